This design comes from an exercise in tuning for small area on the open sky130 flow, not from production work. RTL that was checked went through simulation tests only; none was proved equivalent to the original. Runs are listed by start time; runs that overlapped did not see each other's results, and the first one shown may already differ from the original design. Not every run is shown, and edits may drop behaviour that the tests do not exercise. For runs 6 to 9, only the layout was checked, not whether the RTL still works. The clock cells of runs 8 to 14 come from the design's own scripts or RTL, not from TritonCTS. The flow treats the clock pin as an ideal source. Dropping or thinning the clock tree relies on that and would not hold on a real chip. No activity file was given, so power comes from the tool's default toggle rates.

==> flow/design.v <==
`timescale 1ns / 1ps
module divisor_reloj(
    input clk,
    input rst,                  
    output tick_slow,           
    output tick_anim1,          
    output reg clk_anim2,       
    output reg clk_anim3        
);
    reg [14:0] contador;
    reg clk_slow, clk_anim1;
    always @(posedge clk) begin
        if (rst) begin
            contador  <= 0;
            clk_slow  <= 0;
            clk_anim1 <= 0;
            clk_anim2 <= 0;
            clk_anim3 <= 0;
        end else begin
            contador  <= contador + 1;
            clk_slow  <= contador[1];
            clk_anim1 <= contador[13];
            clk_anim2 <= contador[11];
            clk_anim3 <= contador[12];
        end
    end
    assign tick_slow  = ~clk_slow  & contador[1];
    assign tick_anim1 = ~clk_anim1 & contador[13];
endmodule
`timescale 1ns / 1ps
module multiplexor_nombre(
    input clk,
    input rst,
    input tick,
    input enable,
    output reg [6:0] segmentos,
    output reg [7:0] anodos
);
    reg [2:0] indice;
    wire [6:0] letras [0:4];
    assign letras[0] = 7'b0100001;  
    assign letras[1] = 7'b0001000;  
    assign letras[2] = 7'b1100011;  
    assign letras[3] = 7'b1111011;  
    assign letras[4] = 7'b0100001;  
    always @(posedge clk) begin
        if (rst) begin
            indice <= 0;
            anodos <= 8'b11111111;
            segmentos <= 7'b1111111;
        end else if (tick) begin
            if (enable) begin
                case (indice)
                    0: begin anodos <= 8'b10111111; segmentos <= letras[0]; end
                    1: begin anodos <= 8'b11011111; segmentos <= letras[1]; end
                    2: begin anodos <= 8'b11101111; segmentos <= letras[2]; end
                    3: begin anodos <= 8'b11110111; segmentos <= letras[3]; end
                    4: begin anodos <= 8'b11111011; segmentos <= letras[4]; end
                    default: begin anodos <= 8'b11111111; segmentos <= 7'b1111111; end
                endcase
                indice <= (indice == 4) ? 0 : indice + 1;
            end else begin
                anodos <= 8'b11111111;       
                segmentos <= 7'b1111111;     
            end
        end
    end
endmodule
`timescale 1ns / 1ps
module animacion1(
    input clk,
    input rst,
    input tick,              
    input enable,            
    output reg [6:0] segmentos,
    output reg [7:0] anodos
);
    wire [6:0] letras [0:4];
    assign letras[0] = 7'b0100001;  
    assign letras[1] = 7'b0001000;  
    assign letras[2] = 7'b1100011;  
    assign letras[3] = 7'b1111011;  
    assign letras[4] = 7'b0100001;  
    reg [2:0] display;           
    reg [2:0] letras_mostradas;  
    always @(posedge clk) begin
        if (rst) begin
            display <= 0;
            letras_mostradas <= 0;
            anodos <= 8'b11111111;
            segmentos <= 7'b1111111;
        end else if (tick) begin
            if (enable) begin
                case (display)
                    0: begin anodos <= 8'b10111111; segmentos <= (letras_mostradas > 0) ? letras[0] : 7'b1111111; end
                    1: begin anodos <= 8'b11011111; segmentos <= (letras_mostradas > 1) ? letras[1] : 7'b1111111; end
                    2: begin anodos <= 8'b11101111; segmentos <= (letras_mostradas > 2) ? letras[2] : 7'b1111111; end
                    3: begin anodos <= 8'b11110111; segmentos <= (letras_mostradas > 3) ? letras[3] : 7'b1111111; end
                    4: begin anodos <= 8'b11111011; segmentos <= (letras_mostradas > 4) ? letras[4] : 7'b1111111; end
                    default: begin anodos <= 8'b11111111; segmentos <= 7'b1111111; end
                endcase
                display <= (display == 4) ? 0 : display + 1;
                if (display == 4 && letras_mostradas < 5)
                    letras_mostradas <= letras_mostradas + 1;
            end else begin
                segmentos <= 7'b1111111;
                anodos <= 8'b11111111;
                letras_mostradas <= 0;
                display <= 0;
            end
        end
    end
endmodule
`timescale 1ns / 1ps
module animacion2(
    input clk,
    input rst,
    input tick_slow,         
    input clk_anim,          
    input enable,
    output reg [6:0] segmentos,
    output reg [7:0] anodos
);
    wire [6:0] letras_rom [0:11];
    assign letras_rom[0]  = 7'b1111111;  
    assign letras_rom[1]  = 7'b1111111;  
    assign letras_rom[2]  = 7'b1111111;  
    assign letras_rom[3]  = 7'b0100001;  
    assign letras_rom[4]  = 7'b0001000;  
    assign letras_rom[5]  = 7'b1100011;  
    assign letras_rom[6]  = 7'b1111011;  
    assign letras_rom[7]  = 7'b0100001;  
    assign letras_rom[8]  = 7'b1111111;  
    assign letras_rom[9]  = 7'b1111111;  
    assign letras_rom[10] = 7'b1111111;  
    assign letras_rom[11] = 7'b1111111;  
    reg [3:0] offset;       
    reg dir;                
    reg [2:0] display;
    reg [6:0] buffer [0:7];  
    reg prev_clk_anim;
    integer i;
    always @(posedge clk) begin
        if (rst) begin
            offset <= 0;
            dir <= 0;
            prev_clk_anim <= 0;
            for (i = 0; i < 8; i = i + 1)
                buffer[i] <= 7'b1111111;
        end else if (tick_slow) begin
            prev_clk_anim <= clk_anim;
            if (enable && prev_clk_anim == 0 && clk_anim == 1) begin
                if (dir == 0) begin  
                    if (offset == 4) begin
                        dir <= 1;
                        offset <= offset - 1;
                    end else begin
                        offset <= offset + 1;
                    end
                end else begin  
                    if (offset == 0) begin
                        dir <= 0;
                        offset <= offset + 1;
                    end else begin
                        offset <= offset - 1;
                    end
                end
            end
            buffer[0] <= letras_rom[offset];
            buffer[1] <= letras_rom[offset + 1];
            buffer[2] <= letras_rom[offset + 2];
            buffer[3] <= letras_rom[offset + 3];
            buffer[4] <= letras_rom[offset + 4];
            buffer[5] <= letras_rom[offset + 5];
            buffer[6] <= letras_rom[offset + 6];
            buffer[7] <= letras_rom[offset + 7];
        end
    end
    always @(posedge clk) begin
        if (rst) begin
            display <= 0;
            anodos <= 8'b11111111;
            segmentos <= 7'b1111111;
        end else if (tick_slow) begin
            if (enable) begin
                case (display)
                    0: begin anodos <= 8'b01111111; segmentos <= buffer[0]; end
                    1: begin anodos <= 8'b10111111; segmentos <= buffer[1]; end
                    2: begin anodos <= 8'b11011111; segmentos <= buffer[2]; end
                    3: begin anodos <= 8'b11101111; segmentos <= buffer[3]; end
                    4: begin anodos <= 8'b11110111; segmentos <= buffer[4]; end
                    5: begin anodos <= 8'b11111011; segmentos <= buffer[5]; end
                    6: begin anodos <= 8'b11111101; segmentos <= buffer[6]; end
                    7: begin anodos <= 8'b11111110; segmentos <= buffer[7]; end
                    default: begin anodos <= 8'b11111111; segmentos <= 7'b1111111; end
                endcase
                display <= (display == 7) ? 0 : display + 1;
            end else begin
                anodos <= 8'b11111111;
                segmentos <= 7'b1111111;
                display <= 0;
            end
        end
    end
endmodule
`timescale 1ns / 1ps
module animacion3(
    input clk,
    input rst,
    input tick_slow,         
    input clk_anim,          
    input enable,
    output reg [6:0] segmentos,
    output reg [7:0] anodos
);
    wire [6:0] letras_rom [0:12];
    assign letras_rom[0]  = 7'b0100001;  
    assign letras_rom[1]  = 7'b0001000;  
    assign letras_rom[2]  = 7'b1100011;  
    assign letras_rom[3]  = 7'b1111011;  
    assign letras_rom[4]  = 7'b0100001;  
    assign letras_rom[5]  = 7'b1111111;  
    assign letras_rom[6]  = 7'b1111111;  
    assign letras_rom[7]  = 7'b1111111;  
    assign letras_rom[8]  = 7'b1111111;  
    assign letras_rom[9]  = 7'b1111111;  
    assign letras_rom[10] = 7'b1111111;  
    assign letras_rom[11] = 7'b1111111;  
    assign letras_rom[12] = 7'b1111111;  
    reg [3:0] offset;       
    reg [2:0] display;      
    reg [6:0] buffer [0:7];  
    reg prev_clk_anim;
    integer i;
    always @(posedge clk) begin
        if (rst) begin
            offset <= 0;
            prev_clk_anim <= 0;
            for (i = 0; i < 8; i = i + 1)
                buffer[i] <= 7'b1111111;
        end else if (tick_slow) begin
            prev_clk_anim <= clk_anim;
            if (enable && prev_clk_anim == 0 && clk_anim == 1) begin
                offset <= (offset == 12) ? 0 : offset + 1;  
            end
            buffer[0] <= letras_rom[(offset) % 13];
            buffer[1] <= letras_rom[(offset + 1) % 13];
            buffer[2] <= letras_rom[(offset + 2) % 13];
            buffer[3] <= letras_rom[(offset + 3) % 13];
            buffer[4] <= letras_rom[(offset + 4) % 13];
            buffer[5] <= letras_rom[(offset + 5) % 13];
            buffer[6] <= letras_rom[(offset + 6) % 13];
            buffer[7] <= letras_rom[(offset + 7) % 13];
        end
    end
    always @(posedge clk) begin
        if (rst) begin
            display <= 0;
            anodos <= 8'b11111111;
            segmentos <= 7'b1111111;
        end else if (tick_slow) begin
            if (enable) begin
                case (display)
                    0: begin anodos <= 8'b01111111; segmentos <= buffer[0]; end
                    1: begin anodos <= 8'b10111111; segmentos <= buffer[1]; end
                    2: begin anodos <= 8'b11011111; segmentos <= buffer[2]; end
                    3: begin anodos <= 8'b11101111; segmentos <= buffer[3]; end
                    4: begin anodos <= 8'b11110111; segmentos <= buffer[4]; end
                    5: begin anodos <= 8'b11111011; segmentos <= buffer[5]; end
                    6: begin anodos <= 8'b11111101; segmentos <= buffer[6]; end
                    7: begin anodos <= 8'b11111110; segmentos <= buffer[7]; end
                    default: begin anodos <= 8'b11111111; segmentos <= 7'b1111111; end
                endcase
                display <= (display == 7) ? 0 : display + 1;
            end else begin
                anodos <= 8'b11111111;
                segmentos <= 7'b1111111;
                display <= 0;
            end
        end
    end
endmodule
`timescale 1ns / 1ps
module error_display(
    input clk,
    input rst,
    input tick,
    input enable,
    output reg [6:0] segmentos,
    output reg [7:0] anodos
);
    reg [2:0] indice;   
    wire [6:0] letras_err [0:4];
    assign letras_err[0] = 7'b0000110;  
    assign letras_err[1] = 7'b0101111;  
    assign letras_err[2] = 7'b0101111;  
    assign letras_err[3] = 7'b1000000;  
    assign letras_err[4] = 7'b0101111;  
    always @(posedge clk) begin
        if (rst) begin
            indice <= 0;
            anodos <= 8'b11111111;
            segmentos <= 7'b1111111;
        end else if (tick) begin
            if (enable) begin
                case (indice)
                    0: begin anodos <= 8'b01111111; segmentos <= letras_err[0]; end  
                    1: begin anodos <= 8'b10111111; segmentos <= letras_err[1]; end  
                    2: begin anodos <= 8'b11011111; segmentos <= letras_err[2]; end  
                    3: begin anodos <= 8'b11101111; segmentos <= letras_err[3]; end  
                    4: begin anodos <= 8'b11110111; segmentos <= letras_err[4]; end  
                    default: begin anodos <= 8'b11111111; segmentos <= 7'b1111111; end
                endcase
                indice <= (indice == 4) ? 0 : indice + 1;
            end else begin
                anodos <= 8'b11111111;
                segmentos <= 7'b1111111;
                indice <= 0;
            end
        end
    end
endmodule
`timescale 1ns / 1ps
module main(
    input clk,
    input rst,        
    input [9:0] sw,   
    output reg [6:0] segmentos,
    output reg [7:0] anodos
);
    wire tick_slow, tick_anim1, clk_anim2, clk_anim3;
    wire [6:0] segmentos_a1, segmentos_a2, segmentos_a3, segmentos_mux, segmentos_err;
    wire [7:0] anodos_a1, anodos_a2, anodos_a3, anodos_mux, anodos_err;
    wire error_condition = (sw[7] + sw[8] + sw[9]) > 1;
    divisor_reloj div(
        .clk(clk),
        .rst(rst),
        .tick_slow(tick_slow),
        .tick_anim1(tick_anim1),
        .clk_anim2(clk_anim2),
        .clk_anim3(clk_anim3)
    );
    multiplexor_nombre mux(
        .clk(clk),
        .rst(rst),
        .tick(tick_slow),
        .enable(sw[0] & ~error_condition & ~(sw[7] | sw[8] | sw[9])),
        .segmentos(segmentos_mux),
        .anodos(anodos_mux)
    );
    animacion1 a1 (
        .clk(clk),
        .rst(rst),
        .tick(tick_anim1),
        .enable(sw[7] & sw[0] & ~error_condition),
        .segmentos(segmentos_a1),
        .anodos(anodos_a1)
    );
    animacion2 a2 (
        .clk(clk),
        .rst(rst),
        .tick_slow(tick_slow),
        .clk_anim(clk_anim2),
        .enable(sw[8] & sw[0] & ~error_condition),
        .segmentos(segmentos_a2),
        .anodos(anodos_a2)
    );
    animacion3 a3 (
        .clk(clk),
        .rst(rst),
        .tick_slow(tick_slow),
        .clk_anim(clk_anim3),
        .enable(sw[9] & sw[0] & ~error_condition),
        .segmentos(segmentos_a3),
        .anodos(anodos_a3)
    );
    error_display err (
        .clk(clk),
        .rst(rst),
        .tick(tick_slow),
        .enable(error_condition & sw[0]),
        .segmentos(segmentos_err),
        .anodos(anodos_err)
    );
    always @(*) begin
        if (~sw[0]) begin   
            segmentos = 7'b1111111;
            anodos = 8'b11111111;
        end else if (error_condition) begin   
            segmentos = segmentos_err;
            anodos = anodos_err;
        end else if (sw[9]) begin   
            segmentos = segmentos_a3;
            anodos = anodos_a3;
        end else if (sw[8]) begin
            segmentos = segmentos_a2;
            anodos = anodos_a2;
        end else if (sw[7]) begin
            segmentos = segmentos_a1;
            anodos = anodos_a1;
        end else begin
            segmentos = segmentos_mux;
            anodos = anodos_mux;
        end
    end
endmodule
==> flow/run.sh <==
#!/bin/bash
# synth_recipe.tcl (not shown) runs the flow's synth.tcl, then flattens the netlist and writes it again
# the make line also repeats each setting of config.mk as NAME=value (left out here)
make -C /OpenROAD-flow-scripts/flow DESIGN_CONFIG=/design/flow/config.mk WORK_HOME=/design/flow/orfs CLKGATE_MAP_FILE= SYNTH_SCRIPT=/design/flow/synth_recipe.tcl finish
==> flow/config.mk <==
export PLATFORM = sky130hd
export DESIGN_NAME = main
export DESIGN_NICKNAME = main
export VERILOG_FILES = /design/flow/design.v
export SDC_FILE = /design/flow/constraint.sdc
export NUM_CORES = 4
export LEC_CHECK = 0
export CAP_MARGIN = 20
export CORE_MARGIN = 2
export CORE_UTILIZATION = 40
export SLEW_MARGIN = 20
==> flow/constraint.sdc <==
create_clock -name core_clock -period 10.0 [get_ports {clk}]
set_input_delay 2.0000 -clock core_clock [delete_from_list [all_inputs] [get_ports {clk}]]
set_output_delay 2.0000 -clock core_clock [all_outputs]
set_load 0.01 [all_outputs]
==> impl_metrics.json, run 1 <==
{
  "setup_viol": 0,
  "hpwl_mm": 21.6,
  "async_flop_share_pct": 0,
  "place_inst": 1851,
  "wl_met3_mm": 1.18,
  "clockBufferDepth": 2,
  "ys_ff_latch": 182,
  "cts-root-buf": "clkbuf_16",
  "cts_buffers": 17,
  "finalCriticalPeriod_ns": 7.27,
  "viasPerCell": 5.80,
  "die_area_um2": 31400,
  "power.leakage_nw": 4.89,
  "place_congestion": 0.852,
  "wl_met1_mm": 15.4,
  "hold_ws_ns": 0.445,
  "placed_cell_area_um2": 12400,
  "num_rows": 63,
  "antenna_left": 0,
  "wl_mm": 31.2,
  "final_max_slew_viol_count": 0,
  "die_h_um": 177,
  "synthToLayoutAreaGrowth_pct": 7.97,
  "cp.required_ns": 8.00,
  "finalClockSkew_ns": 0.0143,
  "finalSetupTns_ns": 0,
  "wl_met2_mm": 14.1,
  "htree_levels": 4,
  "dr.pass1.iters": 8,
  "synth_warnings": 9,
  "holdBufCountCts": 0,
  "ios": 27,
  "post-place-ws_ns": 2.74,
  "p_per_area_nw_per_um2": 125,
  "stdcell_count": 1883,
  "finalCritPeriodShare_pct": 72.7,
  "grt_pass1_vias": 9976,
  "drc_errors": 0,
  "grt_usage_pct": 20.1,
  "initial_core_util_pct": 40.6,
  "worst_slew_pin_slew_ns": 1.04,
  "status": "timing/DRC/antenna clean",
  "syn_avg_cell_area_um2": 7.82,
  "hold_path.class": "reg -> reg",
  "wl_per_cell_um": 16.6,
  "crit_path_start_kind": "input pin",
  "dieWidth_um": 177,
  "cp_max_fo": 32,
  "max-vdd-ir-drop_mv": 0.0958,
  "synthCells": 1533,
  "hold_viol_final": 0,
  "setup_ws_ns": 2.73,
  "drv_cap": 0,
  "num_vias": 10900,
  "rsz0062_at_grt": "false",
  "seq_area_frac_synth_pct": 30.4,
  "design.core.area_um2": 29600,
  "drt_iter0_drc": 1005,
  "syn_nets": 1634,
  "synth.distinct_cells": 93,
  "final_area_um2": 13000,
  "path_clk_slew_ns": 0.07,
  "grt_max_degree": 83,
  "clock.fmax_mhz": 138,
  "port_buffers": 20,
  "grt_pass1_wl_mm": 51.6,
  "top_layer": "met4",
  "post_cts_buffers": 0,
  "critPathKind": "in -> out",
  "cts.sinks": 182,
  "num-fill-cells": 2962,
  "antenna_found_initial": 0,
  "diodes": 0,
  "synth_edf_count": 0,
  "syn_area_um2": 12000,
  "cts_tree": "done",
  "post_cts_resized": 0,
  "fin_nets": 1581,
  "drive_above_1_share_pct": 6.70,
  "critPathCaptureType": "primary output",
  "slew_headroom_pct": 30.3,
  "clock_latency_ns": 0.44,
  "synth_ff_type": "dfxtp_1",
  "arrival_ns": 5.27,
  "overflow": 0
}
## worst max-delay path, cell delays in order
cell,delay (ns)
clkdlybuf4s50_1,1.16
ha_1,0.40
a21oi_1,0.47
and2_1,0.49
o21ai_0,0.22
clkdlybuf4s50_1,0.52
## final timing paths
path | start | end | slack [ns] | cells after the start
max | sw[9] | anodos[1] | 2.73 | 6
min | a3.buffer[0][1] | a3.buffer[0][1] | 0.45 | 2
max reg2reg | a3.offset[1] | a3.buffer[3][3] | 4.50 | 16
min reg2reg | a3.buffer[0][1] | a3.buffer[0][1] | 0.45 | 2
## kinds of logic after synthesis
logic type | synth area share [%]
and+or+nand+nor | 21.1
AOI/OAI and AO/OA | 26.7
DFF | 30.4
buffers and inverters | 5.40
adders and majority gates | 9.37
xor gates and xnor gates | 4.37
muxes | 2.75
## power by group
part           internal (mW)  total [mW]  switching, mW
registers              0.762       0.787         0.0248
clock network          0.335       0.674          0.339
logic                 0.0566       0.158          0.101
total                   1.15        1.62          0.465
## state kept, by name, indices dropped and copies added (netlist names), 4 cells and up
| signal | count |
|---|---|
| err.segmentos | 4 |
| mux.anodos | 5 |
| err.anodos | 5 |
| a2.buffer | 40 |
| a3.anodos | 8 |
| a2.anodos | 8 |
| a2.offset | 4 |
| a3.offset | 4 |
| a1.anodos | 5 |
| a1.segmentos | 5 |
| a2.segmentos | 5 |
| div.contador | 14 |
| a3.segmentos | 5 |
| a3.buffer | 40 |
| mux.segmentos | 5 |
## area by class of cell
type                       instances  area, um^2  area share [%]
clock buffer                      17         425            3.28
clock inverter                    15         164            1.27
inverter                          60         225            1.74
multi-input combinational       1187        7720            59.6
sequential                       182        3640            28.1
tap                              390         488            3.77
timing repair buffer              32         285            2.20
## cell usage in the layout (no fill, tap or decap), types with 9 or more instances in the layout
cell and count:
nand2_1 193, dfxtp_1 181, nor2_1 149, a21oi_1 110
ha_1 89, o21ai_0 88, inv_1 54, nand3_1 51
nor3_1 40, xnor2_1 34, o211ai_1 34, mux2i_1 24
nor2b_1 20, clkdlybuf4s50_1 19, o22ai_1 18, a222oi_1 17
clkbuf_16 17, a211oi_1 15, a31oi_1 15, o221ai_1 15
a211o_1 13, nand2b_1 12, a21o_1 12, buf_4 12
xor2_1 11, or3_1 10, o31ai_1 10, o32ai_1 10
and2_1 9, o2111ai_1 9
## synthesized netlist by cell type (all sizes together) (15+ instances only)
cell type	count	area share [%]
a211oi	18	1.3
a21oi	113	4.8
a222oi	17	1.4
a31oi	15	0.78
buf	37	1.4
clkbuf	67	2.1
dfxtp	182	30
ha	89	9.3
inv	59	1.8
mux2i	24	2.0
nand2	194	6.1
nand3	51	2.1
nor2	149	4.7
nor2b	21	1.1
nor3	43	2.0
o211ai	34	2.1
o21ai	95	4.0
o221ai	15	1.1
o22ai	18	0.94
xnor2	40	3.3
## stage by stage
stage / total power [mW] / utilization [%]
after CTS: 1.63 / 43.8
after floorplan: 0.912 / -
after global placement: 0.959 / 41.8
final: 1.62 / 43.8
after global routing: 1.69 / 43.8
after detailed placement: 0.961 / 41.8
## layer usage
layer | vias up | track usage (%)
met5 | - | 0
met4 | 0 | 6.34
met3 | 46 | 2.41
met2 | 256 | 32.1
met1 | 5161 | 28.2
li1 | 5456 | -
==> run 2: changes to the inputs <==
==> flow/design.v (replaced) <==
`timescale 1ns / 1ps
module main(
    input clk,
    input rst,        
    input [9:0] sw,   
    output reg [6:0] segmentos,
    output reg [7:0] anodos
);
    reg [13:0] c;
    always @(posedge clk) c <= rst ? 14'd0 : c + 14'd1;
    wire ts  = (c[1:0] == 2'b10);           
    wire ta1 = (c == 14'h2000);             
    wire cap = (c[10:0] == 11'h002);        
    wire app = (c[10:0] == 11'h00A);        
    wire err   = (sw[7] & sw[8]) | (sw[7] & sw[9]) | (sw[8] & sw[9]);
    wire m_err = sw[0] & err;
    wire m_a3  = sw[0] & ~err & sw[9];
    wire m_a2  = sw[0] & ~err & sw[8];
    wire m_a1  = sw[0] & ~err & sw[7];
    wire m_nom = sw[0] & ~(sw[7] | sw[8] | sw[9]);
    localparam [2:0] G_NONE = 3'd0, G_ERR = 3'd1, G_A2 = 3'd2, G_A3 = 3'd3, G_NOM = 3'd4;
    reg [2:0] g;       
    reg [2:0] k;       
    reg [2:0] n;       
    always @(posedge clk) begin
        if (rst) begin
            g <= G_NONE;
            n <= 3'd0;
        end else if (ts) begin
            if (m_err) begin
                k <= (g == G_ERR) ? ((k == 3'd4) ? 3'd0 : k + 3'd1) : 3'd0;
                g <= G_ERR;
            end else if (m_a2) begin
                k <= (g == G_A2) ? k + 3'd1 : 3'd0;
                g <= G_A2;
            end else if (m_a3) begin
                k <= (g == G_A3) ? k + 3'd1 : 3'd0;
                g <= G_A3;
            end else if (m_nom) begin
                k <= n + 3'd1;
                n <= (n == 3'd4) ? 3'd0 : n + 3'd1;
                g <= G_NOM;
            end else begin
                g <= G_NONE;
            end
        end
    end
    reg fresh;
    always @(posedge clk) fresh <= rst | (fresh & ~(c[2] & c[1]));
    reg       f;       
    reg [2:0] p;       
    reg [3:0] q;       
    always @(posedge clk) begin
        if (cap) f <= c[11] ? m_a2 : (c[12] & m_a3);
        if (rst) begin
            p <= 3'd0;
            q <= 4'd0;
        end else if (app & f) begin
            if (c[11]) p <= p + 3'd1;
            else       q <= (q == 4'd12) ? 4'd0 : q + 4'd1;
        end
    end
    reg [2:0] d;       
    reg [2:0] l;       
    always @(posedge clk) begin
        if (rst) begin
            d <= 3'd0;
            l <= 3'd0;
        end else if (ta1) begin
            if (m_a1) begin
                d <= (d == 3'd4) ? 3'd0 : d + 3'd1;
                if (d == 3'd4 && l != 3'd6) l <= l + 3'd1;
            end else begin
                d <= 3'd0;
                l <= 3'd0;
            end
        end
    end
    function [6:0] david(input [2:0] i);
        case (i)
            3'd0: david = 7'b0100001;  
            3'd1: david = 7'b0001000;  
            3'd2: david = 7'b1100011;  
            3'd3: david = 7'b1111011;  
            3'd4: david = 7'b0100001;  
            default: david = 7'b1111111;
        endcase
    endfunction
    function [6:0] error_l(input [2:0] i);
        case (i)
            3'd0: error_l = 7'b0000110;  
            3'd3: error_l = 7'b1000000;  
            default: error_l = 7'b0101111;  
        endcase
    endfunction
    wire [2:0] o2 = p[2] ? 3'd0 - p : p;            
    wire [3:0] s2 = {1'b0, o2} + {1'b0, k} - 4'd3;   
    wire [4:0] s3r = {1'b0, q} + {2'b0, k};
    wire [3:0] s3 = (s3r >= 5'd13) ? s3r - 5'd13 : s3r[3:0];
    wire [2:0] p1 = (d == 3'd0) ? 3'd5 : d;
    wire show1 = (d == 3'd0) ? (l == 3'd6) : (l >= d);
    always @(*) begin
        segmentos = 7'b1111111;
        anodos = 8'b11111111;
        if (m_a1) begin
            if (d != 3'd0 || l != 3'd0) begin
                anodos = ~(8'h80 >> p1);
                segmentos = show1 ? david(p1 - 3'd1) : 7'b1111111;
            end
        end else if ((m_err & g == G_ERR) | (m_a2 & g == G_A2) |
                     (m_a3 & g == G_A3) | (m_nom & g == G_NOM)) begin
            anodos = ~(8'h80 >> k);
            case (g)
                G_ERR: segmentos = error_l(k);
                G_NOM: segmentos = david(k - 3'd1);
                G_A2:  segmentos = (s2 < 4'd5) ? david(s2[2:0]) : 7'b1111111;
                default: segmentos = (!fresh && s3 < 4'd5) ? david(s3[2:0]) : 7'b1111111;
            endcase
        end
    end
endmodule
==> impl_metrics.json, run 2 <==
{
  "worstHoldEndpoint": "c[0]",
  "diodes": 0,
  "ys_ff_latch": 38,
  "largest_reg_flops": 14,
  "yosysMostFrequentCell": "nor2_1",
  "synthToLayoutAreaGrowth_pct": 11.0,
  "wl_per_cell_um": 13.7,
  "synthTopCellsByCount": "nor2_1 (43), ha_1 (38), dfxtp_1 (34)",
  "finalCriticalPeriod_ns": 6.72,
  "overflow": 0,
  "hpwl_mm": 5.36,
  "synthCells": 400,
  "num_rows": 32,
  "arrival_ns": 4.72,
  "grt.busiest_layer": "met2",
  "clock_latency_ns": 0.29,
  "place_inst": 507,
  "holdPathStages": 1,
  "initial_core_util_pct": 41.3,
  "synth.distinct_cells": 62,
  "r2r_end": "l[2]",
  "cp.required_ns": 8.00,
  "die_area_um2": 8720,
  "ios": 27,
  "synth_warnings": 1,
  "clock.fmax_mhz": 149,
  "yosys-top-cells-area": "dfxtp_1 (21%), ha_1 (15%), nor2_1 (5.1%)",
  "cts_tree": "done",
  "antenna_left": 0,
  "finalClockSkew_ns": 0.00926,
  "seq_area_frac_synth_pct": 25.1,
  "synth_edf_count": 4,
  "post_cts_resized": 0,
  "die_h_um": 93.4,
  "synth_top_area_share_pct": 21.3,
  "slew_headroom_pct": 41.1,
  "rsz0062_at_grt": "false",
  "async_flop_share_pct": 0,
  "p_switching_mw": 0.0723,
  "grt_usage_pct": 16.3,
  "setup_viol": 0,
  "cts_buffers": 5,
  "fin_nets": 464,
  "syn_avg_cell_area_um2": 7.99,
  "place_congestion": 0.880,
  "reg.largest.list": "c (14), q (4)",
  "num_vias": 2853,
  "r2r_slack_ns": 7.83,
  "worst_slew_pin_slew_ns": 0.876,
  "regMostFlops": "c",
  "max-vdd-ir-drop_mv": 0.0737,
  "post_cts_buffers": 0,
  "drt_iter0_drc": 111,
  "p_per_area_nw_per_um2": 82.7,
  "min_from": "c[0]",
  "viasPerCell": 5.54,
  "synth_ff_type": "dfxtp_1",
  "syn_nets": 452,
  "holdBufCountCts": 0,
  "design.core.area_um2": 7730,
  "crit_path_start_kind": "input pin",
  "grt_pass1_wl_mm": 11.7,
  "intPower_mw": 0.221,
  "dr.pass1.iters": 4,
  "grt_pass1_vias": 2516,
  "use_met2_pct": 26.6,
  "status": "timing/DRC/antenna clean",
  "cts-root-buf": "clkbuf_8",
  "rr_worst_depth": 6,
  "final_max_slew_viol_count": 0,
  "drive_above_1_share_pct": 3.87,
  "syn_area_um2": 3190,
  "p_sw_share_pct": 24.6,
  "cts.sinks": 38,
  "drc_errors": 0,
  "critPathCaptureType": "primary output",
  "critPathKind": "in -> out",
  "htree_levels": 2,
  "antenna_found_initial": 0,
  "grt_max_degree": 36,
  "layout_commonest_cell": "nor2_1",
  "r2r_start": "c[7]",
  "hold_path.class": "reg -> reg",
  "dieWidth_um": 93.4,
  "post-synth-top-area-cell": "dfxtp_1",
  "cp_max_fo": 11,
  "finalCritPeriodShare_pct": 67.2,
  "power.share.clock_pct": 37.6,
  "grtUsageMet3_pct": 2.42,
  "port_buffers": 20,
  "stdcell_count": 515,
  "wl_mm": 7.06,
  "comb_power_share_pct": 8.5,
  "path_clk_slew_ns": 0.08,
  "clockBufferDepth": 2,
  "drv_cap": 0,
  "p_seq_share_pct": 53.9,
  "power.leakage_nw": 1.35,
  "final_cell_mix": "nor2_1 (43), ha_1 (38), dfxtp_1 (34)",
  "hold_viol_final": 0,
  "fin_util_pct": 45.9,
  "finalSetupTns_ns": 0,
  "grt_use_met1_pct": 23.1
}
-- run 2: worst max path at each step --
stage,to,slack [ns],cells after the start,startpoint
CTS,segmentos[5],3.29,7,sw[9]
floorplan,segmentos[5],4.24,8,sw[8]
global placement,segmentos[5],3.31,7,sw[9]
detailed placement,segmentos[5],3.29,7,sw[9]
finish,segmentos[5],3.28,7,sw[9]
global route,segmentos[3],3.13,7,sw[8]
-- run 2: logic make-up (layout without fill, tap and decap cells) --
kind of cell	after synthesis	in the layout	share of synthesized area (%)
AND/OR/NAND/NOR	154	154	25.6
AO/OA/AOI/OAI	97	97	20.1
buffers and inverters	46	59	5.91
adder cells (fa/ha/maj)	40	40	16.1
flip-flops	38	38	25.1
XOR/XNOR	20	20	5.48
multiplexers	5	5	1.76
-- run 2: routing by layer --
metal	vias to the layer above	part of all wire, %
met4	0	0.58
met2	65	46
li1	1456	-
met3	4	4.1
met5	-	0
met1	1328	50
-- run 2: layout make-up --
cell class | count | area (um^2)
clock buffers | 6 | 82.6
clock inverters | 2 | 11.3
fillers | 763 | 4180
inverters | 30 | 113
multi-input cells | 316 | 2200
flip-flops and latches | 38 | 801
well taps | 102 | 128
repair buffers | 21 | 208
-- run 2: power by group through the flow --
stage	sequential, mW	combinational [mW]	clock (mW)
after floorplan	0.161	0.0179	0
after global placement	0.162	0.0247	0
after detailed placement	0.162	0.0248	0
after CTS	0.158	0.0252	0.115
after global routing	0.158	0.0281	0.121
final	0.158	0.0249	0.110
-- run 2: per-stage QoR --
step,setup WS [ns],cell area (um^2),hold slack [ns],total power [mW]
after floorplan,4.24,3190,0.417,0.179
after global placement,3.31,3450,0.430,0.186
after detailed placement,3.29,3450,0.436,0.186
after CTS,3.29,3550,0.452,0.299
after global routing,3.13,3550,0.489,0.307
final,3.28,3550,0.452,0.294
-- run 2: critical path, cell delays in order --
cell	delay (ns)
clkdlybuf4s50_1	0.53
nor2_1	0.30
nand3_1	0.42
a211oi_1	0.59
and4_1	0.31
a211oi_1	0.07
clkdlybuf4s50_1	0.49
==> run 3: changes to the inputs <==
==> flow/design.v (replaced) <==
`timescale 1ns / 1ps
module main(
    input clk,
    input rst,        
    input [9:0] sw,   
    output reg [6:0] segmentos,
    output reg [7:0] anodos
);
    reg [13:0] c;
    wire [13:0] cy;    
    assign cy[0] = 1'b1;
    genvar i;
    generate for (i = 1; i < 14; i = i + 1) begin : g_cy
        assign cy[i] = cy[i-1] & c[i-1];
    end endgenerate
    always @(posedge clk) c <= rst ? 14'd0 : (c ^ cy);
    wire ts  = (c[1:0] == 2'b10);           
    wire ta1 = (c == 14'h2000);             
    wire cap = (c[10:0] == 11'h002);        
    wire app = (c[10:0] == 11'h00A);        
    wire err   = (sw[7] & sw[8]) | (sw[7] & sw[9]) | (sw[8] & sw[9]);
    wire m_err = sw[0] & err;
    wire m_a3  = sw[0] & ~err & sw[9];
    wire m_a2  = sw[0] & ~err & sw[8];
    wire m_a1  = sw[0] & ~err & sw[7];
    wire m_nom = sw[0] & ~(sw[7] | sw[8] | sw[9]);
    function [2:0] inc8(input [2:0] x);
        case (x)
            3'd0: inc8 = 3'd1; 3'd1: inc8 = 3'd2; 3'd2: inc8 = 3'd3; 3'd3: inc8 = 3'd4;
            3'd4: inc8 = 3'd5; 3'd5: inc8 = 3'd6; 3'd6: inc8 = 3'd7; default: inc8 = 3'd0;
        endcase
    endfunction
    function [2:0] inc5(input [2:0] x);     
        case (x)
            3'd0: inc5 = 3'd1; 3'd1: inc5 = 3'd2; 3'd2: inc5 = 3'd3; 3'd3: inc5 = 3'd4;
            default: inc5 = 3'd0;
        endcase
    endfunction
    function [2:0] inc15(input [2:0] x);    
        case (x)
            3'd1: inc15 = 3'd2; 3'd2: inc15 = 3'd3; 3'd3: inc15 = 3'd4; 3'd4: inc15 = 3'd5;
            default: inc15 = 3'd1;
        endcase
    endfunction
    localparam [2:0] G_NONE = 3'd0, G_ERR = 3'd1, G_A2 = 3'd2, G_A3 = 3'd3, G_NOM = 3'd4;
    reg [2:0] g;       
    reg [2:0] k;       
    reg [2:0] n;       
    always @(posedge clk) begin
        if (rst) begin
            g <= G_NONE;
            n <= 3'd1;
        end else if (ts) begin
            if (m_err) begin
                k <= (g == G_ERR) ? inc5(k) : 3'd0;
                g <= G_ERR;
            end else if (m_a2) begin
                k <= (g == G_A2) ? inc8(k) : 3'd0;
                g <= G_A2;
            end else if (m_a3) begin
                k <= (g == G_A3) ? inc8(k) : 3'd0;
                g <= G_A3;
            end else if (m_nom) begin
                k <= n;
                n <= inc15(n);
                g <= G_NOM;
            end else begin
                g <= G_NONE;
            end
        end
    end
    reg fresh;
    always @(posedge clk) fresh <= rst | (fresh & ~(c[2] & c[1]));
    reg       f;       
    reg [2:0] p;       
    reg [3:0] q;       
    function [3:0] inc13(input [3:0] x);
        case (x)
            4'd0: inc13 = 4'd1;  4'd1: inc13 = 4'd2;   4'd2: inc13 = 4'd3;   4'd3: inc13 = 4'd4;
            4'd4: inc13 = 4'd5;  4'd5: inc13 = 4'd6;   4'd6: inc13 = 4'd7;   4'd7: inc13 = 4'd8;
            4'd8: inc13 = 4'd9;  4'd9: inc13 = 4'd10;  4'd10: inc13 = 4'd11; 4'd11: inc13 = 4'd12;
            default: inc13 = 4'd0;
        endcase
    endfunction
    always @(posedge clk) begin
        if (cap) f <= c[11] ? m_a2 : (c[12] & m_a3);
        if (rst) begin
            p <= 3'd0;
            q <= 4'd0;
        end else if (app & f) begin
            if (c[11]) p <= inc8(p);
            else       q <= inc13(q);
        end
    end
    reg [2:0] a;       
    reg [2:0] l;       
    always @(posedge clk) begin
        if (rst) begin
            a <= 3'd0;
            l <= 3'd0;
        end else if (ta1) begin
            if (m_a1) begin
                a <= inc15(a);
                if (a == 3'd4 && l != 3'd6) l <= inc8(l);
            end else begin
                a <= 3'd0;
                l <= 3'd0;
            end
        end
    end
    function [6:0] name(input [2:0] j);
        case (j)
            3'd1: name = 7'b0100001;  
            3'd2: name = 7'b0001000;  
            3'd3: name = 7'b1100011;  
            3'd4: name = 7'b1111011;  
            3'd5: name = 7'b0100001;  
            default: name = 7'b1111111;
        endcase
    endfunction
    function [6:0] error_l(input [2:0] x);
        case (x)
            3'd0: error_l = 7'b0000110;  
            3'd3: error_l = 7'b1000000;  
            default: error_l = 7'b0101111;  
        endcase
    endfunction
    function [2:0] pos2(input [2:0] ph, input [2:0] x);
        reg [3:0] s;
        begin
            case ({ph, x})
                default: s = 0;
            endcase
            s = {1'b0, (ph[2] ? (3'd0 - ph) : ph)} + {1'b0, x};
            pos2 = (s >= 4'd3 && s <= 4'd7) ? s - 4'd2 : 3'd0;
        end
    endfunction
    function [2:0] pos3(input [3:0] o, input [2:0] x);
        reg [4:0] s;
        begin
            s = o + x;
            if (s >= 5'd13) s = s - 5'd13;
            pos3 = (s <= 5'd4) ? s + 5'd1 : 3'd0;
        end
    endfunction
    wire match = (m_err & g == G_ERR) | (m_a2 & g == G_A2) |
                 (m_a3 & g == G_A3) | (m_nom & g == G_NOM);
    wire show1 = (a == 3'd5) ? (l == 3'd6) : (l >= a);
    reg [2:0] j;
    always @(*) begin
        case (g)
            G_A2:    j = pos2(p, k);
            G_A3:    j = fresh ? 3'd0 : pos3(q, k);
            default: j = k;
        endcase
        segmentos = 7'b1111111;
        anodos = 8'b11111111;
        if (m_a1) begin
            if (a != 3'd0) begin
                anodos = ~(8'h80 >> a);
                segmentos = show1 ? name(a) : 7'b1111111;
            end
        end else if (match) begin
            anodos = ~(8'h80 >> k);
            segmentos = (g == G_ERR) ? error_l(k) : name(j);
        end
    end
endmodule
--- a/flow/config.mk
+++ b/flow/config.mk
@@ -6,4 +6,5 @@
 export NUM_CORES = 4
 export LEC_CHECK = 0
+export ABC_AREA = 1
 export CAP_MARGIN = 20
 export CORE_MARGIN = 2
==> impl_metrics.json, run 3 <==
{
  "num_vias": 2691,
  "wl_met2_mm": 2.83,
  "cts_buffers": 5,
  "wl_mm": 6.40,
  "syn_area_um2": 3000,
  "port_buffers": 20,
  "diodes": 0,
  "synthToLayoutAreaGrowth_pct": 13.5,
  "holdBufCountCts": 0,
  "crit_path_start_kind": "input pin",
  "grt_pass1_wl_mm": 11.0,
  "synth.distinct_cells": 43,
  "power.share.clock_pct": 39.7,
  "drt_iter0_drc": 126,
  "arrival_ns": 4.66,
  "cts_tree": "done",
  "status": "timing/DRC/antenna clean",
  "htree_levels": 2,
  "p_seq_share_pct": 50.2,
  "synth_warnings": 1,
  "viasPerCell": 4.85,
  "synthTopCellsByCount": "inv_1 (89), nand2_1 (67), nor2_1 (59)",
  "hold_path.class": "reg -> reg",
  "wl_met3_um": 282,
  "overflow": 0,
  "top_layer": "met4",
  "drive_above_1_share_pct": 8.33,
  "cp.buffers_inverters": 6,
  "syn_avg_cell_area_um2": 6.89,
  "critPathKind": "in -> out",
  "die_area_um2": 8200,
  "fin_nets": 502,
  "synth_top_area_share_pct": 22.7,
  "clockBufferDepth": 2,
  "power.leakage_nw": 1.59,
  "finalCriticalPeriod_ns": 6.66,
  "p_per_area_nw_per_um2": 92.6,
  "hold_ws_ns": 0.449,
  "final_max_slew_viol_count": 0,
  "cts.sinks": 38,
  "layout_commonest_cell": "inv_1",
  "post_cts_buffers": 0,
  "finalCritPeriodShare_pct": 66.6,
  "clock.fmax_mhz": 150,
  "wl_met1_mm": 3.24,
  "num-fill-cells": 752,
  "dieWidth_um": 90.5,
  "yosys-top-cells-area": "dfxtp_1 (23%), ha_1 (14%), inv_1 (11%)",
  "cts-root-buf": "clkbuf_8",
  "reg.largest.list": "c (14), q (4)",
  "antenna_found_initial": 0,
  "intPower_mw": 0.239,
  "p_switching_mw": 0.0760,
  "path_clk_slew_ns": 0.07,
  "finalClockSkew_ns": 0.0110,
  "grt_max_degree": 29,
  "post-synth-top-area-cell": "dfxtp_1",
  "num_rows": 31,
  "cp.required_ns": 8.00,
  "r2r_start": "c[1]",
  "synthCells": 435,
  "design.core.area_um2": 7250,
  "setup_viol": 0,
  "seq_area_um2": 801,
  "min_from": "c[0]",
  "final_cell_mix": "inv_1 (89), nand2_1 (67), nor2_1 (59)",
  "wl_per_cell_um": 11.5,
  "ys_ff_latch": 38,
  "slew_headroom_pct": 47.5,
  "critPathCaptureType": "primary output",
  "regMostFlops": "c",
  "grt_usage_pct": 16.3,
  "path_cells": "clkdlybuf4s50_1 > nor2_1 > a21oi_1 > inv_1 > nand3_1 > nor2_1 > nor2_1 > inv_1 > nor2_1 > inv_1 > a21oi_1 > inv_1 > a21oi_1 > clkdlybuf4s50_1",
  "post_cts_resized": 0,
  "cp-startpoint": "sw[8]",
  "p_sw_share_pct": 24.1,
  "cp_top_family": "buffers and inverters",
  "synth_edf_count": 4,
  "slowest_stage": "clkdlybuf4s50_1",
  "slowest_delay_ns": 0.56,
  "die_h_um": 90.5,
  "clock_latency_ns": 0.29,
  "cp_max_fo": 7,
  "place_congestion": 0.850,
  "worst_slew_pin_slew_ns": 0.782,
  "yosysMostFrequentCell": "inv_1",
  "grt_pass1_vias": 2494,
  "multiInputGateArea_um2": 1820,
  "max-vdd-ir-drop_mv": 0.0787,
  "syn_nets": 482,
  "rsz0062_at_grt": "false",
  "comb_power_share_pct": 10.1,
  "initial_core_util_pct": 41.3,
  "dr.pass1.iters": 4,
  "drc_errors": 0,
  "async_flop_share_pct": 0,
  "drv_cap": 0,
  "ios": 27,
  "hold_viol_final": 0,
  "largest_reg_flops": 14,
  "antenna_left": 0,
  "synth_ff_type": "dfxtp_1",
  "hpwl_mm": 5.22,
  "seq_area_frac_synth_pct": 26.7,
  "finalSetupTns_ns": 0
}
==> run 3: area by class of cell <==
class	instances	share of cell area, %
multi-input cells	298	53.4
flip-flops and latches	38	23.5
inverters	91	10.0
repair buffers	21	6.11
well taps	99	3.64
clock buffers	8	3.27
==> run 3: stage by stage <==
| stage | area, um^2 | utilization [%] | power [mW] | instances | setup WS (ns) |
|---|---|---|---|---|---|
| 2_1_floorplan | 3000 | - | 0.183 | 435 | 4.41 |
| 3_3_place_gp | 3290 | 45.4 | 0.193 | 547 | 3.38 |
| 3_5_place_dp | 3290 | 45.4 | 0.193 | 547 | 3.37 |
| 4_1_cts | 3400 | 46.9 | 0.319 | 555 | 3.36 |
| 5_1_grt | 3400 | 46.9 | 0.330 | 555 | 3.09 |
| 6_report | 3400 | 46.9 | 0.315 | 555 | 3.34 |
==> run 3: power groups by stage <==
stage / logic [mW] / clock network (mW) / registers (mW)
after floorplan: 0.0222 / 0 / 0.161
after global routing: 0.0363 / 0.135 / 0.158
after detailed placement: 0.0319 / 0 / 0.162
after global placement: 0.0314 / 0 / 0.161
after CTS: 0.0320 / 0.129 / 0.158
final: 0.0318 / 0.125 / 0.158
==> run 3: worst paths after layout <==
kind | end | slack, ns | cells past startpoint
max | segmentos[0] | 3.34 | 14
max reg2reg | c[13] | 7.19 | 14
min | c[0] | 0.45 | 1
min reg2reg | c[0] | 0.45 | 1
==> run 3: kinds of logic after synthesis <==
| group | count (synthesis) | share of synthesized area, % |
|---|---|---|
| AO/OA/AOI/OAI | 72 | 14.8 |
| XOR/XNOR | 5 | 1.71 |
| adder cells (fa/ha/maj) | 35 | 15.1 |
| buffers and inverters | 99 | 12.7 |
| flip-flops | 38 | 26.7 |
| AND/OR/NAND/NOR | 186 | 28.9 |
==> run 3: per-layer routing <==
layer / GRT usage [%] / vias to the layer above
li1: - / 1439
met1: 22.9 / 1205
met2: 26.1 / 42
met3: 2.50 / 5
met4: 4.23 / 0
met5: 0 / -
==> run 4: changes to the inputs <==
--- a/flow/config.mk
+++ b/flow/config.mk
@@ -10,3 +10,6 @@
 export CORE_MARGIN = 2
 export CORE_UTILIZATION = 40
+export CTS_BUF_LIST = sky130_fd_sc_hd__clkbuf_8
+export CTS_CLUSTER_DIAMETER = 300
+export CTS_CLUSTER_SIZE = 50
 export SLEW_MARGIN = 20
==> impl_metrics.json, run 4 <==
{
  "status": "timing/DRC/antenna clean",
  "synthCells": 435,
  "finalCritPeriodShare_pct": 66.7,
  "multiInputGateArea_um2": 1820,
  "antenna_found_initial": 0,
  "setup_viol": 0,
  "yosysMostFrequentCell": "inv_1",
  "power.leakage_nw": 1.59,
  "initial_core_util_pct": 41.3,
  "drc_errors": 0,
  "worst_slew_pin_slew_ns": 0.777,
  "hold_viol_final": 0,
  "slowest_delay_ns": 0.56,
  "max-vdd-ir-drop_mv": 0.0787,
  "setup_ws_ns": 3.33,
  "final_max_slew_viol_count": 0,
  "hold_path.class": "reg -> reg",
  "place_congestion": 0.850,
  "post_cts_buffers": 0,
  "wl_mm": 6.41,
  "crit_path_start_kind": "input pin",
  "fin_util_pct": 47.0,
  "synth_top_area_share_pct": 22.7,
  "cts_buffers": 5,
  "post_cts_resized": 0,
  "overflow": 0,
  "dieWidth_um": 90.5,
  "die_area_um2": 8200,
  "cts.sinks": 38,
  "reg.largest.list": "c (14), q (4)",
  "ios": 27,
  "rsz0062_at_grt": "false",
  "regMostFlops": "c",
  "drt_iter0_drc": 126,
  "syn_area_um2": 3000,
  "arrival_ns": 4.67,
  "fin_nets": 502,
  "grt_usage_pct": 16.3,
  "finalClockSkew_ns": 0.0112,
  "yosys-top-cells-area": "dfxtp_1 (23%), ha_1 (14%), inv_1 (11%)",
  "synthToLayoutAreaGrowth_pct": 13.7,
  "port_buffers": 20,
  "syn_nets": 482,
  "antenna_left": 0,
  "cts-root-buf": "clkbuf_8",
  "largest_reg_flops": 14,
  "clock_latency_ns": 0.29,
  "synthTopCellsByCount": "inv_1 (89), nand2_1 (67), nor2_1 (59)",
  "cp.required_ns": 8.00,
  "grt_pass1_wl_mm": 11.0,
  "drive_above_1_share_pct": 8.33,
  "synth.distinct_cells": 43,
  "finalCriticalPeriod_ns": 6.67,
  "num_vias": 2697,
  "design.core.area_um2": 7250,
  "num_rows": 31,
  "cts_tree": "done",
  "seq_area_frac_synth_pct": 26.7,
  "path_cells": "clkdlybuf4s50_1 > nor2_1 > a21oi_1 > inv_1 > nand3_1 > nor2_1 > nor2_1 > inv_1 > nor2_1 > inv_1 > a21oi_1 > inv_1 > a21oi_1 > clkdlybuf4s50_1",
  "diodes": 0,
  "num-fill-cells": 751,
  "slew_headroom_pct": 47.8,
  "clock.fmax_mhz": 150,
  "clockBufferDepth": 2,
  "grt_max_degree": 29,
  "async_flop_share_pct": 0,
  "htree_levels": 2,
  "critPathCaptureType": "primary output",
  "path_clk_slew_ns": 0.07,
  "holdBufCountCts": 0,
  "seq_area_um2": 801,
  "post-synth-top-area-cell": "dfxtp_1",
  "ys_ff_latch": 38,
  "layout_commonest_cell": "inv_1",
  "grt_pass1_vias": 2491,
  "synth_edf_count": 4,
  "cp_top_family": "buffers and inverters",
  "critPathKind": "in -> out",
  "final_cell_mix": "inv_1 (90), nand2_1 (67), nor2_1 (59)",
  "die_h_um": 90.5,
  "dr.pass1.iters": 4,
  "cp_max_fo": 7,
  "drv_cap": 0,
  "finalSetupTns_ns": 0,
  "synth_ff_type": "dfxtp_1",
  "hpwl_mm": 5.22,
  "wl_per_cell_um": 11.5,
  "post-place-ws_ns": 3.37,
  "synth_warnings": 1,
  "cp.buffers_inverters": 6,
  "slowest_stage": "clkdlybuf4s50_1",
  "viasPerCell": 4.86,
  "p_per_area_nw_per_um2": 95.0,
  "syn_avg_cell_area_um2": 6.89
}
## run 4: cell type report
class	count	area share (%)
Multi-Input combinational cell	298	53.3
Sequential cell	38	23.5
Clock inverter	2	0.992
Clock buffer	6	2.42
Timing Repair Buffer	21	6.10
Tap cell	99	3.64
Inverter	91	10.0
## run 4: cell families after synthesis
| family | Yosys count | share of synthesized area (%) |
|---|---|---|
| and+or+nand+nor | 186 | 28.9 |
| buffers and inverters | 99 | 12.7 |
| AOI/OAI and AO/OA | 72 | 14.8 |
| DFF | 38 | 26.7 |
| adders and majority gates | 35 | 15.1 |
| xor gates and xnor gates | 5 | 1.71 |
## run 4: through the flow
stage	area (um^2)	cells	hold WS (ns)	total power, mW
after floorplan	3000	435	0.417	0.183
after global placement	3290	547	0.433	0.193
after detailed placement	3290	547	0.437	0.193
after CTS	3410	555	0.453	0.328
after global routing	3410	555	0.462	0.339
final	3410	555	0.449	0.324
## run 4: report_power, final
group          switching, mW  total [mW]  internal (mW)
combinational         0.0202      0.0318         0.0116
clock                 0.0534       0.134         0.0803
sequential           0.00206       0.158          0.156
## run 4: worst reg2reg max path: cells and delay by family, from the launching register on
family,cells,cell delay [ns]
xor+xnor,1,0.14
flops,1,0.34
fa+ha+maj,12,2.19
simple gates,1,0.05
## run 4: path summary, 6_finish.rpt
kind | cells after the start | from | to | slack (ns)
worst max-delay path | 14 | sw[8] | segmentos[0] | 3.33
worst max register to register | 14 | c[1] | c[13] | 7.19
worst min register to register | 1 | c[0] | c[0] | 0.45
worst min-delay path | 1 | c[0] | c[0] | 0.45
## run 4: layer usage
layer  wire length, um  share of wire, %  GRT usage, %  vias to the layer above
met1              3310                52          23.0                     1218
li1                  -                 -             -                     1441
met5                 0                 0             0                        -
met2              2830                44          25.9                       33
met3               217               3.4          2.50                        5
met4                52              0.81          4.23                        0
==> run 5: changes to the inputs <==
==> flow/flow/run.sh (new file) <==
#!/bin/bash
# Own layout flow: the standard flow (standard.sh), with
#  - synthesis through flow/synth.tcl: the standard flow's synthesis script unchanged, except
#    that ABC maps the logic with an area-oriented script (flow/area.abc) and the
#    half/full-adder extraction is off (ADDER_MAP_FILE empty);
#  - the port buffers made from sky130_fd_sc_hd__buf_1;
#  - clock tree synthesis without dummy loads.
# Each tool's full output goes to the ORFS logs under orfs/logs, and make's
# output to flow_make.log in this folder.
set -euo pipefail
cd "$(dirname "$0")/.."
HERE=$(pwd)
bash standard.sh \
  "SYNTH_SCRIPT=$HERE/flow/synth.tcl" \
  "ADDER_MAP_FILE=" \
  "BUFFER_PORTS_ARGS=-buffer_cell sky130_fd_sc_hd__buf_1" \
  "CTS_ARGS=-sink_clustering_enable -repair_clock_nets -dont_use_dummy_load -sink_clustering_size 50 -sink_clustering_max_diameter 500 -buf_list sky130_fd_sc_hd__clkbuf_8" \
  finish > "$HERE/flow_make.log" 2>&1
==> flow/flow/area.abc (new file) <==
strash
dc2
&get -n
&dch -f
&nf -a -R 1000
&put
strash
&get -n
&dch -f
&nf -a -R 1000
&put
topo
==> flow/flow/synth.tcl (new file) <==
# The standard flow's synthesis script (synth_recipe.tcl in the work folder), with ABC's
# mapping script replaced by flow/area.abc. Registers are mapped before ABC
# runs, so they are the same as the standard synthesis's.
set own_abc_script [file join [file dirname [info script]] area.abc]
proc abc {args} {
  set i [lsearch -exact $args -script]
  if { $i >= 0 } {
    set args [lreplace $args $i [expr { $i + 1 }] -script $::own_abc_script]
  }
  yosys abc {*}$args
}
source [file join [file dirname [file dirname [info script]]] synth_recipe.tcl]
==> flow/standard.sh (new file) <==
#!/bin/bash
# synth_recipe.tcl (not shown) runs the flow's synth.tcl, then flattens the netlist and writes it again
# the make line also repeats each setting of config.mk as NAME=value (left out here)
make -C /OpenROAD-flow-scripts/flow DESIGN_CONFIG=/design/flow/config.mk WORK_HOME=/design/flow/orfs CLKGATE_MAP_FILE= SYNTH_SCRIPT=/design/flow/synth_recipe.tcl "${@:-finish}"
==> flow/config.mk (replaced) <==
export PLATFORM = sky130hd
export DESIGN_NAME = main
export DESIGN_NICKNAME = main
export VERILOG_FILES = /design/flow/design.v
export SDC_FILE = /design/flow/constraint.sdc
export NUM_CORES = 4
export LEC_CHECK = 0
export CAP_MARGIN = 20
export CORE_MARGIN = 2
export CORE_UTILIZATION = 40
export SLEW_MARGIN = 20
removed: flow/run.sh
==> impl_metrics.json, run 5 <==
{
  "placed_cell_area_um2": 2480,
  "cts_buffers": 5,
  "final_max_slew_viol_count": 0,
  "p_seq_share_pct": 58.0,
  "fin_nets": 348,
  "holdBufCountCts": 0,
  "p_sw_share_pct": 24.1,
  "dieWidth_um": 80.0,
  "critPathKind": "reg -> out",
  "layout_commonest_cell": "nor2_1",
  "wl_mm": 5.39,
  "cp_max_fo": 12,
  "clockBufferDepth": 2,
  "clock.fmax_mhz": 157,
  "finalCriticalPeriod_ns": 6.37,
  "dr.pass1.iters": 4,
  "syn_nets": 321,
  "final_area_um2": 2540,
  "drc_errors": 0,
  "p_switching_mw": 0.0659,
  "setup_viol": 0,
  "arrival_ns": 4.37,
  "status": "timing/DRC/antenna clean",
  "regMostFlops": "c",
  "overflow": 0,
  "p_total_mw": 0.274,
  "rsz0062_at_grt": "false",
  "setup_ws_ns": 3.63,
  "synth_top_area_share_pct": 29.5,
  "largest_reg_flops": 14,
  "die_area_um2": 6400,
  "die_h_um": 80.0,
  "antenna_found_initial": 0,
  "drive_above_1_share_pct": 1.80,
  "slew_headroom_pct": 55.5,
  "post-synth-top-area-cell": "dfxtp_1",
  "grt_max_degree": 34,
  "synth_warnings": 1,
  "power.leakage_nw": 0.850,
  "path_clk_slew_ns": 0.07,
  "place_congestion": 0.841,
  "synthTopCellsByCount": "nor2_1 (40), a21oi_1 (36), dfxtp_1 (34)",
  "grt.busiest_layer": "met2",
  "cp.required_ns": 8.00,
  "finalCritPeriodShare_pct": 63.7,
  "diodes": 0,
  "final_cell_mix": "nor2_1 (40), a21oi_1 (36), dfxtp_1 (34)",
  "viasPerCell": 5.65,
  "cts.sinks": 38,
  "finalSetupTns_ns": 0,
  "clock_latency_ns": 0.28,
  "intPower_mw": 0.208,
  "async_flop_share_pct": 0,
  "post-place-ws_ns": 3.99,
  "port_buffers": 20,
  "synthCells": 309,
  "post_cts_buffers": 0,
  "cts-root-buf": "clkbuf_8",
  "num_vias": 2295,
  "path_cells": "xnor2_1 > o21ai_0 > xnor2_1 > nor2_1 > maj3_1 > a21oi_1 > nor2_1 > xnor2_1 > a22oi_1 > and2_0 > a22oi_1 > a21oi_1 > nor2b_1 > nor3_1 > a21oi_1 > o221ai_1 > buf_1",
  "drv_cap": 0,
  "grtUsageMet3_pct": 3.51,
  "grt_pass1_wl_mm": 9.18,
  "syn_area_um2": 2310,
  "grt_usage_pct": 18.0,
  "synth.distinct_cells": 45,
  "initial_core_util_pct": 41.7,
  "seq_area_frac_synth_pct": 34.7,
  "synth_edf_count": 4,
  "grt_use_met1_pct": 25.4,
  "yosys-top-cells-area": "dfxtp_1 (29%), a21oi_1 (7.8%), nor3_1 (6.7%)",
  "wl_per_cell_um": 13.3,
  "hold_viol_final": 0,
  "num_rows": 27,
  "finalClockSkew_ns": 0.00878,
  "slowest_delay_ns": 0.59,
  "synth_ff_type": "dfxtp_1",
  "ios": 27,
  "reg.largest.list": "c (14), q (4)",
  "yosysMostFrequentCell": "nor2_1",
  "post_cts_resized": 0,
  "design.core.area_um2": 5540,
  "synthToLayoutAreaGrowth_pct": 10.1,
  "grt_pass1_vias": 2071,
  "syn_avg_cell_area_um2": 7.48,
  "use_met2_pct": 27.6,
  "r2r_slack_ns": 7.38,
  "drt_iter0_drc": 137,
  "power.share.clock_pct": 34.2,
  "place_inst": 401,
  "max-vdd-ir-drop_mv": 0.0897,
  "critPathCaptureType": "primary output",
  "crit_path_start_kind": "register",
  "worst_slew_pin_slew_ns": 0.661,
  "slowest_stage": "edfxtp_1",
  "stdcell_count": 406,
  "antenna_left": 0,
  "ys_ff_latch": 38,
  "hold_path.class": "reg -> reg",
  "htree_levels": 2,
  "hpwl_mm": 3.97,
  "cts_tree": "done",
  "p_per_area_nw_per_um2": 108,
  "comb_power_share_pct": 7.9
}
-- run 5: cell count changes after synthesis, sizes merged, moves of 7 or more --
cell and change:
xnor2 +7, nand3 -15, clkinv +7, nand2 -46
nor2 -22, and2 +11, ha -33, nor3 +22
and3 +11, inv -91
-- run 5: metrics by stage --
| step | util, % | hold slack (ns) |
|---|---|---|
| floorplan | - | 0.427 |
| global placement | 44.7 | 0.435 |
| detailed placement | 44.7 | 0.443 |
| CTS | 45.9 | 0.469 |
| global route | 45.9 | 0.486 |
| finish | 45.9 | 0.464 |
-- run 5: area by class of cell --
class	count	area, um^2
Tap cell	72	90.1
Sequential cell	38	801
Inverter	7	26.3
Multi-Input combinational cell	263	1480
Clock buffer	5	68.8
Fill cell	613	3000
Timing Repair Buffer	21	82.6
-- run 5: routing by layer --
layer	wire (um)	part of all wire, %
met1	2750	51
met2	2350	44
met3	201	3.7
met4	84	1.6
met5	0	0
-- run 5: power groups by stage --
stage | clock network [mW] | registers, mW | logic (mW)
floorplan | 0 | 0.161 | 0.0140
finish | 0.0936 | 0.159 | 0.0216
CTS | 0.0973 | 0.159 | 0.0213
global placement | 0 | 0.162 | 0.0210
detailed placement | 0 | 0.162 | 0.0212
global route | 0.102 | 0.159 | 0.0246
-- run 5: path summary, 6_finish.rpt --
path,cells past startpoint,startpoint,end
worst min register to register,1,fresh,fresh
worst max register to register,6,c[5],l[2]
worst max-delay path,17,k[1],segmentos[2]
worst min-delay path,1,fresh,fresh
-- run 5: logic make-up (layout without fill, tap and decap cells) --
family                     count (synthesis)  in the layout  share of synthesized area, %
xor gates and xnor gates                  14             14                          5.31
and+or+nand+nor                          163            163                          34.7
buffers and inverters                      8             33                          1.46
muxes                                      1              1                         0.433
adders and majority gates                  3              3                          1.30
DFF                                       38             38                          34.7
AOI/OAI and AO/OA                         82             82                          22.1
-- run 5: critical path, delay by kind of cell, from the launching register on --
family / cells / cell delay (ns)
adders and majority gates: 1 / 0.41
DFF: 1 / 0.59
xor gates and xnor gates: 3 / 0.95
AOI/OAI and AO/OA: 7 / 1.27
buffers and inverters: 1 / 0.19
and+or+nand+nor: 5 / 0.69
==> run 6: changes to the inputs <==
==> flow/design.v (replaced) <==
`timescale 1ns / 1ps
module main(
    input clk,
    input rst,        
    input [9:0] sw,   
    output reg [6:0] segmentos,
    output reg [7:0] anodos
);
    reg [13:0] c;
    always @(posedge clk) c <= rst ? 14'd0 : c + 14'd1;
    wire ts  = (c[1:0] == 2'b10);           
    wire ta1 = (c == 14'h2000);             
    wire cap = (c[10:0] == 11'h002);        
    wire app = (c[10:0] == 11'h00A);        
    wire err   = (sw[7] & sw[8]) | (sw[7] & sw[9]) | (sw[8] & sw[9]);
    wire m_err = sw[0] & err;
    wire m_a3  = sw[0] & ~err & sw[9];
    wire m_a2  = sw[0] & ~err & sw[8];
    wire m_a1  = sw[0] & ~err & sw[7];
    wire m_nom = sw[0] & ~(sw[7] | sw[8] | sw[9]);
    localparam [2:0] G_NONE = 3'd0, G_ERR = 3'd1, G_A2 = 3'd2, G_A3 = 3'd3, G_NOM = 3'd4;
    reg [2:0] g;       
    reg [2:0] k;       
    reg [2:0] n;       
    always @(posedge clk) begin
        if (rst) begin
            g <= G_NONE;
            n <= 3'd1;
        end else if (ts) begin
            if (m_err) begin
                k <= (g == G_ERR && k != 3'd4) ? k + 3'd1 : 3'd0;
                g <= G_ERR;
            end else if (m_a2) begin
                k <= (g == G_A2) ? k + 3'd1 : 3'd0;
                g <= G_A2;
            end else if (m_a3) begin
                k <= (g == G_A3) ? k + 3'd1 : 3'd0;
                g <= G_A3;
            end else if (m_nom) begin
                k <= n;
                n <= (n == 3'd5) ? 3'd1 : n + 3'd1;
                g <= G_NOM;
            end else begin
                g <= G_NONE;
            end
        end
    end
    reg       f;       
    reg [2:0] p;       
    reg [3:0] w;       
    always @(posedge clk) begin
        if (cap) f <= c[11] ? m_a2 : (c[12] & m_a3);
        if (rst) begin
            p <= 3'd0;
            w <= 4'd8;
        end else begin
            if (app & f & c[11]) p <= p + 3'd1;
            if (w == 4'd8) begin
                if (c[2] & c[1]) w <= 4'd1;
            end else if (app & f & ~c[11]) begin
                w <= (w == 4'd5) ? 4'd9 : w + 4'd1;
            end
        end
    end
    reg [2:0] a;       
    reg [2:0] m;       
    always @(posedge clk) begin
        if (rst) begin
            a <= 3'd0;
            m <= 3'd0;
        end else if (ta1) begin
            if (m_a1) begin
                a <= (a == 3'd5) ? 3'd1 : a + 3'd1;
                if (a == 3'd5 && m != 3'd5) m <= m + 3'd1;
            end else begin
                a <= 3'd0;
                m <= 3'd0;
            end
        end
    end
    function [6:0] name(input [2:0] t);    
        case (t)
            3'd2: name = 7'b0001000;  
            3'd3: name = 7'b1100011;  
            3'd4: name = 7'b1111011;  
            default: name = 7'b0100001;  
        endcase
    endfunction
    function [6:0] error_l(input [2:0] x);
        case (x)
            3'd0: error_l = 7'b0000110;  
            3'd3: error_l = 7'b1000000;  
            default: error_l = 7'b0101111;  
        endcase
    endfunction
    wire match = (m_err & g == G_ERR) | (m_a2 & g == G_A2) |
                 (m_a3 & g == G_A3) | (m_nom & g == G_NOM);
    wire on = m_a1 ? (a != 3'd0) : match;
    wire [2:0] pos = m_a1 ? a : k;
    wire [2:0] o2 = p[2] ? 3'd0 - p : p;   
    reg [3:0] base;
    always @(*) begin
        if (m_a1)           base = 4'd0;
        else if (g == G_A2) base = {1'b0, o2} - 4'd2;
        else if (g == G_A3) base = w;
        else                base = 4'd0;
    end
    wire [3:0] t = {1'b0, pos} + base;
    wire show1 = (m >= a);
    wire valid = (t >= 4'd1) & (t <= 4'd5) & (~m_a1 | show1);
    always @(*) begin
        segmentos = 7'b1111111;
        anodos = 8'b11111111;
        if (on) begin
            anodos = ~(8'h80 >> pos);
            if (~m_a1 & g == G_ERR) segmentos = error_l(k);
            else if (valid)         segmentos = name(t[2:0]);
        end
    end
endmodule
--- a/flow/flow/run.sh
+++ b/flow/flow/run.sh
@@ -15,4 +15,4 @@
   "ADDER_MAP_FILE=" \
   "BUFFER_PORTS_ARGS=-buffer_cell sky130_fd_sc_hd__buf_1" \
-  "CTS_ARGS=-sink_clustering_enable -repair_clock_nets -dont_use_dummy_load -sink_clustering_size 50 -sink_clustering_max_diameter 500 -buf_list sky130_fd_sc_hd__clkbuf_8" \
+  "CTS_ARGS=-sink_clustering_enable -repair_clock_nets -dont_use_dummy_load -sink_clustering_size 50 -sink_clustering_max_diameter 500 -buf_list sky130_fd_sc_hd__clkbuf_4" \
   finish > "$HERE/flow_make.log" 2>&1
--- a/flow/config.mk
+++ b/flow/config.mk
@@ -8,4 +8,5 @@
 export CAP_MARGIN = 20
 export CORE_MARGIN = 2
-export CORE_UTILIZATION = 40
+export CORE_UTILIZATION = 70
+export PLACE_DENSITY = 0.85
 export SLEW_MARGIN = 20
==> impl_metrics.json, run 6 <==
{
  "status": "timing/DRC/antenna clean",
  "clockBufferDepth": 2,
  "synthToLayoutAreaGrowth_pct": 7.35,
  "layout_commonest_cell": "nor2_1",
  "finalCriticalPeriod_ns": 7.02,
  "viasPerCell": 6.07,
  "grt_pass1_wl_mm": 7.60,
  "yosys-top-cells-area": "dfxtp_1 (32%), nor2_1 (7.1%), nand2_1 (6.9%)",
  "drv_cap": 0,
  "post-synth-top-area-cell": "dfxtp_1",
  "slowest_delay_ns": 0.60,
  "finalClockSkew_ns": 0.0225,
  "drc_errors": 0,
  "rsz0062_at_grt": "false",
  "place_congestion": 0.895,
  "seq_area_frac_synth_pct": 37.9,
  "critPathCaptureType": "primary output",
  "grt_max_degree": 25,
  "num-fill-cells": 212,
  "ios": 27,
  "overflow": 0,
  "grt_usage_pct": 29.4,
  "wl_per_cell_um": 13.4,
  "finalSetupTns_ns": 0,
  "multiInputGateArea_um2": 1240,
  "dieWidth_um": 58.2,
  "drt_iter0_drc": 159,
  "post_cts_resized": 0,
  "slowest_stage": "mux2i_1",
  "p_per_area_nw_per_um2": 110,
  "design.core.area_um2": 2780,
  "synth_ff_type": "dfxtp_1",
  "cts.sinks": 37,
  "fin_nets": 312,
  "seq_area_um2": 781,
  "htree_levels": 2,
  "path_cells": "buf_1 > nor2_1 > nand3_1 > mux2i_1 > maj3_1 > xor2_1 > nor3_1 > a211o_1 > a21oi_1 > o31a_1 > o21ai_0 > buf_1",
  "crit_path_start_kind": "input pin",
  "grt_pass1_vias": 1716,
  "synth_warnings": 1,
  "post-place-ws_ns": 3.02,
  "async_flop_share_pct": 0,
  "reg.largest.list": "c (14), w (4)",
  "finalCritPeriodShare_pct": 70.2,
  "antenna_found_initial": 0,
  "post_cts_buffers": 0,
  "drive_above_1_share_pct": 2.01,
  "hpwl_mm": 3.30,
  "dr.pass1.iters": 4,
  "worst_slew_pin_slew_ns": 0.540,
  "synthCells": 273,
  "setup_ws_ns": 2.98,
  "syn_avg_cell_area_um2": 7.54,
  "synth_top_area_share_pct": 32.1,
  "setup_viol": 0,
  "cts_tree": "done",
  "synth_edf_count": 4,
  "die_h_um": 58.2,
  "initial_core_util_pct": 74.0,
  "arrival_ns": 5.02,
  "cp_max_fo": 13,
  "regMostFlops": "c",
  "final_cell_mix": "nor2_1 (39), nand2_1 (38), dfxtp_1 (33)",
  "synthTopCellsByCount": "nor2_1 (39), nand2_1 (38), dfxtp_1 (33)",
  "cts-root-buf": "clkbuf_4",
  "num_rows": 19,
  "cp.required_ns": 8.00,
  "hold_path.class": "reg -> reg",
  "clock_latency_ns": 0.34,
  "path_common_cell": "buf_1",
  "antenna_left": 0,
  "ys_ff_latch": 37,
  "cts_buffers": 5,
  "power.leakage_nw": 0.803,
  "port_buffers": 20,
  "syn_nets": 285,
  "critPathKind": "in -> out",
  "largest_reg_flops": 14,
  "holdBufCountCts": 0,
  "yosysMostFrequentCell": "nor2_1",
  "syn_area_um2": 2060,
  "synth.distinct_cells": 38,
  "num_vias": 1997,
  "clock.fmax_mhz": 142,
  "hold_viol_final": 0,
  "path_clk_slew_ns": 0.11,
  "die_area_um2": 3390,
  "max-vdd-ir-drop_mv": 0.104,
  "final_max_slew_viol_count": 0,
  "diodes": 0,
  "wl_mm": 4.41,
  "slew_headroom_pct": 63.0
}
[run 6: cells by family (layout without fill, tap and decap cells)]
kind of cell    after synthesis  count (layout)  synth area share [%]
buf+inv                       9              34                  1.82
simple gates                146             146                  34.3
compound gates               66              66                  19.2
mux                           3               3                  1.46
fa+ha+maj                     3               3                  1.46
xor+xnor                      9               9                  3.83
flops                        37              37                  37.9
[run 6: area by class of cell]
class                      count  share of cell area [%]
inverter                       8                    1.36
sequential                    37                    35.3
tap                           31                    1.75
multi-input combinational    227                    56.1
timing repair buffer          21                    3.74
clock buffer                   5                    1.70
[run 6: final timing paths]
kind | slack [ns] | from | cells past startpoint | endpoint
worst max register to register | 7.21 | c[6] | 8 | m[2]
worst max-delay path | 2.98 | sw[9] | 12 | segmentos[6]
worst min register to register | 0.51 | c[0] | 1 | c[0]
worst min-delay path | 0.51 | c[0] | 1 | c[0]
[run 6: per-stage QoR]
| step | power, mW | area, um^2 | hold WS [ns] | util, % | std cells |
|---|---|---|---|---|---|
| 2_1_floorplan | 0.171 | 2060 | 0.452 | - | 273 |
| 3_3_place_gp | 0.178 | 2170 | 0.472 | 78.1 | 324 |
| 3_5_place_dp | 0.179 | 2170 | 0.480 | 78.1 | 324 |
| 4_1_cts | 0.244 | 2210 | 0.508 | 79.5 | 329 |
| 5_1_grt | 0.253 | 2210 | 0.534 | 79.5 | 329 |
| 6_report | 0.243 | 2210 | 0.505 | 79.5 | 329 |
[run 6: layer usage]
metal  GRT usage [%]  part of all wire (%)  wire [um]
met1            38.8                    46       2040
met2            47.9                    47       2070
met3            6.47                   4.7        206
met4            9.97                   2.2         98
met5               0                     0          0
[run 6: critical path: cells and delay by family]
family,cells,cell delay (ns)
buf+inv,2,0.27
simple gates,3,0.70
mux,1,0.60
xor+xnor,1,0.37
compound gates,4,0.79
fa+ha+maj,1,0.29
[run 6: power breakdown]
part | switching (mW) | total (mW) | internal (mW)
clock network | 0.0436 | 0.0671 | 0.0235
registers | 0.00288 | 0.155 | 0.152
logic | 0.0139 | 0.0211 | 0.00720
==> run 7: changes to the inputs <==
--- a/flow/flow/run.sh
+++ b/flow/flow/run.sh
@@ -15,4 +15,4 @@
   "ADDER_MAP_FILE=" \
   "BUFFER_PORTS_ARGS=-buffer_cell sky130_fd_sc_hd__buf_1" \
-  "CTS_ARGS=-sink_clustering_enable -repair_clock_nets -dont_use_dummy_load -sink_clustering_size 50 -sink_clustering_max_diameter 500 -buf_list sky130_fd_sc_hd__clkbuf_4" \
+  "CTS_ARGS=-sink_clustering_enable -repair_clock_nets -dont_use_dummy_load -sink_clustering_size 50 -sink_clustering_max_diameter 500 -buf_list sky130_fd_sc_hd__clkbuf_8" \
   finish > "$HERE/flow_make.log" 2>&1
--- a/flow/config.mk
+++ b/flow/config.mk
@@ -8,5 +8,4 @@
 export CAP_MARGIN = 20
 export CORE_MARGIN = 2
-export CORE_UTILIZATION = 70
-export PLACE_DENSITY = 0.85
+export CORE_UTILIZATION = 40
 export SLEW_MARGIN = 20
==> impl_metrics.json, run 7 <==
{
  "status": "timing/DRC/antenna clean",
  "synth_edf_count": 4,
  "viasPerCell": 5.19,
  "die_area_um2": 5740,
  "drv_cap": 0,
  "diodes": 0,
  "yosys-top-cells-area": "dfxtp_1 (32%), nor2_1 (7.1%), nand2_1 (6.9%)",
  "drc_errors": 0,
  "initial_core_util_pct": 40.8,
  "arrival_ns": 5.09,
  "cp_top_family": "compound AO/OA/AOI/OAI gates",
  "syn_nets": 285,
  "path_clk_slew_ns": 0.08,
  "cts_buffers": 5,
  "cp-startpoint": "sw[9]",
  "post-synth-top-area-cell": "dfxtp_1",
  "wl_mm": 4.34,
  "num-fill-cells": 544,
  "synth_top_area_share_pct": 32.1,
  "dieWidth_um": 75.8,
  "worst_slew_pin_slew_ns": 0.576,
  "wl_per_cell_um": 11.8,
  "grt_pass1_vias": 1594,
  "synth_ff_type": "dfxtp_1",
  "final_max_slew_viol_count": 0,
  "slowest_delay_ns": 0.62,
  "finalCriticalPeriod_ns": 7.09,
  "cts.sinks": 37,
  "regMostFlops": "c",
  "r2r_start": "c[6]",
  "r2r_slack_ns": 7.33,
  "synthTopCellsByCount": "nor2_1 (39), nand2_1 (38), dfxtp_1 (33)",
  "layout_commonest_cell": "nor2_1",
  "synth.distinct_cells": 38,
  "num_rows": 26,
  "fin_util_pct": 45.4,
  "clockBufferDepth": 2,
  "critPathKind": "in -> out",
  "cp.depth": 12,
  "post-place-ws_ns": 2.88,
  "cp_max_fo": 13,
  "clock_latency_ns": 0.29,
  "num_vias": 1910,
  "antenna_found_initial": 0,
  "r2r_end": "m[1]",
  "die_h_um": 75.8,
  "seq_area_frac_synth_pct": 37.9,
  "grt_max_degree": 26,
  "rr_worst_depth": 9,
  "finalSetupTns_ns": 0,
  "synthCells": 273,
  "power.leakage_nw": 0.816,
  "cp.required_ns": 8.00,
  "hold_viol_final": 0,
  "syn_area_um2": 2060,
  "overflow": 0,
  "finalClockSkew_ns": 0.0181,
  "finalCritPeriodShare_pct": 70.9,
  "cts-root-buf": "clkbuf_8",
  "path_cells": "buf_1 > nor2_1 > nand3_1 > mux2i_1 > maj3_1 > xor2_1 > nor3_1 > a211o_1 > a21oi_1 > o31a_1 > o21ai_0 > buf_1",
  "syn_avg_cell_area_um2": 7.54,
  "setup_viol": 0,
  "drt_iter0_drc": 101,
  "path_common_cell": "buf_1",
  "critPathCaptureType": "primary output",
  "slew_headroom_pct": 60.5,
  "clock.fmax_mhz": 141,
  "ios": 27,
  "reg.largest.list": "c (14), w (4)",
  "yosysMostFrequentCell": "nor2_1",
  "max-vdd-ir-drop_mv": 0.0782,
  "grt_pass1_wl_mm": 7.09,
  "port_buffers": 20,
  "drive_above_1_share_pct": 2.01,
  "min_from": "c[0]",
  "slowest_stage": "mux2i_1",
  "rsz0062_at_grt": "false",
  "fin_nets": 312,
  "async_flop_share_pct": 0,
  "dr.pass1.iters": 4,
  "cp.buffers_inverters": 2,
  "post_cts_buffers": 0,
  "post_cts_resized": 0,
  "htree_levels": 2,
  "cts_tree": "done",
  "ys_ff_latch": 37,
  "largest_reg_flops": 14,
  "synth_warnings": 1,
  "setup_ws_ns": 2.91,
  "crit_path_start_kind": "input pin",
  "final_cell_mix": "nor2_1 (39), nand2_1 (38), dfxtp_1 (33)",
  "p_per_area_nw_per_um2": 118,
  "hold_path.class": "reg -> reg",
  "holdBufCountCts": 0,
  "design.core.area_um2": 5040,
  "synthToLayoutAreaGrowth_pct": 11.2,
  "antenna_left": 0,
  "place_congestion": 0.801,
  "cp-endpoint": "segmentos[6]",
  "grt_usage_pct": 16.1,
  "hpwl_mm": 3.26
}
==> run 7: changes by cell type in the layout (fill, tap and decap cells not counted) <==
cell,previous run,this run
clkbuf_8,0,5
clkbuf_4,5,0
==> run 7: cell families after synthesis <==
group	synth area share [%]
simple gates	34.3
compound gates	19.2
flops	37.9
xor+xnor	3.83
buf+inv	1.82
mux	1.46
fa+ha+maj	1.46
==> run 7: per-stage QoR <==
stage | cell area [um^2] | total power [mW] | std cells | hold WS, ns
floorplan | 2060 | 0.171 | 273 | 0.452
global placement | 2220 | 0.179 | 363 | 0.479
detailed placement | 2220 | 0.179 | 363 | 0.486
CTS | 2290 | 0.273 | 368 | 0.501
global route | 2290 | 0.282 | 368 | 0.528
finish | 2290 | 0.270 | 368 | 0.501
==> run 7: layer usage <==
metal	track usage (%)	vias to the layer above	routed length (um)
met5	0	-	0
met4	6.43	0	71
met3	4.10	7	134
met2	25.0	28	1910
met1	21.2	843	2220
li1	-	1032	-
==> run 7: worst register-to-register path: stages, from the launching register on <==
cell	delay, ns
dfxtp_1	0.34
or4_1	0.53
nor4_1	0.42
and4_1	0.36
and2_0	0.29
nand4_1	0.16
nand2b_1	0.15
o21a_1	0.15
nand2b_1	0.10
a21oi_1	0.05
==> run 7: where the power goes <==
group          switching [mW]  internal [mW]
combinational          0.0132        0.00719
sequential            0.00305          0.152
clock                  0.0494         0.0449
total                  0.0657          0.204
==> run 7: worst min-delay path by stage <==
stage | end | slack [ns] | cells after the start
floorplan | c[0] | 0.45 | 1
global placement | c[0] | 0.48 | 1
detailed placement | p[1] | 0.49 | 1
CTS | p[1] | 0.50 | 1
global route | p[1] | 0.53 | 1
finish | c[0] | 0.50 | 1
==> run 7: cell type report <==
class                   count  area, um^2  share of cell area, %
multi-input cells         227        1240                   54.2
flip-flops and latches     37         781                   34.1
well taps                  70        87.6                   3.82
repair buffers             21        82.6                   3.60
clock buffers               5        68.8                   3.00
inverters                   8        30.0                   1.31
==> run 8: changes to the inputs <==
--- a/flow/flow/run.sh
+++ b/flow/flow/run.sh
@@ -5,5 +5,7 @@
 #    half/full-adder extraction is off (ADDER_MAP_FILE empty);
 #  - the port buffers made from sky130_fd_sc_hd__buf_1;
-#  - clock tree synthesis without dummy loads.
+#  - in place of a clock tree, four clock buffers that the clock port drives,
+#    each driving the registers of one quarter of the layout (flow/clkbuf.tcl,
+#    run as the CTS step's PRE_CTS_TCL hook).
 # Each tool's full output goes to the ORFS logs under orfs/logs, and make's
 # output to flow_make.log in this folder.
@@ -15,4 +17,4 @@
   "ADDER_MAP_FILE=" \
   "BUFFER_PORTS_ARGS=-buffer_cell sky130_fd_sc_hd__buf_1" \
-  "CTS_ARGS=-sink_clustering_enable -repair_clock_nets -dont_use_dummy_load -sink_clustering_size 50 -sink_clustering_max_diameter 500 -buf_list sky130_fd_sc_hd__clkbuf_8" \
+  "PRE_CTS_TCL=$HERE/flow/clkbuf.tcl" \
   finish > "$HERE/flow_make.log" 2>&1
==> flow/flow/clkbuf.tcl (new file) <==
# Clock buffering in place of a clock tree: the registers are split into
# four groups by position (along x, then y), and the clock port
# drives one buffer per group, placed at the group's centre.
proc clock_tree_synthesis {args} {
  set cell sky130_fd_sc_hd__clkbuf_4
  set ngroups 4
  set block [ord::get_db_block]
  set clknet [$block findNet clk]
  set master [[ord::get_db] findMaster $cell]
  set sinks {}
  foreach it [$clknet getITerms] {
    set bb [[$it getInst] getBBox]
    lappend sinks [list $it [expr {([$bb xMin] + [$bb xMax]) / 2}] [expr {([$bb yMin] + [$bb yMax]) / 2}]]
  }
  # split into groups: halve along x, then along y, ...
  set groups [list $sinks]
  set axis 1
  while {[llength $groups] < $ngroups} {
    set next {}
    foreach g $groups {
      set s [lsort -integer -index $axis $g]
      set h [expr {[llength $s] / 2}]
      lappend next [lrange $s 0 [expr {$h - 1}]] [lrange $s $h end]
    }
    set groups $next
    set axis [expr {3 - $axis}]
  }
  set gi 0
  foreach g $groups {
    set inst [odb::dbInst_create $block $master clkbuf_g$gi]
    set net [odb::dbNet_create $block clk_g$gi]
    $net setSigType CLOCK
    set sx 0; set sy 0
    foreach s $g {
      set it [lindex $s 0]
      $it disconnect
      $it connect $net
      set sx [expr {$sx + [lindex $s 1]}]
      set sy [expr {$sy + [lindex $s 2]}]
    }
    set n [llength $g]
    [$inst findITerm A] connect $clknet
    [$inst findITerm X] connect $net
    $inst setLocation [expr {$sx / $n}] [expr {$sy / $n}]
    $inst setPlacementStatus PLACED
    puts "clock buffer clkbuf_g$gi ($cell) drives $n registers"
    incr gi
  }
  set_propagated_clock [all_clocks]
}
--- a/flow/config.mk
+++ b/flow/config.mk
@@ -8,4 +8,5 @@
 export CAP_MARGIN = 20
 export CORE_MARGIN = 2
-export CORE_UTILIZATION = 40
+export CORE_UTILIZATION = 70
+export PLACE_DENSITY = 0.85
 export SLEW_MARGIN = 20
==> impl_metrics.json, run 8 <==
{
  "status": "timing/DRC/antenna clean",
  "fin_util_pct": 79.2,
  "holdBufCountCts": 0,
  "post-synth-top-area-cell": "dfxtp_1",
  "design.core.area_um2": 2780,
  "ios": 27,
  "dieWidth_um": 58.2,
  "port_buffers": 20,
  "final_area_um2": 2200,
  "stdcell_count": 328,
  "hold_viol_final": 0,
  "viasPerCell": 6.00,
  "p_per_area_nw_per_um2": 105,
  "hpwl_mm": 3.30,
  "rsz0062_at_grt": "false",
  "clock.fmax_mhz": 143,
  "antenna_left": 0,
  "min_from": "c[0]",
  "syn_area_um2": 2060,
  "setup_viol": 0,
  "cp-startpoint": "sw[9]",
  "r2r_start": "c[6]",
  "finalClockSkew_ns": 0.0160,
  "grt_pass1_wl_mm": 7.51,
  "post_cts_resized": 0,
  "synthTopCellsByCount": "nor2_1 (39), nand2_1 (38), dfxtp_1 (33)",
  "synth_warnings": 1,
  "wl_per_cell_um": 13.0,
  "initial_core_util_pct": 74.0,
  "final_max_slew_viol_count": 0,
  "place_inst": 324,
  "path_clk_slew_ns": 0.09,
  "yosys-top-cells-area": "dfxtp_1 (32%), nor2_1 (7.1%), nand2_1 (6.9%)",
  "max-vdd-ir-drop_mv": 0.126,
  "antenna_found_initial": 0,
  "synthCells": 273,
  "reg.largest.list": "c (14), w (4)",
  "finalSetupTns_ns": 0,
  "r2r_end": "m[2]",
  "synthToLayoutAreaGrowth_pct": 6.99,
  "syn_avg_cell_area_um2": 7.54,
  "async_flop_share_pct": 0,
  "dr.pass1.iters": 5,
  "wl_mm": 4.27,
  "final_cell_mix": "nor2_1 (39), nand2_1 (38), dfxtp_1 (33)",
  "fin_nets": 311,
  "syn_nets": 285,
  "synth_edf_count": 4,
  "grt_pass1_vias": 1707,
  "arrival_ns": 5.00,
  "regMostFlops": "c",
  "r2r_slack_ns": 7.33,
  "setup_ws_ns": 3.00,
  "synth_top_area_share_pct": 32.1,
  "largest_reg_flops": 14,
  "synth_ff_type": "dfxtp_1",
  "drt_iter0_drc": 122,
  "drc_errors": 0,
  "cp_max_fo": 13,
  "grt_usage_pct": 27.3,
  "hold_path.class": "reg -> reg",
  "cp.required_ns": 8.00,
  "post_cts_buffers": 0,
  "worstHoldEndpoint": "c[0]",
  "drive_above_1_share_pct": 1.68,
  "ys_ff_latch": 37,
  "num-fill-cells": 217,
  "placed_cell_area_um2": 2170,
  "rr_worst_depth": 8,
  "post-place-ws_ns": 3.02,
  "overflow": 0,
  "yosysMostFrequentCell": "nor2_1",
  "holdPathStages": 1,
  "clock_latency_ns": 0.17,
  "p_total_mw": 0.232,
  "drv_cap": 0,
  "slew_headroom_pct": 63.6,
  "num_vias": 1967,
  "finalCritPeriodShare_pct": 70.0,
  "hold_ws_ns": 0.498,
  "die_h_um": 58.2,
  "die_area_um2": 3390,
  "crit_path_start_kind": "input pin",
  "num_rows": 19,
  "grt_max_degree": 25,
  "worst_slew_pin_slew_ns": 0.531,
  "critPathKind": "in -> out",
  "place_congestion": 0.895,
  "synth.distinct_cells": 38,
  "diodes": 0,
  "power.leakage_nw": 0.798,
  "seq_area_frac_synth_pct": 37.9,
  "layout_commonest_cell": "nor2_1",
  "finalCriticalPeriod_ns": 7.00,
  "critPathCaptureType": "primary output"
}
run 8: where the power goes:
group	switching, mW	total [mW]	internal [mW]
registers	0.00288	0.155	0.152
clock network	0.0370	0.0562	0.0192
logic	0.0138	0.0210	0.00720
run 8: critical path, stage by stage:
cell and delay (ns):
buf_1 0.13, nor2_1 0.18, nand3_1 0.40, mux2i_1 0.58
maj3_1 0.29, xor2_1 0.37, nor3_1 0.11, a211o_1 0.28
a21oi_1 0.18, o31a_1 0.23, o21ai_0 0.10, buf_1 0.14
run 8: routing by layer:
metal	GRT usage, %	share of wire [%]	up-vias
li1	-	-	1026
met1	39.0	48	900
met2	47.4	48	37
met3	1.56	3.1	4
met4	2.66	0.73	0
met5	0	0	-
run 8: worst max path at each step:
stage	cells past startpoint	slack, ns	end
CTS	12	3.00	segmentos[6]
floorplan	11	3.49	segmentos[5]
global route	12	2.61	segmentos[6]
detailed placement	12	3.02	segmentos[6]
finish	12	3.00	segmentos[6]
global placement	12	3.05	segmentos[6]
run 8: final cells by class:
type / instances / area (um^2) / area share, %
Tap cell: 31 / 38.8 / 1.76
Sequential cell: 37 / 781 / 35.4
Multi-Input combinational cell: 227 / 1240 / 56.3
Buffer: 4 / 30.0 / 1.36
Inverter: 8 / 30.0 / 1.36
Timing Repair Buffer: 21 / 82.6 / 3.75
run 8: cell families after synthesis:
kind of cell             count (synthesis)  synth area share, %
AND/OR/NAND/NOR                        146                 34.3
XOR/XNOR                                 9                 3.83
AO/OA/AOI/OAI                           66                 19.2
flip-flops                              37                 37.9
multiplexers                             3                 1.46
buffers and inverters                    9                 1.82
adder cells (fa/ha/maj)                  3                 1.46
==> run 9: changes to the inputs <==
--- a/flow/design.v
+++ b/flow/design.v
@@ -7,10 +7,14 @@
     output reg [7:0] anodos
 );
-    reg [13:0] c;
-    always @(posedge clk) c <= rst ? 14'd0 : c + 14'd1;
-    wire ts  = (c[1:0] == 2'b10);           
-    wire ta1 = (c == 14'h2000);             
-    wire cap = (c[10:0] == 11'h002);        
-    wire app = (c[10:0] == 11'h00A);        
+    reg [1:0] ph;
+    reg [11:0] c;
+    always @(posedge clk) begin
+        ph <= rst ? 2'b00 : {ph[0], ~ph[1]};
+        c  <= rst ? 12'd0 : c + {11'd0, ph == 2'b10};
+    end
+    wire ts  = (ph == 2'b11);                  
+    wire ta1 = (ph == 2'b00) && (c == 12'h800);  
+    wire cap = ts && (c[8:0] == 9'h000);       
+    wire app = ts && (c[8:0] == 9'h002);       
     wire err   = (sw[7] & sw[8]) | (sw[7] & sw[9]) | (sw[8] & sw[9]);
     wire m_err = sw[0] & err;
@@ -50,13 +54,13 @@
     reg [3:0] w;       
     always @(posedge clk) begin
-        if (cap) f <= c[11] ? m_a2 : (c[12] & m_a3);
+        if (cap) f <= c[9] ? m_a2 : (c[10] & m_a3);
         if (rst) begin
             p <= 3'd0;
             w <= 4'd8;
         end else begin
-            if (app & f & c[11]) p <= p + 3'd1;
+            if (app & f & c[9]) p <= p + 3'd1;
             if (w == 4'd8) begin
-                if (c[2] & c[1]) w <= 4'd1;
-            end else if (app & f & ~c[11]) begin
+                if (ts & c[0]) w <= 4'd1;      
+            end else if (app & f & ~c[9]) begin
                 w <= (w == 4'd5) ? 4'd9 : w + 4'd1;
             end
--- a/flow/flow/run.sh
+++ b/flow/flow/run.sh
@@ -2,5 +2,6 @@
 # Own layout flow: the standard flow (standard.sh), with
 #  - synthesis through flow/synth.tcl: the standard flow's synthesis script unchanged, except
-#    that ABC maps the logic with an area-oriented script (flow/area.abc) and the
+#    that ABC restructures and maps the logic for area (flow/area.abc: deep
+#    AIG synthesis for 60 s, then area-oriented mapping), and the
 #    half/full-adder extraction is off (ADDER_MAP_FILE empty);
 #  - the port buffers made from sky130_fd_sc_hd__buf_1;
==> flow/flow/area.abc (replaced) <==
strash
&get -n
&deepsyn -T 60
&put
&get -n
&dch -f
&nf -a -R 1000
&put
topo
==> impl_metrics.json, run 9 <==
{
  "rsz0062_at_grt": "false",
  "cp.buffers_inverters": 2,
  "syn_area_um2": 1920,
  "fin_nets": 287,
  "die_area_um2": 3170,
  "slowest_delay_ns": 0.38,
  "ys_ff_latch": 37,
  "seq_area_frac_synth_pct": 40.8,
  "crit_path_start_kind": "input pin",
  "synthToLayoutAreaGrowth_pct": 7.05,
  "layout_commonest_cell": "nand2_1",
  "synthCells": 250,
  "regMostFlops": "c",
  "wl_per_cell_um": 13.7,
  "place_congestion": 0.860,
  "grt_pass1_wl_mm": 7.25,
  "dieWidth_um": 56.3,
  "drive_above_1_share_pct": 1.47,
  "post_cts_resized": 0,
  "cp_max_fo": 11,
  "place_inst": 299,
  "power.leakage_nw": 0.754,
  "cp_top_family": "simple AND/OR/NAND/NOR gates",
  "overflow": 0,
  "design.core.area_um2": 2540,
  "min_from": "n[1]",
  "largest_reg_flops": 12,
  "antenna_left": 0,
  "grt_usage_pct": 27.0,
  "num_rows": 18,
  "critPathCaptureType": "primary output",
  "cp-startpoint": "sw[9]",
  "finalClockSkew_ns": 0.0265,
  "finalCritPeriodShare_pct": 67.1,
  "r2r_start": "ph[0]",
  "initial_core_util_pct": 75.3,
  "slew_headroom_pct": 55.5,
  "p_per_area_nw_per_um2": 110,
  "synth_warnings": 1,
  "hpwl_mm": 3.16,
  "path_common_cell": "a21oi_1",
  "ios": 27,
  "yosys-top-cells-area": "dfxtp_1 (34%), a21oi_1 (7.1%), nand2_1 (6.9%)",
  "post-synth-top-area-cell": "dfxtp_1",
  "drc_errors": 0,
  "seq_area_um2": 781,
  "worst_slew_pin_slew_ns": 0.667,
  "slowest_stage": "nand3_1",
  "clock.fmax_mhz": 149,
  "cp.required_ns": 8.00,
  "max-vdd-ir-drop_mv": 0.130,
  "synth_top_area_share_pct": 34.5,
  "holdBufCountCts": 0,
  "grt_pass1_vias": 1702,
  "finalCriticalPeriod_ns": 6.71,
  "setup_viol": 0,
  "status": "timing/DRC/antenna clean",
  "diodes": 0,
  "stdcell_count": 303,
  "yosysMostFrequentCell": "nand2_1",
  "path_clk_slew_ns": 0.08,
  "num_vias": 1889,
  "multiInputGateArea_um2": 1100,
  "num-fill-cells": 189,
  "syn_avg_cell_area_um2": 7.66,
  "finalSetupTns_ns": 0,
  "wl_mm": 4.14,
  "viasPerCell": 6.23,
  "reg.largest.list": "c (12), w (4)",
  "final_cell_mix": "nand2_1 (35), dfxtp_1 (33), nor2_1 (28)",
  "grt_max_degree": 16,
  "synth_edf_count": 4,
  "synth.distinct_cells": 36,
  "final_max_slew_viol_count": 0,
  "drv_cap": 0,
  "syn_nets": 262,
  "port_buffers": 20,
  "arrival_ns": 4.71,
  "path_cells": "buf_1 > nor2_1 > nand3_1 > o21ai_0 > a21oi_1 > a21oi_1 > o31ai_1 > nand2_1 > nand3_1 > a21oi_1 > nand2_1 > or2_0 > a21o_1 > nor2_1 > a21oi_1 > buf_1",
  "hold_path.class": "reg -> reg",
  "async_flop_share_pct": 0,
  "hold_viol_final": 0,
  "critPathKind": "in -> out",
  "p_total_mw": 0.226,
  "antenna_found_initial": 0,
  "clock_latency_ns": 0.17,
  "synth_ff_type": "dfxtp_1",
  "synthTopCellsByCount": "nand2_1 (35), dfxtp_1 (33), nor2_1 (28)",
  "post_cts_buffers": 0,
  "dr.pass1.iters": 4,
  "die_h_um": 56.3,
  "drt_iter0_drc": 121
}
[run 9: changes by cell type after synthesis, sizes merged, moves of 4 or more]
cell    change
or2         +4
or4         -4
a21oi       +4
nand2b      -5
nor2b       -6
nor2       -11
[run 9: per-stage QoR]
| stage | setup slack, ns | area [um^2] | utilization (%) | hold WS [ns] |
|---|---|---|---|---|
| 3_3_place_gp | 3.41 | 2020 | 79.4 | 0.462 |
| 3_5_place_dp | 3.36 | 2020 | 79.4 | 0.480 |
| 5_1_grt | 3.02 | 2050 | 80.6 | 0.531 |
| 2_1_floorplan | 3.76 | 1920 | - | 0.443 |
| 4_1_cts | 3.34 | 2050 | 80.6 | 0.496 |
| 6_report | 3.29 | 2050 | 80.6 | 0.494 |
[run 9: cell families after synthesis]
| family | Yosys count | synth area share (%) |
|---|---|---|
| fa+ha+maj | 1 | 0.523 |
| simple gates | 126 | 31.9 |
| compound gates | 71 | 21.7 |
| buf+inv | 8 | 1.76 |
| xor+xnor | 5 | 2.29 |
| mux | 2 | 1.05 |
| flops | 37 | 40.8 |
[run 9: tightest hold or removal path, delay by kind of cell, from the launching register on]
family        cells  cell delay (ns)
simple gates      2             0.10
flops             1             0.35
[run 9: area by class of cell]
cell class / count / area share (%)
Buffer: 4 / 1.46
Inverter: 7 / 1.28
Tap cell: 30 / 1.83
Multi-Input combinational cell: 205 / 53.7
Sequential cell: 37 / 38.1
Timing Repair Buffer: 20 / 3.66
[run 9: path summary, 6_finish.rpt]
check             slack [ns]  cells after the start            to
setup / recovery        3.29                     16  segmentos[5]
setup reg to reg        7.34                     12          m[1]
hold reg to reg         0.49                      2          n[2]
hold / removal          0.49                      2          n[2]
[run 9: routing by layer]
layer	global-route usage, %	part of all wire, %
met1	35.9	46
met2	47.2	46
met3	2.30	5.8
met4	7.14	2.2
met5	0	0
[run 9: power by group]
group          leakage [nW]  switching, mW  internal [mW]  total, mW
Clock                0.0184         0.0376         0.0192     0.0568
Sequential            0.306        0.00175          0.151      0.153
Combinational         0.430         0.0112        0.00495     0.0161
==> run 10: changes to the inputs <==
--- a/flow/design.v
+++ b/flow/design.v
@@ -57,11 +57,11 @@
         if (rst) begin
             p <= 3'd0;
-            w <= 4'd8;
+            w <= 4'd7;
         end else begin
             if (app & f & c[9]) p <= p + 3'd1;
-            if (w == 4'd8) begin
-                if (ts & c[0]) w <= 4'd1;      
+            if (w == 4'd7) begin
+                if (ts & c[0]) w <= 4'd0;      
             end else if (app & f & ~c[9]) begin
-                w <= (w == 4'd5) ? 4'd9 : w + 4'd1;
+                w <= (w == 4'd4) ? 4'd8 : w + 4'd1;
             end
         end
@@ -85,7 +85,7 @@
     function [6:0] name(input [2:0] t);    
         case (t)
-            3'd2: name = 7'b0001000;  
-            3'd3: name = 7'b1100011;  
-            3'd4: name = 7'b1111011;  
+            3'd1: name = 7'b0001000;  
+            3'd2: name = 7'b1100011;  
+            3'd3: name = 7'b1111011;  
             default: name = 7'b0100001;  
         endcase
@@ -105,12 +105,12 @@
     reg [3:0] base;
     always @(*) begin
-        if (m_a1)           base = 4'd0;
-        else if (g == G_A2) base = {1'b0, o2} - 4'd2;
+        if (m_a1)           base = 4'hF;                   
+        else if (g == G_A2) base = {1'b0, o2} - 4'd3;
         else if (g == G_A3) base = w;
-        else                base = 4'd0;
+        else                base = 4'hF;                   
     end
     wire [3:0] t = {1'b0, pos} + base;
     wire show1 = (m >= a);
-    wire valid = (t >= 4'd1) & (t <= 4'd5) & (~m_a1 | show1);
+    wire valid = (t <= 4'd4) & (~m_a1 | show1);
     always @(*) begin
         segmentos = 7'b1111111;
==> flow/flow/run.sh (replaced) <==
#!/bin/bash
# Own layout flow: the standard flow (standard.sh), with
#  - synthesis through flow/synth.tcl: the standard flow's synthesis script unchanged, except
#    that ABC is run several times (deep AIG synthesis with different seeds,
#    then area-oriented mapping) and the smallest result is kept, and the
#    half/full-adder extraction is off (ADDER_MAP_FILE empty);
#  - the port buffers made from sky130_fd_sc_hd__buf_1;
#  - in place of a clock tree, two clock buffers that the clock port drives,
#    each driving the registers of one half of the layout (flow/clkbuf.tcl,
#    run as the CTS step's PRE_CTS_TCL hook).
# Each tool's full output goes to the ORFS logs under orfs/logs, and make's
# output to flow_make.log in this folder.
set -euo pipefail
cd "$(dirname "$0")/.."
HERE=$(pwd)
bash standard.sh \
  "SYNTH_SCRIPT=$HERE/flow/synth.tcl" \
  "ADDER_MAP_FILE=" \
  "BUFFER_PORTS_ARGS=-buffer_cell sky130_fd_sc_hd__buf_1" \
  "PRE_CTS_TCL=$HERE/flow/clkbuf.tcl" \
  finish > "$HERE/flow_make.log" 2>&1
--- a/flow/flow/clkbuf.tcl
+++ b/flow/flow/clkbuf.tcl
@@ -1,8 +1,8 @@
 # Clock buffering in place of a clock tree: the registers are split into
-# four groups by position (along x, then y), and the clock port
+# two groups by position (halves along x), and the clock port
 # drives one buffer per group, placed at the group's centre.
 proc clock_tree_synthesis {args} {
-  set cell sky130_fd_sc_hd__clkbuf_4
-  set ngroups 4
+  set cell sky130_fd_sc_hd__clkbuf_16
+  set ngroups 2
   set block [ord::get_db_block]
   set clknet [$block findNet clk]
==> flow/flow/synth.tcl (replaced) <==
# The standard flow's synthesis script (synth_recipe.tcl in the work folder), with ABC's
# mapping step replaced: ABC is run several times on the same logic, each run
# restructuring the AIG (&deepsyn with its own random seed) and mapping it for
# area, and the run with the smallest cell area is kept. The runs go in
# parallel in separate Yosys processes on a copy of the design, and the kept
# one's result is read back here. Registers are mapped before ABC runs, so they are the
# same as the standard synthesis's.
set own_flow_dir [file dirname [file normalize [info script]]]
set own_dir [file join $::env(OBJECTS_DIR) own_abc]
file mkdir $own_dir
proc own_abc_script {seed mapper} {
  set f [file join $::own_dir abc_${mapper}_${seed}.script]
  set h [open $f w]
  puts $h "strash"
  puts $h "&get -n"
  puts $h "&deepsyn -J 100 -S $seed"
  puts $h "&put"
  switch $mapper {
    nf    { puts $h "&get -n\n&dch -f\n&nf -a -R 1000\n&put" }
    amap  { puts $h "dch -f\namap -F 4 -A 4" }
    amapm { puts $h "dch -f\namap -m -F 4 -A 4" }
  }
  puts $h "topo"
  close $h
  return $f
}
proc own_area {f} {
  set h [open $f r]; set t [read $h]; close $h
  if {![regexp {Chip area for (?:top )?module '\\[^']*': ([0-9.]+)} $t -> a]} { return {} }
  return $a
}
proc abc {args} {
  set i [lsearch -exact $args -script]
  if { $i < 0 } { yosys abc {*}$args; return }
  set libs {}
  foreach j [lsearch -all -exact $args -liberty] { lappend libs -liberty [lindex $args [expr {$j + 1}]] }
  set pre [file join $::own_dir pre_abc.il]
  yosys write_rtlil $pre
  set jobs [file join $::own_dir jobs.txt]
  set jh [open $jobs w]
  set cands {}
  foreach mapper {amapm amap nf} {
    for {set seed 0} {$seed < 12} {incr seed} {
      set s [own_abc_script $seed $mapper]
      set tag ${mapper}_${seed}
      set ys [file join $::own_dir run_$tag.ys]
      set h [open $ys w]
      puts $h "read_rtlil $pre"
      puts $h "abc [join [lreplace $args $i [expr {$i + 1}] -script $s] { }]"
      puts $h "tee -q -o [file join $::own_dir stat_$tag.txt] stat $libs"
      puts $h "write_rtlil [file join $::own_dir post_$tag.il]"
      close $h
      puts $jh "$::env(YOSYS_EXE) -q -l [file join $::own_dir run_$tag.log] -s $ys"
      lappend cands [list $tag $s]
    }
  }
  close $jh
  set ncpu [expr {[info exists ::env(NUM_CORES)] ? $::env(NUM_CORES) : 4}]
  catch { exec sh -c "tr '\\n' '\\0' < $jobs | xargs -0 -P $ncpu -I CMD sh -c 'CMD > /dev/null 2>&1'" }
  set best {}
  set log [open [file join $::own_dir runs.txt] w]
  foreach c $cands {
    lassign $c tag s
    set a [own_area [file join $::own_dir stat_$tag.txt]]
    puts $log "$tag: $a"
    if {$a ne {} && ($best eq {} || $a < [lindex $best 0])} { set best [list $a $s $tag] }
  }
  close $log
  if {$best eq {}} {
    puts "own abc: no parallel run finished; using the first candidate"
    set best [list {} [lindex [lindex $cands 0] 1] [lindex [lindex $cands 0] 0]]
  }
  set post [file join $::own_dir post_[lindex $best 2].il]
  if {[lindex $best 0] ne {} && [file exists $post]} {
    puts "own abc: keeping [lindex $best 2] (area [lindex $best 0])"
    yosys design -reset
    yosys read_rtlil $post
  } else {
    yosys abc {*}[lreplace $args $i [expr {$i + 1}] -script [lindex $best 1]]
  }
}
source [file join [file dirname $own_flow_dir] synth_recipe.tcl]
--- a/flow/config.mk
+++ b/flow/config.mk
@@ -8,5 +8,4 @@
 export CAP_MARGIN = 20
 export CORE_MARGIN = 2
-export CORE_UTILIZATION = 70
-export PLACE_DENSITY = 0.85
+export CORE_UTILIZATION = 40
 export SLEW_MARGIN = 20
removed: flow/flow/area.abc
==> impl_metrics.json, run 10 <==
{
  "finalCriticalPeriod_ns": 7.54,
  "cp.required_ns": 8.00,
  "final_cell_mix": "clkinv_1 (38), nor2_1 (37), dfxtp_1 (33)",
  "min_from": "ph[1]",
  "r2r_start": "c[8]",
  "grt.busiest_layer": "met2",
  "max-vdd-ir-drop_mv": 0.0874,
  "rr_worst_depth": 12,
  "initial_core_util_pct": 42.3,
  "layout_commonest_cell": "clkinv_1",
  "grt_use_met1_pct": 22.3,
  "rsz0062_at_grt": "false",
  "p_per_area_nw_per_um2": 120,
  "drive_above_1_share_pct": 0.733,
  "place_inst": 323,
  "placed_cell_area_um2": 2010,
  "path_common_cell": "clkinv_1",
  "ys_ff_latch": 37,
  "post_cts_resized": 0,
  "synth_top_area_share_pct": 35.2,
  "arrival_ns": 5.54,
  "crit_path_start_kind": "input pin",
  "post-synth-top-area-cell": "dfxtp_1",
  "synthToLayoutAreaGrowth_pct": 9.72,
  "fin_nets": 287,
  "r2r_end": "w[2]",
  "critPathCaptureType": "primary output",
  "grt_pass1_vias": 1620,
  "synth_warnings": 1,
  "cp_max_fo": 11,
  "hold_viol_final": 0,
  "setup_ws_ns": 2.46,
  "diodes": 0,
  "largest_reg_flops": 12,
  "finalSetupTns_ns": 0,
  "dieWidth_um": 72.5,
  "slew_headroom_pct": 48.3,
  "synthCells": 252,
  "clock_latency_ns": 0.14,
  "grt_usage_pct": 15.8,
  "regMostFlops": "c",
  "final_max_slew_viol_count": 0,
  "die_h_um": 72.5,
  "num_vias": 1764,
  "stdcell_count": 325,
  "async_flop_share_pct": 0,
  "grt_pass1_wl_mm": 7.09,
  "wl_per_cell_um": 12.2,
  "final_area_um2": 2060,
  "viasPerCell": 5.43,
  "drc_errors": 0,
  "synth.distinct_cells": 33,
  "drv_cap": 0,
  "power.leakage_nw": 0.663,
  "hpwl_mm": 3.13,
  "use_met2_pct": 27.8,
  "syn_area_um2": 1880,
  "worstHoldEndpoint": "ph[0]",
  "port_buffers": 20,
  "hold_path.class": "reg -> reg",
  "ios": 27,
  "syn_avg_cell_area_um2": 7.46,
  "die_area_um2": 5260,
  "grtUsageMet3_pct": 0.833,
  "path_clk_slew_ns": 0.07,
  "design.core.area_um2": 4440,
  "finalClockSkew_ns": 0.00838,
  "antenna_found_initial": 0,
  "post-place-ws_ns": 2.57,
  "fin_util_pct": 46.4,
  "seq_area_frac_synth_pct": 41.5,
  "status": "timing/DRC/antenna clean",
  "finalCritPeriodShare_pct": 75.4,
  "worst_slew_pin_slew_ns": 0.768,
  "dr.pass1.iters": 4,
  "holdBufCountCts": 0,
  "num_rows": 24,
  "drt_iter0_drc": 64,
  "holdPathStages": 1,
  "post_cts_buffers": 0,
  "critPathKind": "in -> out",
  "reg.largest.list": "c (12), w (4)",
  "slowest_delay_ns": 0.49,
  "yosys-top-cells-area": "dfxtp_1 (35%), clkinv_1 (7.6%), nor2_1 (7.4%)",
  "antenna_left": 0,
  "grt_max_degree": 20,
  "r2r_slack_ns": 7.14,
  "clock.fmax_mhz": 133,
  "synthTopCellsByCount": "clkinv_1 (38), nor2_1 (37), dfxtp_1 (33)",
  "synth_edf_count": 4,
  "place_congestion": 0.777,
  "synth_ff_type": "dfxtp_1",
  "slowest_stage": "nor2_1",
  "path_cells": "buf_1 > clkinv_1 > nand3_1 > nor2_1 > clkinv_1 > o22ai_1 > nor2_1 > a21oi_1 > clkinv_1 > o21ai_0 > a221oi_1 > a2111oi_0 > o21a_1 > o21ai_0 > o21bai_1 > buf_1",
  "yosysMostFrequentCell": "clkinv_1",
  "setup_viol": 0,
  "syn_nets": 264,
  "wl_mm": 3.98,
  "overflow": 0
}
## run 10: cells by family (layout without fill, tap and decap cells)
kind of cell / after synthesis / after routing / synth area share [%]
and+or+nand+nor: 101 / 101 / 25.0
DFF: 37 / 37 / 41.5
buffers and inverters: 39 / 60 / 7.99
AOI/OAI and AO/OA: 75 / 75 / 25.4
## run 10: critical path, delay by kind of cell
family / cells / cell delay (ns)
buf+inv: 5 / 0.85
compound gates: 8 / 1.95
simple gates: 3 / 0.74
## run 10: area by class of cell
type	count	area, um^2
multi-input cells	176	948
fillers	466	2380
repair buffers	20	75.1
plain buffers	2	50.0
flip-flops and latches	37	781
well taps	52	65.1
inverters	38	143
## run 10: stage by stage
step                hold WS [ns]  power, mW
global route               0.487      0.259
floorplan                  0.417      0.172
finish                     0.455      0.248
CTS                        0.456      0.252
detailed placement         0.437      0.178
global placement           0.438      0.178
## run 10: worst max path at each step
stage               slack, ns           end  start
finish                   2.46  segmentos[5]  sw[8]
global route             1.92  segmentos[5]  sw[9]
CTS                      2.55  segmentos[0]  sw[8]
detailed placement       2.57  segmentos[0]  sw[8]
global placement         2.50  segmentos[5]  sw[8]
floorplan                3.25  segmentos[5]  sw[8]
## run 10: per-layer routing
metal	wire, um	vias to the layer above
met4	35	0
met3	129	2
met1	2020	773
met2	1790	30
li1	-	959
met5	0	-
## run 10: power by group
part           switching [mW]  internal [mW]  total, mW
clock network          0.0370         0.0362     0.0732
registers             0.00185          0.152      0.154
logic                  0.0144        0.00607     0.0205
==> run 11: changes to the inputs <==
--- a/flow/flow/clkbuf.tcl
+++ b/flow/flow/clkbuf.tcl
@@ -3,5 +3,5 @@
 # drives one buffer per group, placed at the group's centre.
 proc clock_tree_synthesis {args} {
-  set cell sky130_fd_sc_hd__clkbuf_16
+  set cell sky130_fd_sc_hd__clkbuf_8
   set ngroups 2
   set block [ord::get_db_block]
--- a/flow/config.mk
+++ b/flow/config.mk
@@ -9,3 +9,4 @@
 export CORE_MARGIN = 2
 export CORE_UTILIZATION = 40
+export PLACE_DENSITY = 0.75
 export SLEW_MARGIN = 20
==> impl_metrics.json, run 11 <==
{
  "grt_usage_pct": 14.7,
  "ios": 27,
  "holdBufCountCts": 0,
  "path_common_cell": "clkinv_1",
  "power.leakage_nw": 0.653,
  "seq_area_frac_synth_pct": 41.5,
  "num_rows": 24,
  "synthTopCellsByCount": "clkinv_1 (38), nor2_1 (37), dfxtp_1 (33)",
  "die_h_um": 72.5,
  "rsz0062_at_grt": "false",
  "final_cell_mix": "clkinv_1 (38), nor2_1 (37), dfxtp_1 (33)",
  "status": "timing/DRC/antenna clean",
  "grt_pass1_wl_mm": 6.50,
  "holdPathStages": 1,
  "largest_reg_flops": 12,
  "hold_path.class": "reg -> reg",
  "num-fill-cells": 464,
  "drive_above_1_share_pct": 0.733,
  "grt_max_degree": 20,
  "wl_mm": 3.86,
  "regMostFlops": "c",
  "r2r_end": "w[2]",
  "ys_ff_latch": 37,
  "worstHoldEndpoint": "n[1]",
  "p_seq_share_pct": 67.1,
  "syn_avg_cell_area_um2": 7.46,
  "slowest_delay_ns": 0.52,
  "die_area_um2": 5260,
  "final_area_um2": 2040,
  "post_cts_resized": 0,
  "synth.distinct_cells": 33,
  "p_sw_share_pct": 22.9,
  "syn_area_um2": 1880,
  "overflow": 0,
  "place_inst": 323,
  "critPathKind": "in -> out",
  "wl_per_cell_um": 11.9,
  "drc_errors": 0,
  "fin_nets": 287,
  "synthCells": 252,
  "p_per_area_nw_per_um2": 113,
  "antenna_found_initial": 0,
  "intPower_mw": 0.177,
  "num_vias": 1800,
  "synth_ff_type": "dfxtp_1",
  "yosysMostFrequentCell": "clkinv_1",
  "worst_slew_pin_slew_ns": 0.759,
  "clock_latency_ns": 0.17,
  "stdcell_count": 325,
  "design.core.area_um2": 4440,
  "path_clk_slew_ns": 0.11,
  "setup_viol": 0,
  "diodes": 0,
  "p_total_mw": 0.230,
  "async_flop_share_pct": 0,
  "syn_nets": 264,
  "synth_edf_count": 4,
  "synth_top_area_share_pct": 35.2,
  "place_congestion": 0.900,
  "layout_commonest_cell": "clkinv_1",
  "finalClockSkew_ns": 0.0104,
  "r2r_slack_ns": 7.15,
  "min_from": "n[1]",
  "rr_worst_depth": 12,
  "grt_pass1_vias": 1481,
  "drv_cap": 0,
  "max-vdd-ir-drop_mv": 0.0799,
  "finalCritPeriodShare_pct": 75.3,
  "viasPerCell": 5.54,
  "cp.buffers_inverters": 5,
  "placed_cell_area_um2": 2010,
  "synth_warnings": 1,
  "arrival_ns": 5.53,
  "finalCriticalPeriod_ns": 7.53,
  "crit_path_start_kind": "input pin",
  "power.share.clock_pct": 23.9,
  "antenna_left": 0,
  "final_max_slew_viol_count": 0,
  "critPathCaptureType": "primary output",
  "dieWidth_um": 72.5,
  "cp.required_ns": 8.00,
  "cp_max_fo": 11,
  "slowest_stage": "nor2_1",
  "synthToLayoutAreaGrowth_pct": 8.52,
  "hold_viol_final": 0,
  "post-synth-top-area-cell": "dfxtp_1",
  "initial_core_util_pct": 42.3,
  "port_buffers": 20,
  "p_switching_mw": 0.0527,
  "comb_power_share_pct": 9.0,
  "post_cts_buffers": 0,
  "hpwl_mm": 2.99,
  "yosys-top-cells-area": "dfxtp_1 (35%), clkinv_1 (7.6%), nor2_1 (7.4%)",
  "drt_iter0_drc": 121,
  "path_cells": "buf_1 > clkinv_1 > nand3_1 > nor2_1 > clkinv_1 > o22ai_1 > nor2_1 > a21oi_1 > clkinv_1 > o21ai_0 > a221oi_1 > a2111oi_0 > o21a_1 > o21ai_0 > o21bai_1 > buf_1",
  "r2r_start": "c[8]",
  "slew_headroom_pct": 49.4,
  "cp_top_family": "compound AO/OA/AOI/OAI gates",
  "clock.fmax_mhz": 133,
  "reg.largest.list": "c (12), w (4)",
  "finalSetupTns_ns": 0,
  "dr.pass1.iters": 4
}
==> run 11: metal layers <==
metal | vias to the layer above | GRT usage, % | share of wire, %
li1 | 965 | - | -
met1 | 803 | 21.2 | 50
met2 | 29 | 25.2 | 46
met3 | 3 | 0.833 | 3.5
met4 | 0 | 1.23 | 0.83
met5 | - | 0 | 0
==> run 11: worst max path at each step <==
stage                        end  slack [ns]   from  cells past startpoint
detailed placement  segmentos[0]        2.58  sw[8]                     16
finish              segmentos[0]        2.47  sw[9]                     16
global placement    segmentos[5]        2.58  sw[9]                     16
floorplan           segmentos[5]        3.25  sw[8]                     15
global route        segmentos[0]        1.87  sw[8]                     16
CTS                 segmentos[0]        2.55  sw[8]                     16
==> run 11: power groups by stage <==
stage	combinational, mW	sequential (mW)	clock, mW
finish	0.0207	0.154	0.0551
global route	0.0235	0.155	0.0623
CTS	0.0205	0.154	0.0588
detailed placement	0.0204	0.158	0
global placement	0.0199	0.158	0
floorplan	0.0143	0.157	0
==> run 11: cell type report <==
class | instances | area, um^2 | share of cell area [%]
Buffer | 2 | 27.5 | 1.35
Timing Repair Buffer | 20 | 75.1 | 3.68
Tap cell | 52 | 65.1 | 3.19
Sequential cell | 37 | 781 | 38.3
Inverter | 38 | 143 | 6.99
Multi-Input combinational cell | 176 | 948 | 46.5
==> run 11: kinds of logic after synthesis <==
logic type / Yosys count / share of synthesized area (%)
AO/OA/AOI/OAI: 75 / 25.4
flip-flops: 37 / 41.5
AND/OR/NAND/NOR: 101 / 25.0
buffers and inverters: 39 / 7.99
==> run 11: stage by stage <==
| stage | hold WS, ns | util [%] | worst slack [ns] |
|---|---|---|---|
| 2_1_floorplan | 0.417 | - | 3.25 |
| 3_3_place_gp | 0.433 | 45.3 | 2.58 |
| 3_5_place_dp | 0.438 | 45.3 | 2.58 |
| 4_1_cts | 0.458 | 45.9 | 2.55 |
| 5_1_grt | 0.473 | 45.9 | 1.87 |
| 6_report | 0.451 | 45.9 | 2.47 |
==> run 12: changes to the inputs <==
--- a/flow/flow/clkbuf.tcl
+++ b/flow/flow/clkbuf.tcl
@@ -3,6 +3,6 @@
 # drives one buffer per group, placed at the group's centre.
 proc clock_tree_synthesis {args} {
-  set cell sky130_fd_sc_hd__clkbuf_8
-  set ngroups 2
+  set cell sky130_fd_sc_hd__clkbuf_4
+  set ngroups 4
   set block [ord::get_db_block]
   set clknet [$block findNet clk]
==> impl_metrics.json, run 12 <==
{
  "r2r_start": "c[8]",
  "holdPathStages": 1,
  "clock_latency_ns": 0.16,
  "die_area_um2": 5260,
  "port_buffers": 20,
  "final_cell_mix": "clkinv_1 (38), nor2_1 (37), dfxtp_1 (33)",
  "post_cts_resized": 0,
  "num_rows": 24,
  "seq_area_frac_synth_pct": 41.5,
  "setup_viol": 0,
  "arrival_ns": 5.52,
  "hpwl_mm": 2.99,
  "rr_worst_depth": 12,
  "synthToLayoutAreaGrowth_pct": 8.66,
  "finalClockSkew_ns": 0.0126,
  "ys_ff_latch": 37,
  "place_congestion": 0.900,
  "final_max_slew_viol_count": 0,
  "wl_per_cell_um": 11.9,
  "largest_reg_flops": 12,
  "final_area_um2": 2040,
  "muxShareOfSynthArea_pct": 0,
  "syn_nets": 264,
  "antenna_found_initial": 0,
  "place_inst": 323,
  "r2r_end": "w[2]",
  "diodes": 0,
  "ios": 27,
  "power.leakage_nw": 0.657,
  "fin_nets": 289,
  "antenna_left": 0,
  "p_total_mw": 0.230,
  "reg.largest.list": "c (12), w (4)",
  "drc_errors": 0,
  "yosys.area_share.adder_pct": 0,
  "drive_above_1_share_pct": 1.45,
  "stdcell_count": 327,
  "grt_pass1_wl_mm": 6.53,
  "design.core.area_um2": 4440,
  "synth.distinct_cells": 33,
  "crit_path_start_kind": "input pin",
  "critPathCaptureType": "primary output",
  "grt_pass1_vias": 1510,
  "synth_top_area_share_pct": 35.2,
  "worstHoldEndpoint": "n[1]",
  "path_clk_slew_ns": 0.09,
  "synthTopCellsByCount": "clkinv_1 (38), nor2_1 (37), dfxtp_1 (33)",
  "num_vias": 1832,
  "post-synth-top-area-cell": "dfxtp_1",
  "syn_area_um2": 1880,
  "post_cts_buffers": 0,
  "synth_ff_type": "dfxtp_1",
  "wl_mm": 3.90,
  "fin_util_pct": 45.9,
  "finalSetupTns_ns": 0,
  "rsz0062_at_grt": "false",
  "die_h_um": 72.5,
  "synth-compound-area-share_pct": 25.4,
  "finalCritPeriodShare_pct": 75.2,
  "viasPerCell": 5.60,
  "slew_headroom_pct": 50.4,
  "dr.pass1.iters": 4,
  "synthSimpleGateAreaFrac_pct": 25.0,
  "initial_core_util_pct": 42.3,
  "dieWidth_um": 72.5,
  "yosys-top-cells-area": "dfxtp_1 (35%), clkinv_1 (7.6%), nor2_1 (7.4%)",
  "cp.required_ns": 8.00,
  "syn_avg_cell_area_um2": 7.46,
  "synthCells": 252,
  "overflow": 0,
  "min_from": "n[1]",
  "synth_edf_count": 4,
  "max-vdd-ir-drop_mv": 0.0750,
  "layout_commonest_cell": "clkinv_1",
  "critPathKind": "in -> out",
  "holdBufCountCts": 0,
  "r2r_slack_ns": 7.16,
  "p_per_area_nw_per_um2": 113,
  "drv_cap": 0,
  "async_flop_share_pct": 0,
  "grt_usage_pct": 14.8,
  "hold_viol_final": 0,
  "synth_xor_area_share_pct": 0,
  "cp-startpoint": "sw[9]",
  "worst_slew_pin_slew_ns": 0.744,
  "clock.fmax_mhz": 133,
  "hold_path.class": "reg -> reg",
  "synth_warnings": 1,
  "cp_max_fo": 11,
  "synth_top_family_by_area": "compound AO/OA/AOI/OAI gates",
  "drt_iter0_drc": 146,
  "yosysMostFrequentCell": "clkinv_1",
  "placed_cell_area_um2": 2010,
  "grt_max_degree": 18,
  "regMostFlops": "c",
  "status": "timing/DRC/antenna clean",
  "finalCriticalPeriod_ns": 7.52
}
run 12: cell counts after synthesis:
No cell type changed its count.
run 12: how the worst max path moves through the flow:
stage / depth (start not counted) / endpoint / slack [ns]
CTS: 16 / segmentos[0] / 2.55
floorplan: 15 / segmentos[5] / 3.25
global placement: 16 / segmentos[5] / 2.58
detailed placement: 16 / segmentos[0] / 2.58
global route: 16 / segmentos[0] / 1.87
finish: 16 / segmentos[0] / 2.48
run 12: logic make-up after synthesis:
kind of cell,after synthesis
AO/OA/AOI/OAI,75
buffers and inverters,39
flip-flops,37
AND/OR/NAND/NOR,101
run 12: critical path, stage by stage:
cell	delay [ns]
buf_1	0.13
clkinv_1	0.12
nand3_1	0.11
nor2_1	0.52
clkinv_1	0.31
o22ai_1	0.41
nor2_1	0.14
a21oi_1	0.21
clkinv_1	0.13
o21ai_0	0.27
a221oi_1	0.12
a2111oi_0	0.36
o21a_1	0.22
o21ai_0	0.11
o21bai_1	0.18
buf_1	0.16
run 12: area by class of cell:
class                           instances  area, um^2
Sequential cell                        37         781
Inverter                               38         143
Tap cell                               52        65.1
Timing Repair Buffer                   20        75.1
Multi-Input combinational cell        176         948
Fill cell                             463        2400
Buffer                                  4        30.0
run 12: metrics by stage:
step	setup slack [ns]	hold WS, ns
floorplan	3.25	0.417
global placement	2.58	0.433
detailed placement	2.58	0.438
CTS	2.55	0.455
global route	1.87	0.470
finish	2.48	0.448
run 12: metal layers:
layer,share of wire (%),GRT usage (%),routed length [um],vias to the layer above
met2,45,25.4,1770,40
met4,1.2,1.65,46,0
met5,0,0,0,-
li1,-,-,-,970
met3,5.0,1.39,193,4
met1,48,20.8,1890,818
run 12: report_power, final:
| group | switching, mW | total, mW | internal (mW) |
|---|---|---|---|
| Combinational | 0.0146 | 0.0207 | 0.00606 |
| Clock | 0.0362 | 0.0554 | 0.0192 |
| Sequential | 0.00172 | 0.154 | 0.152 |
==> run 13: changes to the inputs <==
--- a/flow/design.v
+++ b/flow/design.v
@@ -7,14 +7,10 @@
     output reg [7:0] anodos
 );
-    reg [1:0] ph;
-    reg [11:0] c;
-    always @(posedge clk) begin
-        ph <= rst ? 2'b00 : {ph[0], ~ph[1]};
-        c  <= rst ? 12'd0 : c + {11'd0, ph == 2'b10};
-    end
-    wire ts  = (ph == 2'b11);                  
-    wire ta1 = (ph == 2'b00) && (c == 12'h800);  
-    wire cap = ts && (c[8:0] == 9'h000);       
-    wire app = ts && (c[8:0] == 9'h002);       
+    reg [13:0] c;
+    always @(posedge clk) c <= rst ? 14'd0 : c + 14'd1;
+    wire ts  = (c[1:0] == 2'b10);           
+    wire ta1 = (c == 14'h2000);             
+    wire cap = (c[10:0] == 11'h002);        
+    wire app = (c[10:0] == 11'h00A);        
     wire err   = (sw[7] & sw[8]) | (sw[7] & sw[9]) | (sw[8] & sw[9]);
     wire m_err = sw[0] & err;
@@ -54,13 +50,13 @@
     reg [3:0] w;       
     always @(posedge clk) begin
-        if (cap) f <= c[9] ? m_a2 : (c[10] & m_a3);
+        if (cap) f <= c[11] ? m_a2 : (c[12] & m_a3);
         if (rst) begin
             p <= 3'd0;
             w <= 4'd7;
         end else begin
-            if (app & f & c[9]) p <= p + 3'd1;
+            if (app & f & c[11]) p <= p + 3'd1;
             if (w == 4'd7) begin
-                if (ts & c[0]) w <= 4'd0;      
-            end else if (app & f & ~c[9]) begin
+                if (c[2] & c[1]) w <= 4'd0;
+            end else if (app & f & ~c[11]) begin
                 w <= (w == 4'd4) ? 4'd8 : w + 4'd1;
             end
@@ -105,8 +101,8 @@
     reg [3:0] base;
     always @(*) begin
-        if (m_a1)           base = 4'hF;                   
+        if (m_a1)           base = 4'hF;
         else if (g == G_A2) base = {1'b0, o2} - 4'd3;
         else if (g == G_A3) base = w;
-        else                base = 4'hF;                   
+        else                base = 4'hF;
     end
     wire [3:0] t = {1'b0, pos} + base;
==> impl_metrics.json, run 13 <==
{
  "synth.distinct_cells": 30,
  "antenna_found_initial": 0,
  "max-vdd-ir-drop_mv": 0.0578,
  "synth_ff_type": "dfxtp_1",
  "slowest_stage": "a21oi_1",
  "holdBufCountCts": 0,
  "initial_core_util_pct": 42.3,
  "diodes": 0,
  "final_cell_mix": "nor2_1 (49), clkinv_1 (33), dfxtp_1 (33)",
  "post-synth-top-area-cell": "dfxtp_1",
  "dieWidth_um": 72.3,
  "layout_commonest_cell": "nor2_1",
  "yosysMostFrequentCell": "nor2_1",
  "num-fill-cells": 474,
  "regMostFlops": "c",
  "grt_pass1_wl_mm": 7.05,
  "yosys-top-cells-area": "dfxtp_1 (35%), nor2_1 (9.9%), o21ai_0 (7.2%)",
  "num_rows": 24,
  "overflow": 0,
  "cp.buffers_inverters": 5,
  "place_inst": 328,
  "grt_usage_pct": 15.9,
  "synth_edf_count": 4,
  "wl_per_cell_um": 11.7,
  "critPathKind": "in -> out",
  "grt_pass1_vias": 1645,
  "worst_slew_pin_slew_ns": 0.818,
  "die_area_um2": 5230,
  "finalClockSkew_ns": 0.0122,
  "synthToLayoutAreaGrowth_pct": 9.12,
  "clock.fmax_mhz": 141,
  "syn_avg_cell_area_um2": 7.29,
  "syn_area_um2": 1870,
  "synth_warnings": 1,
  "final_max_slew_viol_count": 0,
  "hold_viol_final": 0,
  "cp_max_fo": 7,
  "finalCritPeriodShare_pct": 71.0,
  "setup_viol": 0,
  "ios": 27,
  "clock_latency_ns": 0.16,
  "grt_max_degree": 17,
  "place_congestion": 0.792,
  "hold_path.class": "reg -> reg",
  "post-place-ws_ns": 2.95,
  "final_area_um2": 2040,
  "largest_reg_flops": 14,
  "cp.required_ns": 8.00,
  "path_cells": "buf_1 > clkinv_1 > nand4_1 > clkinv_1 > o22ai_1 > clkinv_1 > a21oi_1 > a21oi_1 > o21ai_0 > nor2_1 > a21oi_1 > nor2_1 > o221ai_1 > nor2_1 > o21ai_0 > buf_1",
  "num_vias": 1806,
  "syn_nets": 268,
  "viasPerCell": 5.44,
  "slowest_delay_ns": 0.37,
  "drv_cap": 0,
  "wl_mm": 3.88,
  "slew_headroom_pct": 44.9,
  "critPathCaptureType": "primary output",
  "synth_top_area_share_pct": 35.4,
  "path_clk_slew_ns": 0.11,
  "finalCriticalPeriod_ns": 7.10,
  "port_buffers": 20,
  "placed_cell_area_um2": 2010,
  "hold_ws_ns": 0.458,
  "setup_ws_ns": 2.90,
  "rsz0062_at_grt": "false",
  "seq_area_frac_synth_pct": 41.8,
  "synthTopCellsByCount": "nor2_1 (49), clkinv_1 (33), dfxtp_1 (33)",
  "die_h_um": 72.3,
  "post_cts_buffers": 0,
  "dr.pass1.iters": 4,
  "ys_ff_latch": 37,
  "stdcell_count": 332,
  "status": "timing/DRC/antenna clean",
  "arrival_ns": 5.10,
  "reg.largest.list": "c (14), w (4)",
  "hpwl_mm": 2.99,
  "crit_path_start_kind": "input pin",
  "cp_top_family": "compound AO/OA/AOI/OAI gates",
  "drt_iter0_drc": 136,
  "design.core.area_um2": 4410,
  "power.leakage_nw": 0.688,
  "p_per_area_nw_per_um2": 117,
  "async_flop_share_pct": 0,
  "fin_nets": 294,
  "finalSetupTns_ns": 0,
  "drc_errors": 0,
  "antenna_left": 0,
  "drive_above_1_share_pct": 1.79,
  "synthCells": 256,
  "post_cts_resized": 0
}
[run 13: cell count changes after synthesis, sizes merged, moves of 2 or more]
cell	delta
or3	+5
clkinv	-5
or4	-2
nor2	+12
o221ai	+3
o21bai	-3
nor2b	+2
a21oi	+5
o32ai	-2
nand4	-9
o21a	-2
and3	+6
[run 13: cell families (layout without fill, tap and decap cells)]
| logic type | Yosys count | count (layout) | synth area share, % |
|---|---|---|---|
| buf+inv | 34 | 58 | 7.04 |
| simple gates | 116 | 116 | 29.0 |
| flops | 37 | 37 | 41.8 |
| compound gates | 69 | 69 | 22.2 |
[run 13: path summary, 6_finish.rpt]
path | from | endpoint | slack (ns) | depth (start not counted)
max | sw[9] | segmentos[0] | 2.90 | 16
min | m[2] | m[2] | 0.46 | 1
max reg2reg | c[2] | m[2] | 7.40 | 9
min reg2reg | m[2] | m[2] | 0.46 | 1
[run 13: layout make-up]
| type | instances | area [um^2] | share of cell area (%) |
|---|---|---|---|
| multi-input combinational | 185 | 955 | 46.9 |
| sequential | 37 | 781 | 38.3 |
| inverter | 33 | 124 | 6.08 |
| timing repair buffer | 21 | 82.6 | 4.05 |
| tap | 52 | 65.1 | 3.19 |
| buffer | 4 | 30.0 | 1.47 |
[run 13: where the power goes]
group / switching (mW) / internal, mW / leakage [nW]
registers: 0.00255 / 0.154 / 0.304
logic: 0.0172 / 0.00849 / 0.365
clock network: 0.0365 / 0.0192 / 0.0184
total: 0.0562 / 0.181 / 0.688
[run 13: per-stage QoR]
step	utilization [%]	power (mW)
global route	46.1	0.250
finish	46.1	0.238
floorplan	-	0.177
global placement	45.5	0.184
CTS	46.1	0.240
detailed placement	45.5	0.185
[run 13: metal layers]
metal | global-route usage, % | part of all wire, % | wire, um | vias to the layer above
met1 | 22.2 | 50 | 1950 | 811
met3 | 1.25 | 4.4 | 169 | 3
met4 | 1.47 | 1.1 | 43 | 0
met5 | 0 | 0 | 0 | -
li1 | - | - | - | 962
met2 | 27.9 | 44 | 1720 | 30
==> run 14: changes to the inputs <==
--- a/flow/design.v
+++ b/flow/design.v
@@ -57,5 +57,5 @@
             if (app & f & c[11]) p <= p + 3'd1;
             if (w == 4'd7) begin
-                if (c[2] & c[1]) w <= 4'd0;
+                if (c[2] & c[1]) w <= 4'd0;    
             end else if (app & f & ~c[11]) begin
                 w <= (w == 4'd4) ? 4'd8 : w + 4'd1;
@@ -101,8 +101,8 @@
     reg [3:0] base;
     always @(*) begin
-        if (m_a1)           base = 4'hF;
+        if (m_a1)           base = 4'hF;                   
         else if (g == G_A2) base = {1'b0, o2} - 4'd3;
         else if (g == G_A3) base = w;
-        else                base = 4'hF;
+        else                base = 4'hF;                   
     end
     wire [3:0] t = {1'b0, pos} + base;
--- a/flow/flow/run.sh
+++ b/flow/flow/run.sh
@@ -6,6 +6,6 @@
 #    half/full-adder extraction is off (ADDER_MAP_FILE empty);
 #  - the port buffers made from sky130_fd_sc_hd__buf_1;
-#  - in place of a clock tree, two clock buffers that the clock port drives,
-#    each driving the registers of one half of the layout (flow/clkbuf.tcl,
+#  - in place of a clock tree, four clock buffers that the clock port drives,
+#    each driving the registers of one quarter of the layout (flow/clkbuf.tcl,
 #    run as the CTS step's PRE_CTS_TCL hook).
 # Each tool's full output goes to the ORFS logs under orfs/logs, and make's
--- a/flow/flow/clkbuf.tcl
+++ b/flow/flow/clkbuf.tcl
@@ -1,4 +1,4 @@
 # Clock buffering in place of a clock tree: the registers are split into
-# two groups by position (halves along x), and the clock port
+# four groups by position (halves along x, then along y), and the clock port
 # drives one buffer per group, placed at the group's centre.
 proc clock_tree_synthesis {args} {
==> impl_metrics.json, run 14 <==
{
  "status": "timing/DRC/antenna clean",
  "regMostFlops": "c",
  "cp.required_ns": 8.00,
  "largest_reg_flops": 14,
  "drive_above_1_share_pct": 1.79,
  "synthTopCellsByCount": "nor2_1 (49), clkinv_1 (33), dfxtp_1 (33)",
  "synthCells": 256,
  "wl_per_cell_um": 11.7,
  "diodes": 0,
  "seq_area_frac_synth_pct": 41.8,
  "critPathCaptureType": "primary output",
  "drt_iter0_drc": 136,
  "p_per_area_nw_per_um2": 117,
  "wl_mm": 3.88,
  "worst_slew_pin_slew_ns": 0.818,
  "antenna_left": 0,
  "final_cell_mix": "nor2_1 (49), clkinv_1 (33), dfxtp_1 (33)",
  "ios": 27,
  "grt_pass1_wl_mm": 7.05,
  "path_clk_slew_ns": 0.11,
  "synth_warnings": 1,
  "antenna_found_initial": 0,
  "dieWidth_um": 72.3,
  "power.leakage_nw": 0.688,
  "finalCritPeriodShare_pct": 71.0,
  "hold_path.class": "reg -> reg",
  "dr.pass1.iters": 4,
  "layout_commonest_cell": "nor2_1",
  "fin_util_pct": 46.1,
  "async_flop_share_pct": 0,
  "rr_worst_depth": 9,
  "synthSimpleGateAreaFrac_pct": 29.0,
  "syn_avg_cell_area_um2": 7.29,
  "slew_headroom_pct": 44.9,
  "setup_viol": 0,
  "place_congestion": 0.792,
  "syn_nets": 268,
  "cp-endpoint": "segmentos[0]",
  "grt_max_degree": 17,
  "port_buffers": 20,
  "finalSetupTns_ns": 0,
  "synth_top_area_share_pct": 35.4,
  "num_vias": 1806,
  "yosys-top-cells-area": "dfxtp_1 (35%), nor2_1 (9.9%), o21ai_0 (7.2%)",
  "clock.fmax_mhz": 141,
  "holdBufCountCts": 0,
  "cp_max_fo": 7,
  "grt_pass1_vias": 1645,
  "overflow": 0,
  "hpwl_mm": 2.99,
  "r2r_slack_ns": 7.40,
  "drv_cap": 0,
  "post_cts_buffers": 0,
  "finalClockSkew_ns": 0.0122,
  "die_h_um": 72.3,
  "num_rows": 24,
  "drc_errors": 0,
  "yosysMostFrequentCell": "nor2_1",
  "die_area_um2": 5230,
  "post_cts_resized": 0,
  "muxShareOfSynthArea_pct": 0,
  "design.core.area_um2": 4410,
  "synth_top_family_by_area": "simple AND/OR/NAND/NOR gates",
  "min_from": "m[2]",
  "ys_ff_latch": 37,
  "synthToLayoutAreaGrowth_pct": 9.12,
  "cp-startpoint": "sw[9]",
  "crit_path_start_kind": "input pin",
  "p_total_mw": 0.238,
  "initial_core_util_pct": 42.3,
  "r2r_start": "c[2]",
  "hold_viol_final": 0,
  "synth_edf_count": 4,
  "rsz0062_at_grt": "false",
  "hold_ws_ns": 0.458,
  "clock_latency_ns": 0.16,
  "arrival_ns": 5.10,
  "grt_usage_pct": 15.9,
  "reg.largest.list": "c (14), w (4)",
  "max-vdd-ir-drop_mv": 0.0578,
  "viasPerCell": 5.44,
  "r2r_end": "m[2]",
  "synth.distinct_cells": 30,
  "yosys.area_share.adder_pct": 0,
  "critPathKind": "in -> out",
  "fin_nets": 294,
  "finalCriticalPeriod_ns": 7.10,
  "synth_xor_area_share_pct": 0,
  "synth-compound-area-share_pct": 22.2,
  "post-synth-top-area-cell": "dfxtp_1",
  "synth_ff_type": "dfxtp_1",
  "syn_area_um2": 1870,
  "final_max_slew_viol_count": 0
}
-- run 14: cell counts after synthesis --
Identical to the previous run, type by type.
-- run 14: layer usage --
layer | part of all wire [%] | global-route usage, %
met1 | 50 | 22.2
met3 | 4.4 | 1.25
met4 | 1.1 | 1.47
met2 | 44 | 27.9
met5 | 0 | 0
-- run 14: worst min-delay path by stage --
| stage | endpoint | depth (start not counted) | slack, ns |
|---|---|---|---|
| CTS | m[2] | 1 | 0.46 |
| floorplan | c[13] | 1 | 0.42 |
| detailed placement | m[2] | 1 | 0.45 |
| global route | c[13] | 1 | 0.51 |
| global placement | m[2] | 1 | 0.44 |
| finish | m[2] | 1 | 0.46 |
-- run 14: power breakdown --
part	switching (mW)	internal [mW]
clock	0.0365	0.0192
combinational	0.0172	0.00849
sequential	0.00255	0.154
-- run 14: area by class of cell --
cell class | instances | area, um^2
well taps | 52 | 65.1
inverters | 33 | 124
repair buffers | 21 | 82.6
fillers | 474 | 2380
multi-input cells | 185 | 955
flip-flops and latches | 37 | 781
plain buffers | 4 | 30.0
-- run 14: worst max-delay path, cell delays in order --
cell	delay [ns]
buf_1	0.21
clkinv_1	0.16
nand4_1	0.26
clkinv_1	0.25
o22ai_1	0.35
clkinv_1	0.20
a21oi_1	0.37
a21oi_1	0.16
o21ai_0	0.25
nor2_1	0.06
a21oi_1	0.14
nor2_1	0.06
o221ai_1	0.26
nor2_1	0.09
o21ai_0	0.12
buf_1	0.18
-- run 14: cells by family (layout without fill, tap and decap cells) --
group,count (synthesis),after routing
AND/OR/NAND/NOR,116,116
AO/OA/AOI/OAI,69,69
buffers and inverters,34,58
flip-flops,37,37
-- run 14: stage by stage --
stage | instances | area (um^2) | setup WS [ns]
2_1_floorplan | 256 | 1870 | 3.62
3_3_place_gp | 328 | 2010 | 2.98
3_5_place_dp | 328 | 2010 | 2.95
4_1_cts | 332 | 2040 | 2.93
5_1_grt | 332 | 2040 | 2.48
6_report | 332 | 2040 | 2.90

==> static timing again, ports no longer ideal <==
In the flow no input, the clock included, has a driving cell. The finished layouts below were timed again as built, in two steps.
Step 1 sets driving cells, clkbuf_16 on the clock port and buf_2 on the other inputs (assumed; they add their load-dependent delay and slew).
Step 2 times the ports against the registers' clock, not the clock port: input delays grow and output delays shrink by t, the midpoint of the rising clock arrivals with the driver on.
a / b / c = ideal ports / drivers / drivers and shift; a / b = the first two.
| run | shift t [ns] | setup slack, ns | worst hold slack (ns) |
|---|---|---|---|
| run 1 | 0.485 | 2.731 / 2.707 / 2.707 | 0.445 / 0.445 / 0.445 |
| run 2 | 0.310 | 3.282 / 3.261 / 3.261 | 0.452 / 0.452 / 0.452 |
| run 3 | 0.311 | 3.337 / 3.309 / 3.309 | 0.449 / 0.449 / 0.449 |
| run 4 | 0.311 | 3.329 / 3.302 / 3.302 | 0.449 / 0.449 / 0.449 |
| run 5 | 0.308 | 3.626 / 3.597 / 3.906 | 0.464 / 0.464 / 0.464 |
| run 6 | 0.356 | 2.981 / 2.949 / 2.949 | 0.505 / 0.505 / 0.505 |
| run 7 | 0.309 | 2.906 / 2.886 / 2.886 | 0.501 / 0.501 / 0.501 |
| run 8 | 0.198 | 3.002 / 2.969 / 2.969 | 0.498 / 0.498 / 0.498 |
| run 9 | 0.206 | 3.291 / 3.270 / 3.270 | 0.494 / 0.494 / 0.494 |
| run 10 | 0.186 | 2.460 / 2.441 / 2.441 | 0.455 / 0.455 / 0.455 |
| run 11 | 0.198 | 2.472 / 2.449 / 2.449 | 0.451 / 0.451 / 0.451 |
| run 12 | 0.205 | 2.478 / 2.455 / 2.455 | 0.448 / 0.448 / 0.448 |
| run 13 | 0.202 | 2.896 / 2.875 / 2.875 | 0.458 / 0.458 / 0.458 |
| run 14 | 0.202 | 2.896 / 2.875 / 2.875 | 0.458 / 0.458 / 0.458 |
After both steps setup and hold are still met in every run listed. For run 8, which loses most, drivers alone change the setup slack by -0.033 ns; drivers and shift together by -0.033 ns.
